This design comes from an exercise in tuning for a short achievable clock period and few clock cycles on the open sky130 flow, not from production work. Where RTL was checked, it was by simulation tests only, not by an equivalence proof against the original. Order is by start time. A run may have started before the one above it ended, and the first run may already hold edits. The series may have gaps, and a smaller design here may also do less where the tests do not look. No functional check of the RTL was part of run 2. Power figures rest on the tool's default switching activity, not on a simulated workload.

File: constraint.sdc
create_clock -name core_clock -period 8.0 [get_ports {clk}]
set_input_delay 1.6000 -clock core_clock [delete_from_list [all_inputs] [get_ports {clk}]]
set_output_delay 1.6000 -clock core_clock [all_outputs]
set_load 0.01 [all_outputs]
File: design.v
module Alu(ALUcontrol, opA, opB, ALUresult);
input [3:0] ALUcontrol;
input [31:0] opA, opB;
output [31:0] ALUresult;
 wire [31:0] ss;
  assign ss = (opA<opB) ? 32'd1: 32'd0;
  assign ALUresult = (ALUcontrol == 4'b0010) ? (opA+opB):
						(ALUcontrol == 4'b0110) ? (opA-opB):
						(ALUcontrol == 4'b0000) ? (opA&opB):
						(ALUcontrol == 4'b0001) ?  (opA|opB): 
						(ALUcontrol == 4'b0111) ? ss : 
						(ALUcontrol == 4'b0100) ? opA << opB[10:6]:
						(ALUcontrol == 4'b0111) ? opA >> opB[10:6]: 32'd0;
endmodule 
module adder(i1, i2, o);
input [31:0] i1, i2;
output [31:0] o;
assign o = i1 + i2;
endmodule
module mux2_32bits(i1, i2, s, o);
input [31:0] i1, i2;
input s;
output [31:0] o;
assign o = s ? i2: i1;
endmodule
module mux3_32bits(i1, i2, i3, s, o);
input [31:0] i1, i2, i3;
input [1:0] s;
output [31:0] o;
assign o = (s == 2'd0) ? i1 :
            (s == 2'd1) ? i2: 
            (s == 2'd2) ? i3: 32'd0;
endmodule
module regfile(clk, rst, A1, A2, A3, WD, RegWrite, RD1, RD2);
input clk, rst, RegWrite;
input [4:0] A1, A2, A3;
input [31:0] WD;
output [31:0] RD1, RD2;
reg [31:0] mem[0:31];
integer i;
assign RD1 = mem[A1];
assign RD2 = mem[A2];
always @(posedge clk or negedge rst) begin
    if (!rst) 
        for(i = 0; i<32; i = i+1) 
            mem[i] <= 32'd0;
    else if(RegWrite && (A3 != 5'd0))
        mem[A3] <= WD;
end
endmodule 
module signextend (i, o);
    input [15:0] i;
    output [31:0] o;
    assign o = i[15] ? {16'hffff, i}: {16'd0, i};
endmodule
module RegEx_Mem(clk, Reset, RegWriteE, RegWriteM, MemtoRegE,
		 MemtoRegM, MemWriteE, MemWriteM, ALUOutE, ALUOutM,
		 WriteDataE, WriteDataM, WriteRegE, WriteRegM);
  input clk, Reset,  RegWriteE, MemtoRegE, MemWriteE;
  input [31:0] WriteRegE, WriteDataE, ALUOutE;
  output reg RegWriteM, MemtoRegM, MemWriteM;
  output reg [31:0] WriteRegM, WriteDataM, ALUOutM;
  always @ (posedge clk or negedge Reset) 
  begin
    if (!Reset) 
	 begin
			RegWriteM <= 0;
			MemtoRegM <= 0;
			MemWriteM <= 0;
			WriteRegM <= 0;
			WriteDataM <= 0;
			ALUOutM <= 0;
    end
    else 
	 begin
			RegWriteM <= RegWriteE;
			MemtoRegM <= MemtoRegE;
			MemWriteM <= MemWriteE;
			WriteRegM <= WriteRegE;
			WriteDataM <= WriteDataE;
			ALUOutM <= ALUOutE;
    end
  end
endmodule
module HazardUnit(rst, StallFi, StallDi, BranchDi, ForwardADi, ForwardBDi, FlushEi, 
		 ForwardAEi, ForwardBEi, MemtoRegEi, RegWriteEi, MemtoRegMi, RegWriteMi,
		 RegWriteWi, RsEi, RtEi, RsDi, RtDi, WriteRegMi, WriteRegWi, WriteRegEi);
  input rst, BranchDi, MemtoRegEi, RegWriteEi, MemtoRegMi, RegWriteMi, RegWriteWi;
  input [4:0] RsEi, RtEi, RsDi, RtDi, WriteRegMi, WriteRegWi, WriteRegEi;
  output StallFi, StallDi, FlushEi;
  output [1:0] ForwardAEi, ForwardBEi, ForwardADi, ForwardBDi;
  wire lwstall, branchstall;
  reg BranchD, MemtoRegE, RegWriteE, MemtoRegM, RegWriteM, RegWriteW;
  reg [4:0] RsE, RtE, RsD, RtD, WriteRegM, WriteRegW, WriteRegE;
  always @(*) begin
    BranchD = BranchDi;
    MemtoRegE = MemtoRegEi;
    RegWriteE = RegWriteEi;
    MemtoRegM = MemtoRegMi;
    RegWriteM = RegWriteMi;
    RegWriteW = RegWriteWi;
    RsE = RsEi;
    RtE = RtEi;
    RsD = RsDi;
    RtD = RtDi;
    WriteRegM = WriteRegMi;
    WriteRegW = WriteRegWi;
    WriteRegE = WriteRegEi;
  end
  assign ForwardAEi = ((RsE!=0)&&(RsE==WriteRegM)&&(RegWriteM))? 2'b10:
							((RsE!=0)&&(RsE==WriteRegW)&&(RegWriteW))? 2'b01: 2'b00;
  assign ForwardBEi = ((RtE!=0)&&(RtE==WriteRegM)&&(RegWriteM))? 2'b10:
							((RtE!=0)&&(RtE==WriteRegW)&&(RegWriteW))? 2'b01: 2'b00;
  assign branchstall = (BranchD && RegWriteE &&((WriteRegE==RsD)|| (WriteRegE==RtD)) )||
							  (BranchD && MemtoRegM &&((WriteRegM==RsD)||(WriteRegM==RtD)));
  assign ForwardADi = ((RsD!=0)&&(RsD==WriteRegM)&&RegWriteM) ? 2'b01:
                      ((RsD!=0)&&(RsD==WriteRegW)&&RegWriteW) ? 2'b10: 2'b00;
  assign ForwardBDi = ((RtD!=0)&&(RtD==WriteRegM)&&RegWriteM) ? 2'b01:
                      ((RtD!=0)&&(RtD==WriteRegW)&&RegWriteW) ? 2'b10: 2'b00;
  assign lwstall = ((RsD==RtE)||(RtD==RtE))&& MemtoRegE;
  assign StallFi = (!rst) ? 1'b0: (lwstall || branchstall);
  assign StallDi = (!rst) ? 1'b0: lwstall || branchstall;
  assign FlushEi = (!rst) ? 1'b0: lwstall || branchstall;
endmodule
module RegDe_Ex(clk, reset, FlushE, RegWriteD, RegWriteE, MemtoRegD,
		 MemtoRegE, MemWriteD, MemWriteE, ALUControlD, ALUControlE, 
		 ALUSrcD, ALUSrcE, RegDstD, RegDstE, RD1_in, RD1_out, RD2_in,
		 RD2_out, RsD, RsE, RtD, RtE, RdE, RdD, SignImmE, SignImmD);
  input clk, reset, FlushE, RegWriteD, MemtoRegD, MemWriteD, ALUSrcD, RegDstD;
  input [4:0]  RsD, RtD, RdD;
  input [3:0] ALUControlD;
  input [31:0] RD1_in, RD2_in, SignImmD;
  output reg RegWriteE, MemtoRegE, MemWriteE, ALUSrcE, RegDstE;
  output reg [4:0]  RsE, RtE, RdE;
  output reg [3:0] ALUControlE;
  output reg [31:0] RD1_out, RD2_out, SignImmE;
  always @ (posedge clk or negedge reset) 
  begin
    if (!reset) 
	 begin
			RegWriteE <= 0;
			MemtoRegE <= 0;
			MemWriteE <= 0;
			ALUSrcE <= 0;
			RegDstE <= 0;
			ALUControlE <= 0;
			RD1_out <= 0;
			RD2_out <= 0;
			RsE <= 0;
			RtE <= 0;
			RdE <= 0;
			SignImmE <= 0;
    end
    else if (FlushE)
	 begin
			RegWriteE <= 0;
			MemtoRegE <= 0;
			MemWriteE <= 0;
			ALUSrcE <= 0;
			RegDstE <= 0;
			ALUControlE <= 0;
			RD1_out <= 0;
			RD2_out <= 0;
			RsE <= 0;
			RtE <= 0;
			RdE <= 0;
			SignImmE <= 0;
    end
    else 
	 begin
			RegWriteE <= RegWriteD;
			MemtoRegE <= MemtoRegD;
			MemWriteE <= MemWriteD;
			ALUSrcE <= ALUSrcD;
			RegDstE <= RegDstD;
			ALUControlE <= ALUControlD;
			RD1_out <= RD1_in;
			RD2_out <= RD2_in;
			RsE <= RsD;
			RtE <= RtD;
			RdE <= RdD;
			SignImmE <= SignImmD;
    end
  end
endmodule
module RegFe(clk, rst, StallF, PC, PCF);
input clk, rst, StallF;
input [31:0] PC;
output reg [31:0] PCF;
always @(posedge clk or negedge rst) begin
    if(!rst) begin
        PCF <= 32'd0;
    end else if (!StallF)
        PCF <= PC;
end
endmodule
module RegFe_De(clk, rst, StallD, Flush, Ins_i, Ins_o, PC_i, PC_o);
input clk, rst, StallD, Flush;
input [31:0] Ins_i, PC_i;
output reg [31:0] PC_o, Ins_o;
always @(posedge clk or negedge rst) begin
    if(!rst) begin
        Ins_o <= 32'd0;
        PC_o <= 32'd0;
    end
    else if(!StallD) begin
        if(!Flush) begin
        Ins_o <= Ins_i;
        PC_o <= PC_i;
        end else begin
            Ins_o <= 32'd0;
            PC_o <= 32'd0;
        end
    end
end
endmodule
module RegMem_WB(clk, rst, RegWriteM, RegWriteW, MemtoRegM, MemtoRegW,
		 ReadDataM, ReadDataW, ALUOutM, ALUOutW, WriteRegM, WriteRegW);
  input clk, rst, RegWriteM, MemtoRegM;
  input [31:0] ReadDataM, ALUOutM;
  input [4:0] WriteRegM;
  output reg RegWriteW, MemtoRegW;
  output reg [31:0] ReadDataW, ALUOutW;
  output reg [4:0] WriteRegW;
  always @ (posedge clk or negedge rst) 
  begin
    if (!rst) 
	 begin
      RegWriteW <= 0;
		MemtoRegW <= 0;
		ReadDataW <= 0;
		ALUOutW <= 0;
		WriteRegW <= 0;
    end
    else 
	 begin
	   WriteRegW <= WriteRegM;
      RegWriteW <= RegWriteM;
		MemtoRegW <= MemtoRegM;
		ReadDataW <= ReadDataM;
		ALUOutW <= ALUOutM;
    end
  end
endmodule
module control(opcode, inst,
RegDst, MemWrite, MemToReg, 
ALUcontrol, ALUSrc, RegWrite, Branch, Jump, stall);
input [5:0] opcode, inst;
input stall;
output RegDst, MemWrite, MemToReg, ALUSrc, RegWrite, Branch, Jump;
output [3:0] ALUcontrol;
parameter R = 6'h00;
parameter lw = 6'h23;
parameter sw = 6'h2b;
parameter beq = 6'h04;
parameter addi = 6'h08;
parameter bne = 6'h05;
parameter J  = 6'h02;
wire [9:0] c;
assign c = 
            (opcode == R) ? 10'h122 :
            (opcode == lw) ? 10'h0f0 :
            (opcode == sw) ? 10'h1c8 :
            (opcode == beq) ? 10'h005 :
            (opcode == bne) ? 10'h004 :
            (opcode == addi) ? 10'h0a0 : 
            (opcode == J) ? 10'h200 : 10'd0 ; 
assign Jump = c[9];
assign RegDst = c[8];
assign ALUSrc = c[7];
assign MemToReg = c[6];
assign RegWrite = c[5];
assign MemWrite = c[3];
assign Branch = c[2];
wire [1:0] alu_control;
assign alu_control = c[1:0];
wire Rtype;
assign Rtype = (alu_control == 2'b10) ? 1'b1: 1'b0;
wire lww;  
assign lww = (alu_control == 2'b00) ? 1'b1: 1'b0;
parameter [5:0] And = 6'h24;
parameter [5:0] Add = 6'h20;
parameter [5:0] Sub = 6'h22;
parameter [5:0] Or = 6'h25;
parameter [5:0] Slt = 6'h2a;
parameter [5:0] Sll = 6'h00;
parameter [5:0] Srl = 6'h02;
assign ALUcontrol = lww ? 4'b0010:
                 (alu_control == 2'b01) ? 4'b0110: 
						    	(Rtype && inst == Add) ? 4'b0010:
						     (Rtype && inst == Sub) ? 4'b0110:
						     (Rtype && inst == And) ? 4'b0000:
						     (Rtype && inst == Or) ? 4'b0001:
						     (Rtype && inst == Slt) ? 4'b0111: 
						     (Rtype && inst == Sll) ? 4'b0100:
						     (Rtype && inst == Srl) ? 4'b0111: 4'b1111; 
endmodule
module Decode(clk, rst, InstrD, PCPlus4D, RegWriteW, WriteRegW, ResultW,
RegWriteD, MemToRegD, MemWriteD, ALUcontrolD, ALUSrcD, RegDstD,
PCSrcD, RD1, RD2, RsD, RtD,RdD, SignImmD, PCBranchD, BranchD, ForwardAD, ForwardBD, ALUOutM, JA, Jump, stall);
input clk, rst, RegWriteW, stall;
input [4:0] WriteRegW;
input [31:0] PCPlus4D, ResultW, InstrD, ALUOutM;
input [1:0] ForwardAD, ForwardBD;
output RegWriteD, MemToRegD, MemWriteD, ALUSrcD, RegDstD, PCSrcD, BranchD, Jump;
output [3:0] ALUcontrolD;
output [31:0] PCBranchD, SignImmD, RD1, RD2, JA;
output [4:0] RsD, RtD, RdD;
wire equal, br;
wire [31:0] shifted, c1, c2, s1, RD1i, RD2i;
control c(InstrD[31:26], InstrD[5:0],
RegDstD, MemWriteD, MemToRegD, 
ALUcontrolD, ALUSrcD, RegWriteD, BranchD, Jump, stall);
regfile rf(clk, rst, InstrD[25:21], InstrD[20:16], WriteRegW, ResultW, RegWriteW, RD1i, RD2i);
signextend se(InstrD[15:0], SignImmD);
assign shifted = SignImmD << 2;
mux3_32bits mu7(RD1i, ALUOutM, ResultW, ForwardAD, c1);
mux3_32bits mu8(RD2i, ALUOutM, ResultW, ForwardBD, c2);
adder add4_PC(shifted, PCPlus4D, PCBranchD);
assign JA = InstrD[25:0] << 2;
assign br = ((InstrD[31:26] == 6'h05) && (c1 != c2)) ? 1'b1 :
             ((InstrD[31:26] == 6'h04) && (c1  == c2)) ? 1'b1 :1'b0;
assign PCSrcD = ((br || Jump) && BranchD);
assign RsD = InstrD[25:21];
assign RtD = InstrD[20:16];
assign RdD = InstrD[15:11];
assign RD1 = c1;
assign RD2 = c2;
endmodule
module Ex(ALUcontrolE, ALUSrcE, RegDstE, RD1, RD2, RtE, RdE, ForwardAE, 
ForwardBE, ResultW, ALUOutM, SignImmE, ALUOutE, WriteDataE, WriteRegE);
input [3:0] ALUcontrolE;
input ALUSrcE, RegDstE;
input [31:0] ALUOutM, ResultW, RD1, RD2, SignImmE;
input [4:0] RtE, RdE;
input [1:0] ForwardAE, ForwardBE;
output [31:0] ALUOutE, WriteDataE;
output [4:0] WriteRegE;
wire [31:0] SrcAE, SrcBE;
mux2_32bits muxRegDst(RtE, RdE, RegDstE, WriteRegE);
mux3_32bits m1(RD1, ResultW, ALUOutM, ForwardAE, SrcAE);
mux3_32bits m2(RD2, ResultW, ALUOutM, ForwardBE, WriteDataE);
mux2_32bits m3(WriteDataE, SignImmE, ALUSrcE, SrcBE);
Alu alu(ALUcontrolE, SrcAE, SrcBE, ALUOutE);
endmodule
module Fetch(clk, rst, StallF, imem_rdata, RD, PCSrcD, PCBranchD, PCPlus4_F, PCF, PC, JA, Jump);
input clk, rst, StallF, PCSrcD, Jump;
input [31:0] PCBranchD, PCF, JA, imem_rdata;
output [31:0] RD, PCPlus4_F;
output [31:0] PC;
wire [31:0] P;
mux2_32bits PC_mux(PCPlus4_F, PCBranchD, PCSrcD, P);
mux2_32bits PCJ(P, JA, Jump, PC);
adder add4_PC(32'd4, PCF, PCPlus4_F);
assign RD = imem_rdata;
endmodule
module WB(MemToRegW, ReadDataW, ALUOutW, ResultW);
input MemToRegW;
input [31:0] ReadDataW, ALUOutW;
output [31:0] ResultW;
mux2_32bits mux6(ALUOutW, ReadDataW, MemToRegW, ResultW);
endmodule
module cpu(clk, rst, imem_addr, imem_rdata, dmem_addr, dmem_wdata, dmem_we, dmem_rdata);
input clk, rst;
input [31:0] imem_rdata, dmem_rdata;
output [31:0] imem_addr, dmem_addr, dmem_wdata;
output dmem_we;
wire StallF, PCSrcD;
wire [31:0] PC, PCF, PCPlus4F, PCBranchD, RDF;
wire StallD, RegWriteW, RegWriteD, MemToRegD, MemWriteD, ALUSrcD, RegDstD, BranchD, Jump;
wire [3:0] ALUcontrolD;
wire [31:0] InstrD, PCPlus4D, RD1_in, RD2_in, SignImmD, ALUOutM, JA, ResultW ; 
wire [4:0] RsD, RtD,RdD, WriteRegW;
wire FlushE, RegWriteE, MemtoRegE, MemWriteE, ALUSrcE, RegDstE;
wire [3:0] ALUControlE;
wire [31:0]  RD1_out, RD2_out, SignImmE, ALUOutE, WriteDataE;
wire [1:0] ForwardAE, ForwardBE, ForwardAD, ForwardBD;
wire [4:0] WriteRegE, RsE, RtE, RdE;
wire RegWriteM, MemtoRegM, MemWriteM;
wire [31:0] WriteDataM, ReadDataM;
wire [4:0] WriteRegM;
wire MemtoRegW;
wire [31:0] ReadDataW, ALUOutW;
RegFe fe(clk, rst, StallF, PC, PCF);
Fetch fetch(clk, rst, StallF, imem_rdata, RDF, PCSrcD, PCBranchD, PCPlus4F, PCF, PC, JA, Jump);
RegFe_De fe_de(clk, rst, StallD, PCSrcD, RDF, InstrD, PCPlus4F, PCPlus4D);
Decode decode(clk, rst, InstrD, PCPlus4D, RegWriteW, WriteRegW, ResultW, RegWriteD, MemToRegD, MemWriteD, ALUcontrolD, ALUSrcD, RegDstD, PCSrcD, RD1_in, RD2_in, 
RsD, RtD,RdD, SignImmD, PCBranchD, BranchD, ForwardAD, ForwardBD, ALUOutM, JA, Jump, StallD);
RegDe_Ex de_ex(clk, rst, FlushE, RegWriteD, RegWriteE, MemToRegD,
		 MemtoRegE, MemWriteD, MemWriteE, ALUcontrolD, ALUControlE, 
		 ALUSrcD, ALUSrcE, RegDstD, RegDstE, RD1_in, RD1_out, RD2_in,
		 RD2_out, RsD, RsE, RtD, RtE, RdE, RdD, SignImmE, SignImmD);
Ex ex(ALUControlE, ALUSrcE, RegDstE, RD1_out, RD2_out, RtE, RdE, ForwardAE, 
ForwardBE, ResultW, ALUOutM, SignImmE, ALUOutE, WriteDataE, WriteRegE);
RegEx_Mem ex_mem(clk, rst, RegWriteE, RegWriteM, MemtoRegE,
		 MemtoRegM, MemWriteE, MemWriteM, ALUOutE, ALUOutM,
		 WriteDataE, WriteDataM, WriteRegE, WriteRegM);
assign ReadDataM = dmem_rdata;
assign imem_addr = PCF;
assign dmem_addr = ALUOutM;
assign dmem_wdata = WriteDataM;
assign dmem_we = MemWriteM;
RegMem_WB mem_wb(clk, rst, RegWriteM, RegWriteW, MemtoRegM, MemtoRegW,
		 ReadDataM, ReadDataW, ALUOutM, ALUOutW, WriteRegM, WriteRegW);
WB wb(MemtoRegW, ReadDataW, ALUOutW, ResultW);
HazardUnit hazard(rst, StallF, StallD, BranchD, ForwardAD, ForwardBD, FlushE, 
		 ForwardAE, ForwardBE, MemtoRegE, RegWriteE, MemtoRegM, RegWriteM,
		 RegWriteW, RsE, RtE, RsD, RtD, WriteRegM, WriteRegW, WriteRegE);
endmodule
File: config.mk
export PLATFORM = sky130hd
export DESIGN_NAME = cpu
export DESIGN_NICKNAME = cpu
export VERILOG_FILES = /design/flow/design.v
export SDC_FILE = /design/flow/constraint.sdc
export NUM_CORES = 4
export LEC_CHECK = 0
export CAP_MARGIN = 30
export CORE_MARGIN = 2
export CORE_UTILIZATION = 30
export PLACE_DENSITY = 0.4
export SLEW_MARGIN = 30
File: run.sh
#!/bin/bash
# synth_recipe.tcl (not shown) runs the flow's synth.tcl, then flattens the netlist and writes it again
# the make line also repeats each setting of config.mk as NAME=value (left out here)
make -C /OpenROAD-flow-scripts/flow DESIGN_CONFIG=/design/flow/config.mk WORK_HOME=/design/flow/orfs CLKGATE_MAP_FILE= SYNTH_SCRIPT=/design/flow/synth_recipe.tcl finish
==> results of run 1 <==
==> state kept, by name (all words and copies together), names as in the netlist, 16 cells and up <==
name	flops
de_ex.RD1_out	32
de_ex.RD2_out	32
de_ex.SignImmE	16
decode.rf.mem	1024
ex_mem.ALUOutM	32
ex_mem.WriteDataM	32
fe.PCF	32
fe_de.Ins_o	32
fe_de.PC_o	32
mem_wb.ALUOutW	32
mem_wb.ReadDataW	32
==> layout by cell type, fill, tap and decap left out, types with 24 or more instances in the layout <==
| cell | synthesis | routed |
|---|---|---|
| or3_1 | 31 | 30 |
| a21oi_1 | 785 | 785 |
| xor2_1 | 64 | 64 |
| a21o_1 | 33 | 33 |
| o21a_1 | 28 | 28 |
| mux2_2 | 32 | 32 |
| inv_1 | 127 | 126 |
| clkdlybuf4s50_1 | 0 | 161 |
| buf_4 | 28 | 319 |
| o22ai_1 | 60 | 60 |
| clkbuf_1 | 547 | 39 |
| nand3_1 | 122 | 121 |
| nor2_1 | 987 | 942 |
| a211oi_1 | 53 | 51 |
| a221oi_1 | 82 | 82 |
| and2_1 | 68 | 63 |
| mux2i_4 | 0 | 34 |
| clkbuf_16 | 0 | 169 |
| nor3_1 | 68 | 56 |
| nand2b_1 | 31 | 31 |
| dfrtp_1 | 1362 | 1354 |
| a22o_1 | 64 | 64 |
| mux2i_1 | 118 | 83 |
| o21ai_0 | 640 | 637 |
| nand4_1 | 139 | 139 |
| and3_1 | 276 | 275 |
| nor4_1 | 53 | 34 |
| o31ai_1 | 53 | 51 |
| clkinv_2 | 0 | 24 |
| a2111oi_0 | 78 | 78 |
| xnor2_1 | 88 | 88 |
| nor2_4 | 5 | 69 |
| or4_1 | 27 | 27 |
| ha_1 | 127 | 127 |
| nand2_1 | 799 | 785 |
| diode_2 | 0 | 53 |
| clkbuf_8 | 0 | 33 |
| a22oi_1 | 655 | 655 |
==> layer usage <==
metal / up-vias / global-route usage (%) / share of wire (%)
met4: 32 / 20.89 / 7.0
met5: - / 0 / 0.065
li1: 29460 / - / -
met1: 36460 / 48.42 / 42
met3: 1483 / 10.49 / 11
met2: 5123 / 50.09 / 41
==> power by group <==
group	internal, W	leakage, nW	total, W	switching, W
registers	0.00750	18.4	0.00838	0.000882
clock network	0.00468	2.79	0.00812	0.00344
logic	0.00148	15.9	0.00430	0.00282
total	0.0137	37.2	0.0208	0.00714
==> worst max-delay path by stage <==
stage	from	end	slack, ps	cells after the start
finish	fe_de.Ins_o[25]$_DFFE_PN0N_	fe_de.Ins_o[18]$_DFFE_PN0N_	20	15
global route	mem_wb.WriteRegW[1]$_DFF_PN0_	ex_mem.ALUOutM[30]$_DFF_PN0_	80	21
CTS	fe_de.Ins_o[25]$_DFFE_PN0N_	fe_de.Ins_o[18]$_DFFE_PN0N_	410	15
detailed placement	fe_de.Ins_o[25]$_DFFE_PN0N_	fe_de.Ins_o[18]$_DFFE_PN0N_	440	15
global placement	fe_de.Ins_o[25]$_DFFE_PN0N_	fe_de.Ins_o[18]$_DFFE_PN0N_	-320	15
floorplan	de_ex.RtE[2]$_DFF_PN0_	ex_mem.ALUOutM[30]$_DFF_PN0_	2630	24
==> final cells by class <==
| class | count | area [µm²] | area share, % |
|---|---|---|---|
| antenna | 53 | 132.6 | 0.1556 |
| clock buffer | 241 | 4830 | 5.666 |
| clock inverter | 62 | 910.9 | 1.069 |
| inverter | 129 | 484.2 | 0.5681 |
| multi-input combinational | 5925 | 36040 | 42.28 |
| sequential | 1362 | 34100 | 40.00 |
| tap | 3185 | 3985 | 4.676 |
| timing repair buffer | 514 | 4757 | 5.581 |
==> cell families after synthesis <==
kind of cell	count (synthesis)
compound gates	2730
flops	1362
fa+ha+maj	130
simple gates	2762
mux	151
buf+inv	871
xor+xnor	152
==> worst max-delay path: stages (launching register included) <==
cell,delay (ps)
dfrtp_1,610
buf_4,330
or3_1,490
nor2_1,650
or3_2,670
buf_4,330
nor2_1,70
a211oi_2,650
o21ai_1,560
xor2_1,300
nor4_1,670
nand4_1,630
o211ai_1,490
nand2_2,470
buf_4,320
o21ai_0,510
==> through the flow <==
stage	instance area [µm²]	total power (W)
floorplan	72380	0.01039
global placement	78850	0.01264
detailed placement	79260	0.01266
CTS	85000	0.02077
global route	85110	0.02148
finish	85230	0.02080
==> flow_summary.json, run 1 <==
{
  "placed_cells": 11110,
  "fin_crit_ps": 7980,
  "slew_headroom_pct": 22.83,
  "fin_cells": 11470,
  "tritoncts": "yes",
  "yosysMostFrequentCell": "dfrtp_1",
  "grtUsageTotal_pct": 35.71,
  "critPathMaxFanout": 23,
  "antenna_found_initial": 62,
  "avgSynthCellArea_um2": 8.872,
  "async_flop_share_pct": 100.0,
  "ys_seq_area_share_pct": 47.09,
  "io-pin-count": 163,
  "detailed_place_hpwl_um": 301100,
  "synthAdderAreaFrac_pct": 2.278,
  "worstMarginPinSlew_ps": 1155,
  "synth_cell_types": 97,
  "cp.required_ps": 8700,
  "rsz0062_at_grt": "false",
  "r2r-end": "fe_de.Ins_o[18]$_DFFE_PN0N_",
  "crit_path_end_kind": "flop",
  "grt_pass1_wl_um": 603300,
  "synth_simple_gate_area_share_pct": 17.77,
  "dr.pass1.iters": 13,
  "ir_drop_mv": 0.2416,
  "skew_ps": 50.66,
  "synth_edf_count": 0,
  "p_leak_nw": 37.16,
  "via_per_inst": 6.325,
  "postSynthCellCount": 8158,
  "gp_congestion": 0.9934,
  "synth-compound-area-share_pct": 23.91,
  "die_area_um2": 245200,
  "rrSetupSlack_ps": 20,
  "reg2reg_depth": 15,
  "power.density_nw_per_um2": 244.1,
  "place_ws_ps": 442.8,
  "outcome": "finished clean",
  "fin_ws_ps": 20.30,
  "post-route-period-util_pct": 99.75,
  "crit_type": "flop to flop",
  "grt_pass1_vias": 67890,
  "clkSlewWorstSetupHoldPaths_ps": 60,
  "cts_setup_buffers": 0,
  "die_y_um": 495.2,
  "cp-start-kind": "flop",
  "final_antenna_net_count": 0,
  "clockBufferDepth": 3,
  "drt-total-wl_um": 449200,
  "yosys-top-cells-count": "1362 x dfrtp_1, 987 x nor2_1, 799 x nand2_1, 785 x a21oi_1, 655 x a22oi_1",
  "core_area_um2": 240300,
  "cp.arrival_ps": 8680,
  "synth-xor-area-share_pct": 1.839,
  "hold_slack_ps": 346.4,
  "avgRoutedWirePerCell_um": 39.16,
  "final_max_slew_viol_count": 0,
  "cts-resized-gates": 0,
  "yosys_warnings": 13,
  "setup_tns_ps": 0,
  "hold-path-cell-count": 0,
  "cts_buffers": 168,
  "yosysTopAreaCell": "dfrtp_1",
  "min_from": "de_ex.MemWriteE$_DFF_PN0_",
  "route.detailed.drc": 0,
  "synth_ff_type": "dfrtp_1",
  "muxShareOfSynthArea_pct": 2.161,
  "cts.sinks": 1362,
  "start_util_pct": 30.12,
  "hp-class": "flop to flop",
  "hold_end": "ex_mem.MemWriteM$_DFF_PN0_",
  "r2r_start": "fe_de.Ins_o[25]$_DFFE_PN0N_",
  "die_x_um": 495.2,
  "synth_top_family_by_area": "compound AO/OA/AOI/OAI gates",
  "drv_cap": 0,
  "fmax_mhz": 125.3,
  "nFillCells": 24390,
  "synth_area_um2": 72380,
  "finish.utilization_pct": 35.47,
  "cts.htree.levels": 4,
  "hold_viol": 0,
  "nets": 8296,
  "portBuffers": 162,
  "fp-row-count": 180,
  "yosys.area.top_type_share_pct": 47.09,
  "grt_max_degree": 166,
  "syn2layout_area_growth_pct": 17.75,
  "synth_area_leaders": "dfrtp_1 47%, a22oi_1 6.8%, a21oi_1 5.4%",
  "vias": 72560,
  "clock_latency_ps": 880,
  "setup_viol": 0,
  "ys_ff_latch": 1362,
  "grt-ovfl-total": 0,
  "post_route_cells_drive_above_1_share_pct": 10.88,
  "drt_iter0_markers": 11480,
  "cts-hold-fix-buffers": 0,
  "clock-root-buffer": "clkbuf_16"
}
Testbench counts, summed over its fixed seeds: cycles 75,505.
==> run 2, diff against run 1 <==
==> design.v (replaced) <==
module cpu(clk, rst, imem_addr, imem_rdata, dmem_addr, dmem_wdata, dmem_we, dmem_rdata);
input clk, rst;
input [31:0] imem_rdata, dmem_rdata;
output [31:0] imem_addr, dmem_addr, dmem_wdata;
output dmem_we;
reg  [9:0]  pcF;
reg  [31:0] instD;
reg  [9:0]  pcp1D;
reg         ptD;
reg  [31:0] aE, bE, sE;
reg         selAM, selAW, selBM, selBW, selSM, selSW, lateE;
reg         oAdd, oAnd, oOr, oSlt, oSll, subE;
reg         wrE, ldE, stE, brE, beqE, ptE;
reg  [4:0]  dstE;
reg  [9:0]  altE;
reg  [31:0] aluM, sdM;
reg         wrM, ldM, stM, lateM;
reg  [4:0]  dstM;
reg  [31:0] resW;
reg         wrW;
reg  [4:0]  dstW;
reg  [31:0] rf [1:31];
wire [31:0] instF = imem_rdata;
wire [5:0]  opF   = instF[31:26];
wire        brF   = (opF[5:1] == 5'b00010);
wire        ptF   = brF & (opF[0] | instF[15]);
wire [9:0]  pcp1F = pcF + 10'd1;
wire [9:0]  tgtF  = pcp1F + instF[9:0];
wire [5:0] opD = instD[31:26];
wire [5:0] fnD = instD[5:0];
wire [4:0] rsD = instD[25:21];
wire [4:0] rtD = instD[20:16];
wire [4:0] rdD = instD[15:11];
wire isR    = (opD == 6'h00);
wire isAddi = (opD == 6'h08);
wire isLw   = (opD == 6'h23);
wire isSw   = (opD == 6'h2b);
wire isBeq  = (opD == 6'h04);
wire isBne  = (opD == 6'h05);
wire isJ    = (opD == 6'h02);
wire [4:0] dstD = isR ? rdD : rtD;
wire wrD   = (isR | isAddi | isLw) & (dstD != 5'd0);
wire useRs = isR | isAddi | isLw | isSw | isBeq | isBne;
wire useRt = isR | isBeq | isBne;           
wire immD  = isAddi | isLw | isSw;
wire [31:0] simmD = {{16{instD[15]}}, instD[15:0]};
wire rsE_hit = wrE & (dstE == rsD);
wire rtE_hit = wrE & (dstE == rtD);
wire rsM_hit = wrM & (dstM == rsD);
wire rtM_hit = wrM & (dstM == rtD);
wire rsW_hit = wrW & (dstW == rsD);
wire rtW_hit = wrW & (dstW == rtD);
wire stall = ldE & ((useRs & rsE_hit) | (useRt & rtE_hit));
wire [31:0] rfA = (rsD == 5'd0) ? 32'd0 : rf[rsD];
wire [31:0] rfB = (rtD == 5'd0) ? 32'd0 : rf[rtD];
wire [31:0] rdA = rsW_hit ? resW : rfA;
wire [31:0] rdB = rtW_hit ? resW : rfB;
wire [9:0] tgtD = pcp1D + instD[9:0];
wire fR_add = isR & ((fnD == 6'h20) | (fnD == 6'h22));
wire fR_and = isR & (fnD == 6'h24);
wire fR_or  = isR & (fnD == 6'h25);
wire fR_slt = isR & ((fnD == 6'h2a) | (fnD == 6'h02));
wire fR_sll = isR & (fnD == 6'h00);
wire fR_sub = isR & ((fnD == 6'h22) | (fnD == 6'h2a) | (fnD == 6'h02));
wire [31:0] A  = selAM ? aluM : selAW ? resW : aE;
wire [31:0] B  = selBM ? aluM : selBW ? resW : bE;
wire [31:0] SD = selSM ? aluM : selSW ? resW : sE;
wire [31:0] Bx = subE ? ~B : B;
wire [32:0] sum = {1'b0, A} + {1'b0, Bx} + {32'd0, subE};
wire lt = ~sum[32];
wire [31:0] shl = A << B[10:6];
wire [31:0] resE = ({32{oAdd}} & sum[31:0]) | ({32{oAnd}} & (A & B)) |
                   ({32{oOr}} & (A | B)) | ({31'd0, oSlt & lt}) | ({32{oSll}} & shl);
wire eq = (A == B);
wire takenE = beqE ? eq : ~eq;
wire mispE = brE & (takenE ^ ptE);
assign imem_addr  = {20'd0, pcF, 2'b00};
assign dmem_addr  = aluM;
assign dmem_wdata = lateM ? resW : sdM;
assign dmem_we    = stM;
reg [9:0] pcN;
always @* begin
  if (mispE)      pcN = altE;
  else if (stall) pcN = pcF;
  else if (isJ)   pcN = instD[9:0];
  else if (ptF)   pcN = tgtF;
  else            pcN = pcp1F;
end
always @(posedge clk or negedge rst) begin
  if (!rst) begin
    pcF <= 10'd0;
    instD <= 32'd0;
    ptD <= 1'b0;
    wrE <= 1'b0; ldE <= 1'b0; stE <= 1'b0; brE <= 1'b0;
    wrM <= 1'b0; ldM <= 1'b0; stM <= 1'b0;
    wrW <= 1'b0;
  end else begin
    pcF <= pcN;
    if (mispE) begin
      instD <= 32'd0;
      ptD <= 1'b0;
    end else if (!stall) begin
      instD <= instF;
      ptD <= ptF & ~isJ;
    end
    if (mispE | stall) begin
      wrE <= 1'b0; ldE <= 1'b0; stE <= 1'b0; brE <= 1'b0;
    end else begin
      wrE <= wrD; ldE <= isLw; stE <= isSw; brE <= isBeq | isBne;
    end
    wrM <= wrE; ldM <= ldE; stM <= stE;
    wrW <= wrM;
  end
end
always @(posedge clk) begin
  if (!mispE && !stall) pcp1D <= pcp1F;
  aE <= rdA;
  bE <= immD ? simmD : rdB;
  sE <= rdB;
  selAM <= rsE_hit;
  selAW <= ~rsE_hit & rsM_hit;
  selBM <= ~immD & rtE_hit;
  selBW <= ~immD & ~rtE_hit & rtM_hit;
  selSM <= rtE_hit & ~ldE;
  selSW <= ~rtE_hit & rtM_hit;
  lateE <= rtE_hit & ldE;
  oAdd <= isAddi | isLw | isSw | fR_add;
  oAnd <= fR_and;
  oOr  <= fR_or;
  oSlt <= fR_slt;
  oSll <= fR_sll;
  subE <= fR_sub;
  dstE <= dstD;
  beqE <= isBeq;
  ptE  <= ptD;
  altE <= ptD ? pcp1D : tgtD;
  aluM <= resE;
  sdM <= SD;
  lateM <= lateE;
  dstM <= dstE;
  resW <= ldM ? dmem_rdata : aluM;
  dstW <= dstM;
end
integer i;
always @(posedge clk or negedge rst) begin
  if (!rst) begin
    for (i = 1; i < 32; i = i + 1) rf[i] <= 32'd0;
  end else if (wrW) begin
    rf[dstW] <= resW;
  end
end
endmodule
--- a/config.mk
+++ b/config.mk
@@ -5,8 +5,10 @@
 export SDC_FILE = /design/flow/constraint.sdc
 export NUM_CORES = 4
 export LEC_CHECK = 0
+export ABC_CLOCK_PERIOD_IN_PS = 2500
 export CAP_MARGIN = 30
 export CORE_MARGIN = 2
-export CORE_UTILIZATION = 30
-export PLACE_DENSITY = 0.4
+export CORE_UTILIZATION = 40
+export PLACE_DENSITY = 0.6
+export SETUP_SLACK_MARGIN = 5.0
 export SLEW_MARGIN = 30
==> run 2 against run 1 <==
First-iteration DRC count rose by 1.3%. Utilization is 15 points higher. Final area shrank 2.2%. Worst setup slack better by 3900 ps. Die area down 31%. Clock power shrank 15%. Clock skew is 20 ps lower. Critical endpoint is now aluM[0]$_DFF_P_. Largest power group is now clock.
==> flow_summary.json, run 2 <==
{
  "outcome": "finished clean",
  "async_flop_share_pct": 81.10,
  "fmax_mhz": 247.6,
  "final_cell_area_um2": 83340,
  "mostFrequentLayoutCells": "1060 x mux2_2, 1025 x dfrtp_1, 434 x a22oi_1, 311 x nand2_1, 295 x buf_4",
  "clkSlewWorstSetupHoldPaths_ps": 70,
  "route.met3.wl_um": 51840,
  "worstMarginPinSlew_ps": 1155,
  "yosys_warnings": 2,
  "grt_max_degree": 172,
  "min_from": "lateE$_DFF_P_",
  "topRoutingLayerUsed": "met5",
  "via_per_inst": 7.100,
  "synth_edf_count": 10,
  "r2r_start": "selBW$_DFF_P_",
  "synth_area_leaders": "dfrtp_1 39%, mux2_2 19%, dfxtp_1 7.1%",
  "net-switching-power_w": 0.004157,
  "clock-root-buffer": "clkbuf_16",
  "route.detailed.drc": 0,
  "grtUsageTotal_pct": 37.61,
  "slew_headroom_pct": 22.98,
  "p_total_w": 0.01546,
  "regMostFlops": "rf",
  "largest_reg_flops": 992,
  "synth_ff_type": "dfrtp_1",
  "yosys-top-cells-count": "1116 x mux2_2, 1043 x dfrtp_1, 453 x clkbuf_1, 448 x a22oi_1, 331 x nand2_1",
  "power.share.switching_pct": 26.89,
  "cp.arrival_ps": 4780,
  "start_util_pct": 40.16,
  "final_max_slew_viol_count": 0,
  "final_common_cell": "mux2_2",
  "synthAdderAreaFrac_pct": 2.264,
  "synth-xor-area-share_pct": 1.639,
  "die_y_um": 410.5,
  "crit_type": "flop to flop",
  "core_area_um2": 164600,
  "critPathMaxFanout": 6,
  "crit_start": "selBW$_DFF_P_",
  "gp_congestion": 0.9566,
  "fin_crit_ps": 4039,
  "setup_viol": 0,
  "synth_cell_types": 81,
  "cp-start-kind": "flop",
  "nets": 6453,
  "drt-total-wl_um": 335200,
  "drv_cap": 0,
  "p_clk_share_pct": 44.9,
  "skew_ps": 30.58,
  "syn2layout_area_growth_pct": 26.07,
  "yosysTopAreaCell": "dfrtp_1",
  "grt_pass1_vias": 57630,
  "p_leak_nw": 37.82,
  "p_int_w": 0.01130,
  "setup_tns_ps": 0,
  "tritoncts": "yes",
  "nFillCells": 14300,
  "grt_pass1_wl_um": 449300,
  "hp-class": "flop to flop",
  "grt-ovfl-total": 0,
  "clock_latency_ps": 830,
  "muxShareOfSynthArea_pct": 21.11,
  "hold_viol": 0,
  "yosys.area.top_type_share_pct": 39.48,
  "clockBufferDepth": 3,
  "cts.sinks": 1286,
  "placed_cells": 7920,
  "cts_buffers": 140,
  "io-pin-count": 163,
  "drt_iter0_markers": 11630,
  "ys_seq_area_share_pct": 46.99,
  "avgSynthCellArea_um2": 11.11,
  "cp.required_ps": 8740,
  "ys_ff_latch": 1286,
  "seqPwrFrac_pct": 43.8,
  "synth_area_um2": 66100,
  "die_x_um": 410.5,
  "die_area_um2": 168500,
  "fin_cells": 8599,
  "power.density_nw_per_um2": 185.5,
  "crit_path_end_kind": "flop",
  "avgRoutedWirePerCell_um": 38.98,
  "fp-row-count": 149,
  "vias": 61060,
  "synth_top_family_by_area": "multiplexers",
  "place_area_um2": 70590,
  "wl_met1_um": 122300,
  "detailed_place_hpwl_um": 178100,
  "combPwrFrac_pct": 11.3,
  "synth_simple_gate_area_share_pct": 6.821,
  "post_route_cells_drive_above_1_share_pct": 39.61,
  "cts.htree.levels": 4,
  "rsz0062_at_grt": "true",
  "antenna_found_initial": 17,
  "portBuffers": 140,
  "met2_length_um": 130700,
  "synth-compound-area-share_pct": 17.03,
  "dr.pass1.iters": 15,
  "post-route-period-util_pct": 50.49,
  "postSynthCellCount": 5950,
  "yosysMostFrequentCell": "mux2_2",
  "final_antenna_net_count": 0,
  "ir_drop_mv": 0.1789
}
[run 2: power by group through the flow]
stage	Clock [W]	Combinational, W	Sequential [W]
after floorplan	0	0.000814	0.00685
after global placement	0	0.00138	0.00692
after detailed placement	0	0.00140	0.00692
after CTS	0.00693	0.00157	0.00676
after global routing	0.00720	0.00184	0.00678
final	0.00694	0.00175	0.00677
[run 2: cell type report]
type	instances	area [µm²]	area share (%)
multi-input cells	3994	35420	42.50
flip-flops and latches	1286	31270	37.52
repair buffers	743	8596	10.31
clock buffers	198	4056	4.868
well taps	2189	2739	3.287
clock inverters	64	792.0	0.9504
inverters	104	409.1	0.4910
diodes	20	50.05	0.06006
repair inverters	1	5.005	0.006006
[run 2: metrics by stage]
step                setup slack [ps]  util, %  hold slack, ps
finish                          3961    50.62           318.0
global route                    3897    50.60           329.5
floorplan                       4184        -           309.6
global placement                3194    42.79           311.6
detailed placement              3197    42.88           312.0
CTS                             4069    48.44           320.8
[run 2: final timing paths]
check,endpoint,slack (ps),depth (start not counted)
max,aluM[0]$_DFF_P_,3960,17
min,lateM$_DFF_P_,320,0
max reg2reg,aluM[0]$_DFF_P_,3960,17
min reg2reg,lateM$_DFF_P_,320,0
max in group asynchronous,rf[30][13]$_DFFE_PN0P_,5310,3
min in group asynchronous,rf[21][6]$_DFFE_PN0P_,770,1
[run 2: cell families (layout without fill, tap and decap cells)]
group	Yosys count	count (layout)
compound gates	1531	1531
xor+xnor	119	119
fa+ha+maj	118	118
buf+inv	693	1110
flops	1286	1286
mux	1251	1251
other cells	1	42
simple gates	951	953
[run 2: repair_timing]
action                                  CTS  global route
endpoints found under the setup margin  281           322
hold buffers                              0             0
gates resized for setup                 793           481
pin swaps                               111           175
cloned                                   11            23
buffers inserted                        222           139
[run 2: layer usage]
| layer | up-vias | GRT usage, % |
|---|---|---|
| met2 | 5633 | 50.84 |
| met3 | 1848 | 16.89 |
| li1 | 23110 | - |
| met1 | 30440 | 47.42 |
| met5 | - | 0.9045 |
| met4 | 29 | 26.05 |
[run 2: worst max-delay path: stages, from the launching register on]
cell       delay [ps]
dfxtp_4           360
buf_12            130
mux2_4            310
mux2i_4           210
mux2i_4           280
fa_2              270
nor2b_4            50
o31a_1            250
o21a_2            250
o2111ai_4         220
o311ai_4          160
a31oi_4           270
o211ai_4          150
o21ai_4           280
o31ai_4           120
buf_6             150
o311a_1           290
o211ai_1          190
==> run 3, diff against run 2 <==
==> design.v (replaced) <==
module cpu(clk, rst, imem_addr, imem_rdata, dmem_addr, dmem_wdata, dmem_we, dmem_rdata);
input clk, rst;
input [31:0] imem_rdata, dmem_rdata;
output [31:0] imem_addr, dmem_addr, dmem_wdata;
output dmem_we;
reg  [9:0]  pcF;
reg  [31:0] instD;
reg  [9:0]  pcp1D;
reg         vD, ptD;
reg  [31:0] aE, bE, sE;
reg         lateE;
reg         oAdd, oSub, oAnd, oOr, oSlt, oSll;
reg         wrE, ldE, stE, brE, beqE, ptE;
reg  [4:0]  dstE;
reg  [9:0]  altE;
reg  [31:0] aluM, sdM;
reg         wrM, ldM, stM;
reg  [4:0]  dstM;
reg  [31:0] resW;
reg         wrW;
reg  [4:0]  dstW;
reg  [31:0] rf [1:31];
wire [31:0] instF = imem_rdata;
wire [5:0]  opF   = instF[31:26];
wire        brF   = (opF[5:1] == 5'b00010);
wire        ptF   = brF & (opF[0] | instF[15]);
wire [9:0]  pcp1F = pcF + 10'd1;
wire [9:0]  tgtF  = pcp1F + instF[9:0];
wire [31:0] sum  = aE + bE;
wire [31:0] diff = aE - bE;
wire        lt   = aE < bE;
wire [31:0] shl  = aE << bE[10:6];
wire [31:0] resE = ({32{oAdd}} & sum) | ({32{oSub}} & diff) | ({32{oAnd}} & (aE & bE)) |
                   ({32{oOr}} & (aE | bE)) | {31'd0, oSlt & lt} | ({32{oSll}} & shl);
wire eq     = (aE == bE);
wire mispE  = brE & ~(eq ^ beqE ^ ptE);    
wire takenE = beqE ? eq : ~eq;
wire [5:0] opD = instD[31:26];
wire [5:0] fnD = instD[5:0];
wire [4:0] rsD = instD[25:21];
wire [4:0] rtD = instD[20:16];
wire [4:0] rdD = instD[15:11];
wire isR    = vD & (opD == 6'h00);
wire isAddi = vD & (opD == 6'h08);
wire isLw   = vD & (opD == 6'h23);
wire isSw   = vD & (opD == 6'h2b);
wire isBeq  = vD & (opD == 6'h04);
wire isBne  = vD & (opD == 6'h05);
wire isJ    = vD & (opD == 6'h02);
wire [4:0] dstD = isR ? rdD : rtD;
wire wrD   = (isR | isAddi | isLw) & (dstD != 5'd0);
wire useRs = isR | isAddi | isLw | isSw | isBeq | isBne;
wire useRt = isR | isBeq | isBne;           
wire immD  = isAddi | isLw | isSw;
wire [31:0] simmD = {{16{instD[15]}}, instD[15:0]};
wire rsE_hit = wrE & (dstE == rsD);
wire rtE_hit = wrE & (dstE == rtD);
wire rsM_hit = wrM & (dstM == rsD);
wire rtM_hit = wrM & (dstM == rtD);
wire rsW_hit = wrW & (dstW == rsD);
wire rtW_hit = wrW & (dstW == rtD);
wire stall = ldE & ((useRs & rsE_hit) | (useRt & rtE_hit));
wire [31:0] rfA = (rsD == 5'd0) ? 32'd0 : rf[rsD];
wire [31:0] rfB = (rtD == 5'd0) ? 32'd0 : rf[rtD];
wire [31:0] valM = ldM ? dmem_rdata : aluM;      
wire [31:0] oldA = rsM_hit ? valM : rsW_hit ? resW : rfA;
wire [31:0] oldB = rtM_hit ? valM : rtW_hit ? resW : rfB;
wire [9:0] tgtD = pcp1D + instD[9:0];
wire isBrD  = isBeq | isBne;
wire [31:0] Yx = bE ^ {32{oSub}};
wire [31:0] Xy = aE ^ Yx;
wire [31:0] genc = aE | Yx;                           
wire sumEq  = (Xy[0] == oSub) & (&(Xy[31:1] ~^ genc[30:0]));
wire andEq  = ~|(aE & bE);
wire orEq   = ~|(aE | bE);
wire eqE    = ((oAdd | oSub) & sumEq) | (oAnd & andEq) | (oOr & orEq) |
              ~(oAdd | oSub | oAnd | oOr);
wire zcmp   = (rtD == 5'd0) ? rsE_hit : (rsD == 5'd0) & rtE_hit;
wire resD   = zcmp & ~(oSlt | oSll);
wire eqD    = eqE;
wire mispD  = isBrD & resD & ~(eqD ^ isBeq ^ ptD);
wire fR_add = isR & (fnD == 6'h20);
wire fR_sub = isR & (fnD == 6'h22);
wire fR_and = isR & (fnD == 6'h24);
wire fR_or  = isR & (fnD == 6'h25);
wire fR_slt = isR & ((fnD == 6'h2a) | (fnD == 6'h02));
wire fR_sll = isR & (fnD == 6'h00);
assign imem_addr  = {20'd0, pcF, 2'b00};
assign dmem_addr  = aluM;
assign dmem_wdata = sdM;
assign dmem_we    = stM;
reg [9:0] pcN;
always @* begin
  if (mispE)      pcN = altE;
  else if (stall) pcN = pcF;
  else if (mispD) pcN = ptD ? pcp1D : tgtD;
  else if (isJ)   pcN = instD[9:0];
  else if (ptF)   pcN = tgtF;
  else            pcN = pcp1F;
end
always @(posedge clk or negedge rst) begin
  if (!rst) begin
    pcF <= 10'd0;
    vD <= 1'b0;
    wrE <= 1'b0; ldE <= 1'b0; stE <= 1'b0; brE <= 1'b0;
    wrM <= 1'b0; ldM <= 1'b0; stM <= 1'b0;
    wrW <= 1'b0;
  end else begin
    pcF <= pcN;
    if (mispE | (mispD & ~stall)) vD <= 1'b0;
    else if (!stall) vD <= 1'b1;
    if (mispE | stall) begin
      wrE <= 1'b0; ldE <= 1'b0; stE <= 1'b0; brE <= 1'b0;
    end else begin
      wrE <= wrD; ldE <= isLw; stE <= isSw; brE <= isBrD & ~resD;
    end
    wrM <= wrE; ldM <= ldE; stM <= stE;
    wrW <= wrM;
  end
end
always @(posedge clk) begin
  if (!stall) begin
    instD <= instF;
    pcp1D <= pcp1F;
    ptD   <= ptF & ~isJ;
  end
  aE <= rsE_hit ? resE : oldA;
  bE <= immD ? simmD : rtE_hit ? resE : oldB;
  sE <= rtE_hit ? resE : oldB;
  lateE <= rtE_hit & ldE;
  oAdd <= isAddi | isLw | isSw | fR_add;
  oSub <= fR_sub;
  oAnd <= fR_and;
  oOr  <= fR_or;
  oSlt <= fR_slt;
  oSll <= fR_sll;
  dstE <= dstD;
  beqE <= isBeq;
  ptE  <= ptD;
  altE <= ptD ? pcp1D : tgtD;
  aluM <= resE;
  sdM <= lateE ? dmem_rdata : sE;
  dstM <= dstE;
  resW <= valM;
  dstW <= dstM;
end
integer i;
always @(posedge clk or negedge rst) begin
  if (!rst) begin
    for (i = 1; i < 32; i = i + 1) rf[i] <= 32'd0;
  end else if (wrW) begin
    rf[dstW] <= resW;
  end
end
endmodule
--- a/config.mk
+++ b/config.mk
@@ -5,7 +5,7 @@
 export SDC_FILE = /design/flow/constraint.sdc
 export NUM_CORES = 4
 export LEC_CHECK = 0
-export ABC_CLOCK_PERIOD_IN_PS = 2500
+export ABC_CLOCK_PERIOD_IN_PS = 1000
 export CAP_MARGIN = 30
 export CORE_MARGIN = 2
 export CORE_UTILIZATION = 40
==> run 3 against run 2 <==
Still clean on timing, DRC and antenna. Count of clock-buffer cells in the layout is 1 higher. Via count is 4.5% higher. Die area is 3.0% higher. Clock skew is 2.8 ps lower. First-iteration DRC count is 15% higher. Combinational power is 21% higher. Total power is 1.3% higher.
==> flow_summary.json, run 3 <==
{
  "setup_viol": 0,
  "yosys_warnings": 2,
  "via_per_inst": 7.142,
  "avgRoutedWirePerCell_um": 39.39,
  "rsz0062_at_grt": "true",
  "yosys-top-cells-count": "1085 x mux2_2, 1011 x dfrtp_1, 826 x a22oi_1, 392 x clkbuf_1, 367 x nand2_1",
  "crit_path_end_kind": "flop",
  "fin_ws_ps": 4518,
  "dr.pass1.iters": 20,
  "grt-ovfl-total": 0,
  "cp-start-kind": "flop",
  "vias": 63790,
  "yosysTopAreaCell": "dfrtp_1",
  "slowest_stage": "nor4_1",
  "crit_top_cell": "nor3_1",
  "route.detailed.drc": 0,
  "p_leak_nw": 37.98,
  "syn2layout_area_growth_pct": 25.73,
  "gp_congestion": 1.003,
  "nets": 6820,
  "hp-class": "flop to flop",
  "fmax_mhz": 287.2,
  "rrSetupSlack_ps": 4520,
  "clkSlewWorstSetupHoldPaths_ps": 60,
  "final_max_slew_viol_count": 0,
  "worstMarginPinSlew_ps": 1184,
  "grtUsageTotal_pct": 38.58,
  "grt_pass1_wl_um": 476000,
  "yosys.area.top_type_share_pct": 37.13,
  "power.density_nw_per_um2": 182.8,
  "cp.arrival_ps": 4170,
  "fp-row-count": 151,
  "fin_crit_ps": 3482,
  "synth_cell_types": 93,
  "synth_area_leaders": "dfrtp_1 37%, mux2_2 18%, a22oi_1 9.1%",
  "async_flop_share_pct": 78.98,
  "outcome": "finished clean",
  "avgSynthCellArea_um2": 10.91,
  "post-route-period-util_pct": 43.52,
  "final_common_cell": "mux2_2",
  "yosysMostFrequentCell": "mux2_2",
  "place_area_um2": 72110,
  "die_x_um": 416.7,
  "cp.required_ps": 8690,
  "io-pin-count": 163,
  "final_cell_area_um2": 85660,
  "start_util_pct": 40.25,
  "skew_ps": 27.82,
  "ir_drop_mv": 0.2335,
  "slew_headroom_pct": 21.05,
  "synth_edf_count": 43,
  "drt-total-wl_um": 351800,
  "portBuffers": 140,
  "antenna_found_initial": 19,
  "synth_area_um2": 68130,
  "die_area_um2": 173600,
  "cts.sinks": 1280,
  "clock_latency_ps": 820,
  "clockBufferDepth": 3,
  "hold_viol": 0,
  "slowest_delay_ps": 560,
  "ys_ff_latch": 1280,
  "clock-root-buffer": "clkbuf_16",
  "mostFrequentLayoutCells": "1077 x mux2_2, 1004 x dfrtp_1, 814 x a22oi_1, 373 x buf_4, 339 x nand2_1",
  "cts_buffers": 140,
  "ys_seq_area_share_pct": 45.67,
  "synth_ff_type": "dfrtp_1",
  "worstPathCellList": "bufbuf_16, ha_1, nor4_1, nand4_1, nor3_1, nor3_1, o21ai_2, xnor2_2, nor3_4, buf_12, mux2i_1, o21ai_1",
  "largest_reg_flops": 992,
  "crit_type": "flop to flop",
  "die_y_um": 416.7,
  "place_ws_ps": 3480,
  "critPathMaxFanout": 13,
  "core_area_um2": 169300,
  "drt_iter0_markers": 13320,
  "cts.htree.levels": 4,
  "drv_cap": 0,
  "tritoncts": "yes",
  "grt_pass1_vias": 60640,
  "setup_tns_ps": 0,
  "final_antenna_net_count": 0,
  "regMostFlops": "rf",
  "grt_max_degree": 159,
  "post_route_cells_drive_above_1_share_pct": 39.91,
  "postSynthCellCount": 6244,
  "detailed_place_hpwl_um": 195900
}
run 3: power breakdown:
group	switching (W)	internal [W]
clock	0.00289	0.00387
sequential	0.000155	0.00663
combinational	0.00126	0.000849
total	0.00430	0.0113
run 3: critical path, delay by kind of cell (launching register included):
family                   cells  cell delay [ps]
XOR/XNOR                     1              100
AND/OR/NAND/NOR              5             1720
multiplexers                 1              220
adder cells (fa/ha/maj)      1              210
flip-flops                   1              380
AO/OA/AOI/OAI                2              240
buffers and inverters        2              480
run 3: cell families after synthesis:
kind of cell | share of synthesized area, %
adders and majority gates | 2.983
other | 0.005504
muxes | 20.30
buffers and inverters | 4.224
AOI/OAI and AO/OA | 16.51
xor gates and xnor gates | 1.954
and+or+nand+nor | 8.351
DFF | 45.67
run 3: final cells by class:
class	instances	area (µm²)
diodes	11	27.53
well taps	2218	2775
fillers	14700	83630
flip-flops and latches	1280	31340
multi-input cells	4284	38110
repair buffers	757	8127
clock inverters	51	605.6
inverters	129	546.8
clock buffers	199	4104
repair inverters	2	23.77
run 3: metrics by stage:
step | total power [W] | util, % | hold WS [ps] | instances
2_1_floorplan | 0.007802 | - | 331.2 | 6265
3_3_place_gp | 0.008480 | 42.55 | 348.4 | 8207
3_5_place_dp | 0.008500 | 42.60 | 341.8 | 8208
4_1_cts | 0.01544 | 48.53 | 364.9 | 8761
5_1_grt | 0.01605 | 50.59 | 370.5 | 8925
6_report | 0.01566 | 50.60 | 362.7 | 8931
run 3: worst paths after layout:
path	start	end	cells past startpoint
worst max-delay path	bE[7]$_DFF_P_	pcF[5]$_DFFE_PN0P_	12
worst min-delay path	stE$_DFF_PN0_	stM$_DFF_PN0_	0
worst max register to register	bE[7]$_DFF_P_	pcF[5]$_DFFE_PN0P_	12
worst min register to register	stE$_DFF_PN0_	stM$_DFF_PN0_	0
max in group asynchronous	rst	rf[22][25]$_DFFE_PN0P_	4
min in group asynchronous	rst	rf[13][3]$_DFFE_PN0P_	1
run 3: repair_timing:
item	4_1_cts	5_1_grt
hold endpoints to repair	0	0
endpoints found under the setup margin	332	320
hold buffers	0	0
pin swaps	142	173
gates resized for setup	884	387
setup buffers	284	146
gates cloned	19	10
run 3: routing by layer:
| layer | up-vias | GRT usage [%] | part of all wire, % |
|---|---|---|---|
| met5 | - | 1.778 | 0.20 |
| met4 | 26 | 28.40 | 10 |
| met3 | 2225 | 18.53 | 15 |
| met2 | 6028 | 54.52 | 40 |
| met1 | 31330 | 45.17 | 34 |
| li1 | 24180 | - | - |
Testbench counts for the RTL of run 3, summed over its fixed seeds: cycles 66,205.
==> run 4, diff against run 3 <==
--- a/design.v
+++ b/design.v
@@ -23,7 +23,10 @@
 wire [31:0] instF = imem_rdata;
 wire [5:0]  opF   = instF[31:26];
 wire        brF   = (opF[5:1] == 5'b00010);
-wire        ptF   = brF & (opF[0] | instF[15]);
+wire        sameF = (instF[25:21] == instF[20:16]);    
+reg  [31:0] zr;     
+wire        zeqF  = zr[instF[25:21]] & zr[instF[20:16]];
+wire        ptF   = brF & ((sameF | zeqF) ? ~opF[0] : (opF[0] | instF[15]));
 wire [9:0]  pcp1F = pcF + 10'd1;
 wire [9:0]  tgtF  = pcp1F + instF[9:0];
 wire [31:0] sum  = aE + bE;
@@ -67,13 +70,12 @@
 wire [31:0] oldB = rtM_hit ? valM : rtW_hit ? resW : rfB;
 wire [9:0] tgtD = pcp1D + instD[9:0];
 wire isBrD  = isBeq | isBne;
-wire [31:0] Yx = bE ^ {32{oSub}};
-wire [31:0] Xy = aE ^ Yx;
-wire [31:0] genc = aE | Yx;                           
-wire sumEq  = (Xy[0] == oSub) & (&(Xy[31:1] ~^ genc[30:0]));
+wire [31:0] Xy = aE ^ bE;
+wire [31:0] genc = aE | bE;                           
+wire sumEq  = ~Xy[0] & (&(Xy[31:1] ~^ genc[30:0]));
 wire andEq  = ~|(aE & bE);
-wire orEq   = ~|(aE | bE);
-wire eqE    = ((oAdd | oSub) & sumEq) | (oAnd & andEq) | (oOr & orEq) |
+wire orEq   = ~|genc;
+wire eqE    = (oAdd & sumEq) | (oSub & eq) | (oAnd & andEq) | (oOr & orEq) |
               ~(oAdd | oSub | oAnd | oOr);
 wire zcmp   = (rtD == 5'd0) ? rsE_hit : (rsD == 5'd0) & rtE_hit;
 wire resD   = zcmp & ~(oSlt | oSll);
@@ -85,19 +87,24 @@
 wire fR_or  = isR & (fnD == 6'h25);
 wire fR_slt = isR & ((fnD == 6'h2a) | (fnD == 6'h02));
 wire fR_sll = isR & (fnD == 6'h00);
+function [31:0] fwd(input hit, input [31:0] other);
+  fwd = ({32{hit & oAdd}} & sum) | ({32{hit & oSub}} & diff) |
+        ({32{hit & oAnd}} & (aE & bE)) | ({32{hit & oOr}} & (aE | bE)) |
+        {31'd0, hit & oSlt & lt} | ({32{hit & oSll}} & shl) | ({32{~hit}} & other);
+endfunction
 assign imem_addr  = {20'd0, pcF, 2'b00};
 assign dmem_addr  = aluM;
 assign dmem_wdata = sdM;
 assign dmem_we    = stM;
-reg [9:0] pcN;
+reg [9:0] pcE;       
 always @* begin
-  if (mispE)      pcN = altE;
-  else if (stall) pcN = pcF;
-  else if (mispD) pcN = ptD ? pcp1D : tgtD;
-  else if (isJ)   pcN = instD[9:0];
-  else if (ptF)   pcN = tgtF;
-  else            pcN = pcp1F;
+  if (mispE)      pcE = altE;
+  else if (stall) pcE = pcF;
+  else if (mispD) pcE = ptD ? pcp1D : tgtD;
+  else            pcE = instD[9:0];
 end
+wire redir = mispE | stall | mispD | isJ;
+wire [9:0] pcN = redir ? pcE : ptF ? tgtF : pcp1F;
 always @(posedge clk or negedge rst) begin
   if (!rst) begin
     pcF <= 10'd0;
@@ -124,9 +131,9 @@
     pcp1D <= pcp1F;
     ptD   <= ptF & ~isJ;
   end
-  aE <= rsE_hit ? resE : oldA;
-  bE <= immD ? simmD : rtE_hit ? resE : oldB;
-  sE <= rtE_hit ? resE : oldB;
+  aE <= fwd(rsE_hit, oldA);
+  bE <= fwd(rtE_hit & ~immD, immD ? simmD : oldB);
+  sE <= fwd(rtE_hit, oldB);
   lateE <= rtE_hit & ldE;
   oAdd <= isAddi | isLw | isSw | fR_add;
   oSub <= fR_sub;
@@ -144,6 +151,10 @@
   resW <= valM;
   dstW <= dstM;
 end
+always @(posedge clk or negedge rst) begin
+  if (!rst) zr <= 32'hffffffff;
+  else if (wrW) zr[dstW] <= ~|resW;
+end
 integer i;
 always @(posedge clk or negedge rst) begin
   if (!rst) begin
==> run 4 against run 3 <==
Critical endpoint is now aE[7]$_DFF_P_. Sequential power grew 3%. Routed wire length grew 4.0%. Via count grew 5.3%. Die area is 1.6% higher. Clock power grew 4.0%. Register-to-register slack got worse by 170 ps.
==> flow_summary.json, run 4 <==
{
  "cts-hold-fix-buffers": 0,
  "portBuffers": 140,
  "async_flop_share_pct": 79.50,
  "clock_latency_ps": 840,
  "ys_ff_latch": 1312,
  "regArea_um2": 32200,
  "fin_cells": 9358,
  "hp-class": "flop to flop",
  "skew_ps": 41.62,
  "power.density_nw_per_um2": 179.6,
  "start_util_pct": 40.32,
  "fin_crit_ps": 3651,
  "vias": 67140,
  "setup_viol": 0,
  "final_antenna_net_count": 0,
  "largest_reg_flops": 992,
  "crit_type": "flop to flop",
  "fp-row-count": 152,
  "synth_area_um2": 69250,
  "via_per_inst": 7.174,
  "reg2reg_depth": 12,
  "busiest_layer": "met2",
  "die_area_um2": 176500,
  "p_clk_share_pct": 43.1,
  "synth_top_family_by_area": "multiplexers",
  "tritoncts": "yes",
  "cts.htree.levels": 4,
  "antenna_found_initial": 19,
  "final_common_cell": "mux2_2",
  "fin_ws_ps": 4349,
  "hold-path-cell-count": 0,
  "postSynthCellCount": 6331,
  "cp-start-kind": "flop",
  "grt-ovfl-total": 0,
  "nets": 7095,
  "setup_tns_ps": 0,
  "net-switching-power_w": 0.004491,
  "critPathMaxFanout": 13,
  "io-pin-count": 163,
  "detailed_place_hpwl_um": 202100,
  "muxShareOfSynthArea_pct": 20.10,
  "clock-root-buffer": "clkbuf_16",
  "grt_pass1_wl_um": 493500,
  "yosysMostFrequentCell": "mux2_2",
  "mostFrequentLayoutCells": "1084 x mux2_2, 1003 x dfrtp_1, 742 x a22oi_1, 495 x buf_4, 333 x nand2_1",
  "final_max_slew_viol_count": 0,
  "cp.arrival_ps": 4360,
  "power.share.switching_pct": 27.51,
  "syn2layout_area_growth_pct": 31.23,
  "combPwrFrac_pct": 14.3,
  "use_met2_pct": 53.60,
  "synth_ff_type": "dfrtp_1",
  "fmax_mhz": 273.9,
  "core_area_um2": 171700,
  "synthAdderAreaFrac_pct": 2.338,
  "outcome": "finished clean",
  "drv_cap": 0,
  "nFillCells": 14380,
  "die_x_um": 420.1,
  "multi_input_area_um2": 39340,
  "placed_cells": 8424,
  "hold_viol": 0,
  "yosysTopAreaCell": "dfrtp_1",
  "grt_pass1_vias": 62820,
  "synth_cell_types": 95,
  "slew_headroom_pct": 23.20,
  "grt_max_degree": 178,
  "finish.utilization_pct": 52.91,
  "grtUsageTotal_pct": 39.79,
  "use_met1_pct": 48.23,
  "yosys.area.top_type_share_pct": 36.54,
  "synth_area_leaders": "dfrtp_1 37%, mux2_2 18%, a22oi_1 8.6%",
  "gp_congestion": 0.9995,
  "synth-compound-area-share_pct": 16.86,
  "synth_simple_gate_area_share_pct": 8.637,
  "clockBufferDepth": 3,
  "post-route-period-util_pct": 45.63,
  "worstMarginPinSlew_ps": 1152,
  "drt_iter0_markers": 13340,
  "p_int_w": 0.01183,
  "cp.required_ps": 8710,
  "avgRoutedWirePerCell_um": 39.11,
  "yosys-top-cells-count": "1108 x mux2_2, 1011 x dfrtp_1, 797 x a22oi_1, 431 x clkbuf_1, 348 x nand2_1",
  "clkSlewWorstSetupHoldPaths_ps": 60,
  "dr.pass1.iters": 17,
  "synth_edf_count": 43,
  "ir_drop_mv": 0.2207,
  "crit_path_end_kind": "flop",
  "ys_seq_area_share_pct": 46.15,
  "avgSynthCellArea_um2": 10.94,
  "synth-xor-area-share_pct": 1.733,
  "rsz0062_at_grt": "true",
  "regMostFlops": "rf",
  "cts.sinks": 1312,
  "grt_use_met3_pct": 19.08,
  "p_leak_nw": 39.78,
  "cts_buffers": 145,
  "seqPwrFrac_pct": 42.6,
  "yosys_warnings": 2,
  "drt-total-wl_um": 366000,
  "place_ws_ps": 2820,
  "post_route_cells_drive_above_1_share_pct": 44.10,
  "route.detailed.drc": 0,
  "die_y_um": 420.1
}
[run 4: path summary, 6_finish.rpt]
path                                     endpoint  slack, ps           startpoint
max in group asynchronous       zr[4]$_DFFE_PN1P_       5420                  rst
max                                 aE[7]$_DFF_P_       4350  instD[24]$_DFFE_PN_
min in group asynchronous  rf[22][18]$_DFFE_PN0P_        720                  rst
min                                 stM$_DFF_PN0_        340        stE$_DFF_PN0_
min reg2reg                         stM$_DFF_PN0_        340        stE$_DFF_PN0_
max reg2reg                         aE[7]$_DFF_P_       4350  instD[24]$_DFFE_PN_
[run 4: worst max-delay path, stage by stage (launching register included)]
cell      delay (ps)
edfxtp_1         420
buf_12           180
or3b_4           330
nor2_4            70
buf_4            170
buf_16           190
a22oi_1          230
nand4_1          200
nor4_4           890
nor3_4           180
a211oi_4         380
a211oi_2          80
a21o_1           190
[run 4: cell type report]
type                            instances  area share [%]
Multi-Input combinational cell       4325           43.29
Sequential cell                      1312           35.43
Timing Repair Buffer                  981           11.97
Clock buffer                          211           4.712
Tap cell                             2310           3.181
Clock inverter                         55          0.6953
Inverter                              136          0.6334
Antenna cell                           27         0.07435
Timing Repair inverter                  1        0.005508
[run 4: layer usage]
| layer | wire (µm) | vias up |
|---|---|---|
| met2 | 142600 | 6706 |
| met3 | 57580 | 2297 |
| li1 | - | 25080 |
| met4 | 37610 | 28 |
| met1 | 127400 | 33020 |
| met5 | 805 | - |
[run 4: cell families (layout without fill, tap and decap cells)]
family,after synthesis,in the layout
AO/OA/AOI/OAI,1639,1642
XOR/XNOR,137,137
adder cells (fa/ha/maj),127,127
buffers and inverters,718,1384
flip-flops,1312,1312
multiplexers,1204,1204
other,1,49
AND/OR/NAND/NOR,1193,1193
[run 4: what timing repair did]
action	CTS	global route
cloned	28	6
endpoints found under the setup margin	436	392
pin swaps	255	205
gates resized for setup	1233	432
buffers inserted	397	206
endpoints found under the hold margin	0	0
[run 4: metrics by stage]
stage / hold slack (ps) / power, W / instance area (µm²)
floorplan: 331.2 / 0.007979 / 69650
global placement: 334.1 / 0.008691 / 73650
detailed placement: 337.8 / 0.008698 / 73830
CTS: 348.9 / 0.01599 / 87120
global route: 366.0 / 0.01667 / 90820
finish: 345.0 / 0.01632 / 90870
[run 4: power by group through the flow]
stage | clock (W) | combinational (W) | sequential, W
finish | 0.00703 | 0.00233 | 0.00696
global route | 0.00729 | 0.00242 | 0.00696
CTS | 0.00700 | 0.00203 | 0.00695
detailed placement | 0 | 0.00160 | 0.00710
global placement | 0 | 0.00159 | 0.00710
floorplan | 0 | 0.000945 | 0.00703
Testbench counts for the RTL of run 4, summed over its fixed seeds: cycles 63,595.
==> run 5, diff against run 4 <==
--- a/design.v
+++ b/design.v
@@ -5,6 +5,7 @@
 output dmem_we;
 reg  [9:0]  pcF;
 reg  [31:0] instD;
+reg  [31:1] rsOH, rtOH;    
 reg  [9:0]  pcp1D;
 reg         vD, ptD;
 reg  [31:0] aE, bE, sE;
@@ -30,14 +31,16 @@
 wire [9:0]  pcp1F = pcF + 10'd1;
 wire [9:0]  tgtF  = pcp1F + instF[9:0];
 wire [31:0] sum  = aE + bE;
-wire [31:0] diff = aE - bE;
-wire        lt   = aE < bE;
+wire [32:0] dif33 = {1'b0, aE} - {1'b0, bE};
+wire [31:0] diff = dif33[31:0];
+wire        lt   = dif33[32];             
 wire [31:0] shl  = aE << bE[10:6];
 wire [31:0] resE = ({32{oAdd}} & sum) | ({32{oSub}} & diff) | ({32{oAnd}} & (aE & bE)) |
                    ({32{oOr}} & (aE | bE)) | {31'd0, oSlt & lt} | ({32{oSll}} & shl);
 wire eq     = (aE == bE);
-wire mispE  = brE & ~(eq ^ beqE ^ ptE);    
-wire takenE = beqE ? eq : ~eq;
+wire mispEx = brE & ~(eq ^ beqE ^ ptE);    
+reg  mispE;             
+reg  [9:0] altM;
 wire [5:0] opD = instD[31:26];
 wire [5:0] fnD = instD[5:0];
 wire [4:0] rsD = instD[25:21];
@@ -63,8 +66,17 @@
 wire rsW_hit = wrW & (dstW == rsD);
 wire rtW_hit = wrW & (dstW == rtD);
 wire stall = ldE & ((useRs & rsE_hit) | (useRt & rtE_hit));
-wire [31:0] rfA = (rsD == 5'd0) ? 32'd0 : rf[rsD];
-wire [31:0] rfB = (rtD == 5'd0) ? 32'd0 : rf[rtD];
+reg  [31:0] rfA, rfB;
+integer k;
+integer j;
+always @* begin
+  rfA = 32'd0;
+  rfB = 32'd0;
+  for (k = 1; k < 32; k = k + 1) begin
+    rfA = rfA | ({32{rsOH[k]}} & rf[k]);
+    rfB = rfB | ({32{rtOH[k]}} & rf[k]);
+  end
+end
 wire [31:0] valM = ldM ? dmem_rdata : aluM;      
 wire [31:0] oldA = rsM_hit ? valM : rsW_hit ? resW : rfA;
 wire [31:0] oldB = rtM_hit ? valM : rtW_hit ? resW : rfB;
@@ -98,7 +110,7 @@
 assign dmem_we    = stM;
 reg [9:0] pcE;       
 always @* begin
-  if (mispE)      pcE = altE;
+  if (mispE)      pcE = altM;
   else if (stall) pcE = pcF;
   else if (mispD) pcE = ptD ? pcp1D : tgtD;
   else            pcE = instD[9:0];
@@ -110,7 +122,7 @@
     pcF <= 10'd0;
     vD <= 1'b0;
     wrE <= 1'b0; ldE <= 1'b0; stE <= 1'b0; brE <= 1'b0;
-    wrM <= 1'b0; ldM <= 1'b0; stM <= 1'b0;
+    wrM <= 1'b0; ldM <= 1'b0; stM <= 1'b0; mispE <= 1'b0;
     wrW <= 1'b0;
   end else begin
     pcF <= pcN;
@@ -121,13 +133,21 @@
     end else begin
       wrE <= wrD; ldE <= isLw; stE <= isSw; brE <= isBrD & ~resD;
     end
-    wrM <= wrE; ldM <= ldE; stM <= stE;
+    if (mispE) begin
+      wrM <= 1'b0; ldM <= 1'b0; stM <= 1'b0; mispE <= 1'b0;
+    end else begin
+      wrM <= wrE; ldM <= ldE; stM <= stE; mispE <= mispEx;
+    end
     wrW <= wrM;
   end
 end
 always @(posedge clk) begin
   if (!stall) begin
     instD <= instF;
+    for (j = 1; j < 32; j = j + 1) begin
+      rsOH[j] <= (instF[25:21] == j);
+      rtOH[j] <= (instF[20:16] == j);
+    end
     pcp1D <= pcp1F;
     ptD   <= ptF & ~isJ;
   end
@@ -145,6 +165,7 @@
   beqE <= isBeq;
   ptE  <= ptD;
   altE <= ptD ? pcp1D : tgtD;
+  altM <= altE;
   aluM <= resE;
   sdM <= lateE ? dmem_rdata : sE;
   dstM <= dstE;
==> run 5 against run 4 <==
Worst hold slack got worse by 20 ps. Register-to-register slack better by 250 ps. Clock power increased by 3.6%. Highest routed layer unchanged. Final area is 5.9% lower. First-iteration DRC count shrank 7.9%. Global-route usage decreased by 2.5 points.
==> flow_summary.json, run 5 <==
{
  "die_y_um": 424.3,
  "place_area_um2": 75070,
  "place_ws_ps": 2747,
  "cts.sinks": 1385,
  "p_clk_share_pct": 44.6,
  "slowest_stage": "dfxtp_2",
  "crit_type": "flop to flop",
  "dr.pass1.iters": 12,
  "net-switching-power_w": 0.004270,
  "ys_seq_area_share_pct": 48.18,
  "cts.htree.levels": 4,
  "clock-root-buffer": "clkbuf_16",
  "nets": 6520,
  "grt_max_degree": 171,
  "hold_slack_ps": 325.1,
  "drt-total-wl_um": 346800,
  "postSynthCellCount": 6119,
  "p_total_w": 0.01631,
  "rsz0062_at_grt": "true",
  "power.share.switching_pct": 26.17,
  "crit_path_end_kind": "flop",
  "setup_viol": 0,
  "cts_buffers": 151,
  "cp.arrival_ps": 4100,
  "via_per_inst": 7.216,
  "fp-row-count": 154,
  "largest_reg_flops": 992,
  "synth_area_um2": 70660,
  "avgRoutedWirePerCell_um": 39.37,
  "p_int_w": 0.01204,
  "io-pin-count": 163,
  "fin_crit_ps": 3398,
  "drv_cap": 0,
  "yosys_warnings": 2,
  "avgSynthCellArea_um2": 11.55,
  "final_antenna_net_count": 0,
  "cp.required_ps": 8700,
  "drt_iter0_markers": 12280,
  "worstPathCellList": "inv_1, ha_4, xor2_2, nand4_1, nor4_2, a22o_4, o21a_1, nor4_4, buf_6, buf_12, nor3_4, buf_4, buf_6, nand2_2, o221a_2",
  "p_leak_nw": 37.60,
  "yosys.area.top_type_share_pct": 35.84,
  "core_area_um2": 175900,
  "fmax_mhz": 294.3,
  "power.density_nw_per_um2": 190.8,
  "ir_drop_mv": 0.2098,
  "synth_area_leaders": "dfrtp_1 36%, mux2_2 18%, dfxtp_1 6.7%",
  "ys_ff_latch": 1385,
  "post_route_cells_drive_above_1_share_pct": 38.37,
  "grt_pass1_wl_um": 476400,
  "tritoncts": "yes",
  "grt_pass1_vias": 60480,
  "nFillCells": 15470,
  "yosysTopAreaCell": "dfrtp_1",
  "die_area_um2": 180000,
  "syn2layout_area_growth_pct": 21.04,
  "combPwrFrac_pct": 10.3,
  "skew_ps": 40.10,
  "clkSlewWorstSetupHoldPaths_ps": 60,
  "clockBufferDepth": 3,
  "regMostFlops": "rf",
  "die_x_um": 424.3,
  "grtUsageTotal_pct": 37.27,
  "async_flop_share_pct": 75.38,
  "seqPwrFrac_pct": 45.1,
  "vias": 63570,
  "hold_viol": 0,
  "grt-ovfl-total": 0,
  "cp-start-kind": "flop",
  "portBuffers": 140,
  "outcome": "finished clean",
  "crit_top_cell": "buf_6",
  "synth_cell_types": 90,
  "final_common_cell": "mux2_2",
  "detailed_place_hpwl_um": 205100,
  "antenna_found_initial": 18,
  "route.detailed.drc": 0,
  "synth_ff_type": "dfrtp_1",
  "post-route-period-util_pct": 42.48,
  "final_max_slew_viol_count": 0,
  "mostFrequentLayoutCells": "1096 x mux2_2, 1002 x dfrtp_1, 339 x buf_4, 315 x a22o_1, 307 x a221oi_1",
  "setup_tns_ps": 0,
  "slowest_delay_ps": 460,
  "yosysMostFrequentCell": "mux2_2",
  "fin_ws_ps": 4602,
  "critPathMaxFanout": 12,
  "start_util_pct": 40.17,
  "clock_latency_ps": 850,
  "yosys-top-cells-count": "1109 x mux2_2, 1012 x dfrtp_1, 437 x clkbuf_1, 319 x a221oi_1, 315 x a22o_1",
  "worstMarginPinSlew_ps": 1186,
  "synth_edf_count": 105,
  "gp_congestion": 0.9815,
  "hp-class": "flop to flop",
  "slew_headroom_pct": 20.19,
  "final_cell_area_um2": 85530
}
[run 5: worst paths after layout]
| kind | to | slack, ps | depth (start not counted) | from |
|---|---|---|---|---|
| max reg2reg | pcF[8]$_DFFE_PN0P_ | 4600 | 15 | aE[23]$_DFF_P_ |
| min in group asynchronous | rf[4][11]$_DFFE_PN0P_ | 850 | 1 | rst |
| max | pcF[8]$_DFFE_PN0P_ | 4600 | 15 | aE[23]$_DFF_P_ |
| min reg2reg | altM[0]$_DFF_P_ | 330 | 0 | altE[0]$_DFF_P_ |
| max in group asynchronous | pcF[2]$_DFFE_PN0P_ | 5340 | 3 | rst |
| min | altM[0]$_DFF_P_ | 330 | 0 | altE[0]$_DFF_P_ |
[run 5: per-stage QoR]
stage / util, % / std cells
final: 48.62 / 8809
after detailed placement: 42.67 / 8278
after global placement: 42.62 / 8275
after global routing: 48.60 / 8796
after CTS: 47.73 / 8717
after floorplan: - / 6140
[run 5: cell type report]
type                       instances  area (µm²)  share of cell area, %
antenna                           13       32.53                0.03804
multi-input combinational       4060       37150                  43.44
clock inverter                    69       818.3                 0.9567
timing repair inverter             1       7.507               0.008777
inverter                         138       559.3                 0.6539
clock buffer                     210        4273                  4.996
timing repair buffer             593        5500                  6.431
sequential                      1385       34260                  40.06
tap                             2340        2928                  3.423
[run 5: routing by layer]
metal,wire length [µm],global-route usage (%),vias to the layer above
li1,-,-,23990
met2,141100,52.35,5836
met1,123300,46.05,31920
met4,31390,26.85,18
met5,167,0.2646,-
met3,50900,15.17,1812
[run 5: logic make-up (layout without fill, tap and decap cells)]
group / Yosys count / count (layout) / synth area share, %
AOI/OAI and AO/OA: 1571 / 1571 / 17.27
DFF: 1385 / 1385 / 48.18
and+or+nand+nor: 1011 / 1015 / 7.145
adders and majority gates: 124 / 124 / 2.238
buffers and inverters: 699 / 1011 / 3.896
muxes: 1196 / 1196 / 19.63
other: 1 / 35 / 0.005307
xor gates and xnor gates: 132 / 132 / 1.636
[run 5: power by group through the flow]
| stage | Sequential [W] | Combinational, W | Clock, W |
|---|---|---|---|
| 2_1_floorplan | 0.00746 | 0.000739 | 0 |
| 4_1_cts | 0.00736 | 0.00150 | 0.00728 |
| 5_1_grt | 0.00736 | 0.00175 | 0.00756 |
| 3_3_place_gp | 0.00751 | 0.00127 | 0 |
| 6_report | 0.00736 | 0.00168 | 0.00728 |
| 3_5_place_dp | 0.00751 | 0.00127 | 0 |
[run 5: timing repair]
item | in CTS | in global routing
endpoints found under the setup margin | 829 | 436
gates cloned | 10 | 1
resized for setup | 872 | 219
buffers inserted | 150 | 75
hold buffers | 0 | 0
pin swaps | 121 | 86
[run 5: critical path: cells and delay by family, from the launching register on]
kind                       cells  cell delay, ps
adders and majority gates      1             400
buffers and inverters          5             670
and+or+nand+nor                5             930
xor gates and xnor gates       1             270
AOI/OAI and AO/OA              3             500
DFF                            1             460
Testbench counts for the RTL of run 5, summed over its fixed seeds: cycles 64,002.
==> run 6, diff against run 5 <==
--- a/design.v
+++ b/design.v
@@ -85,14 +85,9 @@
 wire [31:0] Xy = aE ^ bE;
 wire [31:0] genc = aE | bE;                           
 wire sumEq  = ~Xy[0] & (&(Xy[31:1] ~^ genc[30:0]));
-wire andEq  = ~|(aE & bE);
-wire orEq   = ~|genc;
-wire eqE    = (oAdd & sumEq) | (oSub & eq) | (oAnd & andEq) | (oOr & orEq) |
-              ~(oAdd | oSub | oAnd | oOr);
 wire zcmp   = (rtD == 5'd0) ? rsE_hit : (rsD == 5'd0) & rtE_hit;
-wire resD   = zcmp & ~(oSlt | oSll);
-wire eqD    = eqE;
-wire mispD  = isBrD & resD & ~(eqD ^ isBeq ^ ptD);
+wire resD   = zcmp & oAdd;                             
+wire mispD  = isBrD & resD & ~(sumEq ^ isBeq ^ ptD);
 wire fR_add = isR & (fnD == 6'h20);
 wire fR_sub = isR & (fnD == 6'h22);
 wire fR_and = isR & (fnD == 6'h24);
@@ -112,11 +107,11 @@
 always @* begin
   if (mispE)      pcE = altM;
   else if (stall) pcE = pcF;
-  else if (mispD) pcE = ptD ? pcp1D : tgtD;
   else            pcE = instD[9:0];
 end
-wire redir = mispE | stall | mispD | isJ;
-wire [9:0] pcN = redir ? pcE : ptF ? tgtF : pcp1F;
+wire redir = mispE | stall | isJ;
+wire [9:0] pcN0 = redir ? pcE : ptF ? tgtF : pcp1F;
+wire [9:0] pcN = (mispD & ~mispE & ~stall) ? (ptD ? pcp1D : tgtD) : pcN0;
 always @(posedge clk or negedge rst) begin
   if (!rst) begin
     pcF <= 10'd0;
==> run 6 against run 5 <==
Global-route usage down 0.66 points. Synthesized area up 0.16%. Synthesized cell count rose by 1.1%. Final cell count rose by 0.41%. Sequential share of layout area is essentially flat. Worst setup slack improved by 50 ps. Non-clock buffer count down 20. Fmax up 1.5%. Die area is 0.16% higher. Largest cell class unchanged.
==> flow_summary.json, run 6 <==
{
  "critPathMaxFanout": 4,
  "crit_type": "primary input to flop",
  "grt_max_degree": 186,
  "route.met3.wl_um": 48260,
  "rsz0062_at_grt": "true",
  "met2_length_um": 138800,
  "final_cell_area_um2": 85380,
  "ir_drop_mv": 0.1912,
  "async_flop_share_pct": 75.38,
  "yosysTopAreaCell": "dfrtp_1",
  "hold_slack_ps": 316.2,
  "nFillCells": 15600,
  "start_util_pct": 40.23,
  "die_x_um": 424.6,
  "ys_seq_area_share_pct": 48.10,
  "die_y_um": 424.6,
  "post_route_cells_drive_above_1_share_pct": 37.02,
  "outcome": "finished clean",
  "synth_ff_type": "dfrtp_1",
  "synth_area_leaders": "dfrtp_1 36%, mux2_2 18%, dfxtp_1 6.7%",
  "grt_pass1_wl_um": 469200,
  "postSynthCellCount": 6185,
  "dr.pass1.iters": 10,
  "nets": 6559,
  "yosys.area.top_type_share_pct": 35.78,
  "fp-row-count": 154,
  "grt_pass1_vias": 60170,
  "multi_input_area_um2": 36900,
  "cts-hold-fix-buffers": 0,
  "cts.htree.levels": 4,
  "cp-start-kind": "primary input",
  "crit_start": "imem_rdata[17]",
  "route.detailed.drc": 0,
  "avgSynthCellArea_um2": 11.44,
  "power.density_nw_per_um2": 191.1,
  "p_leak_nw": 37.34,
  "skew_ps": 44.63,
  "clock-root-buffer": "clkbuf_16",
  "largest_reg_flops": 992,
  "cts_buffers": 152,
  "topRoutingLayerUsed": "met5",
  "vias": 63200,
  "io-pin-count": 163,
  "final_common_cell": "mux2_2",
  "drt-total-wl_um": 342000,
  "ys_ff_latch": 1385,
  "clockBufferDepth": 3,
  "syn2layout_area_growth_pct": 20.64,
  "die_area_um2": 180300,
  "antenna_found_initial": 16,
  "regArea_um2": 34190,
  "synth_area_um2": 70770,
  "core_area_um2": 175900,
  "synth_edf_count": 105,
  "drt_iter0_markers": 11230,
  "r2r_start": "aE[25]$_DFF_P_",
  "clock_latency_ps": 820,
  "drv_cap": 0,
  "grt-ovfl-total": 0,
  "cp.required_ps": 8660,
  "yosys-top-cells-count": "1111 x mux2_2, 1012 x dfrtp_1, 442 x clkbuf_1, 348 x a22oi_1, 306 x a221oi_1",
  "post-route-period-util_pct": 41.85,
  "fin_cells": 8845,
  "portBuffers": 140,
  "tritoncts": "yes",
  "yosys_warnings": 2,
  "hold_viol": 0,
  "crit_path_end_kind": "flop",
  "final_antenna_net_count": 0,
  "setup_viol": 0,
  "regMostFlops": "rf",
  "grtUsageTotal_pct": 36.62,
  "mostFrequentLayoutCells": "1103 x mux2_2, 1005 x dfrtp_1, 344 x a22oi_1, 298 x buf_4, 294 x a22o_1",
  "wl_met1_um": 120700,
  "hp-class": "flop to flop",
  "yosysMostFrequentCell": "mux2_2",
  "setup_tns_ps": 0,
  "worstMarginPinSlew_ps": 1156,
  "cts.sinks": 1385,
  "detailed_place_hpwl_um": 197600,
  "clkSlewWorstSetupHoldPaths_ps": 60,
  "gp_congestion": 0.9728,
  "slew_headroom_pct": 22.94,
  "place_area_um2": 75050,
  "fin_crit_ps": 3348,
  "via_per_inst": 7.145,
  "final_max_slew_viol_count": 0,
  "cp.arrival_ps": 4010,
  "min_from": "altE[4]$_DFF_P_",
  "synth_cell_types": 86,
  "fmax_mhz": 298.7,
  "finish.utilization_pct": 48.53,
  "avgRoutedWirePerCell_um": 38.67,
  "placed_cells": 8329
}
==> run 6: cell types whose count changed in the layout (fill, tap and decap cells not counted), sizes merged, moves of 14 or more <==
cell,before,now
a22oi,299,348
xor2,77,39
xnor2,55,91
buf,499,466
nor2,222,254
nor3,93,120
mux2i,46,70
clkbuf,217,240
nand2,239,216
a22o,316,294
mux4,41,22
nand4,157,139
dlygate4sd2,1,15
==> run 6: path summary, 6_finish.rpt <==
check,to,depth (start not counted),slack [ps]
min in group asynchronous,rf[24][16]$_DFFE_PN0P_,1,790
min reg2reg,altM[4]$_DFF_P_,0,320
max reg2reg,pcF[9]$_DFFE_PN0P_,11,4750
min,altM[4]$_DFF_P_,0,320
max in group asynchronous,rf[18][27]$_DFFE_PN0P_,3,5460
max,pcF[8]$_DFFE_PN0P_,11,4650
==> run 6: area by class of cell <==
class                           count  area share, %
Sequential cell                  1385          40.05
Multi-Input combinational cell   4117          43.21
Antenna cell                       12        0.03517
Inverter                          139         0.6858
Timing Repair Buffer              573          6.524
Timing Repair inverter              1        0.01026
Tap cell                         2340          3.429
Clock buffer                      234          5.410
Clock inverter                     44         0.6448
==> run 6: what timing repair did <==
action	4_1_cts	5_1_grt
setup buffers	138	73
cloned	7	3
endpoints found under the setup margin	965	440
gates resized for setup	761	265
pin swaps	108	124
==> run 6: cell families (layout without fill, tap and decap cells) <==
kind of cell    after synthesis  in the layout  share of synthesized area (%)
compound gates             1605           1605                          17.60
flops                      1385           1385                          48.10
mux                        1203           1203                          19.37
simple gates               1030           1033                          7.132
buf+inv                     707            991                          3.951
xor+xnor                    130            130                          1.609
fa+ha+maj                   124            124                          2.235
other cells                   1             34                       0.005299
==> run 6: metal layers <==
layer / vias up / GRT usage [%]
li1: 24160 / -
met1: 31510 / 44.53
met2: 5587 / 51.32
met3: 1912 / 15.03
met4: 26 / 28.09
met5: - / 0.5026
==> run 6: through the flow <==
stage	worst slack, ps	power [W]
after CTS	4642	0.01618
after global placement	2389	0.008790
after floorplan	4045	0.008206
final	4652	0.01631
after global routing	4570	0.01670
after detailed placement	2419	0.008797
==> run 6: power breakdown <==
| group | internal [W] | leakage (nW) | switching, W | total (W) |
|---|---|---|---|---|
| Combinational | 0.000646 | 17.2 | 0.00101 | 0.00165 |
| Clock | 0.00420 | 2.54 | 0.00312 | 0.00732 |
| Sequential | 0.00723 | 17.6 | 0.000116 | 0.00734 |
| Total | 0.0121 | 37.3 | 0.00424 | 0.0163 |
==> run 6: critical path: stages <==
cell and delay [ps]:
buf_16 90, mux4_2 510, a221oi_2 250, a31oi_1 70
or3_4 410, a21o_1 210, a211oi_4 200, buf_6 180
mux2i_1 200, nor2_1 60, a211o_1 230
Testbench counts for the RTL of run 6, summed over its fixed seeds: cycles 64,038.
==> run 7, diff against run 6 <==
--- a/config.mk
+++ b/config.mk
@@ -8,7 +8,7 @@
 export ABC_CLOCK_PERIOD_IN_PS = 1000
 export CAP_MARGIN = 30
 export CORE_MARGIN = 2
-export CORE_UTILIZATION = 40
-export PLACE_DENSITY = 0.6
+export CORE_UTILIZATION = 55
+export PLACE_DENSITY = 0.7
 export SETUP_SLACK_MARGIN = 5.0
 export SLEW_MARGIN = 30
==> run 7 against run 6 <==
Critical endpoint is now pcF[2]$_DFFE_PN0P_. Synthesized cell count is the same. First-iteration DRC count rose by 21%. Worst hold slack better by 4.7 ps. Critical path type unchanged. Clock power grew 2%. Critical path depth increased by 1. Register-to-register slack got worse by 30 ps. Clock skew shrank 4.2 ps. Via count is 1.1% higher. Flip-flop and latch count unchanged. Die area fell by 27%.
==> flow_summary.json, run 7 <==
{
  "avgRoutedWirePerCell_um": 40.09,
  "grt_pass1_vias": 61030,
  "grtUsageTotal_pct": 48.27,
  "final_max_slew_viol_count": 0,
  "p_leak_nw": 37.09,
  "post-route-period-util_pct": 41.35,
  "synth_edf_count": 105,
  "clock-root-buffer": "clkbuf_16",
  "via_per_inst": 7.839,
  "setup_viol": 0,
  "cp.required_ps": 8690,
  "vias": 63910,
  "yosys-top-cells-count": "1111 x mux2_2, 1012 x dfrtp_1, 442 x clkbuf_1, 348 x a22oi_1, 306 x a221oi_1",
  "ir_drop_mv": 0.1913,
  "cts-hold-fix-buffers": 0,
  "synth_area_um2": 70770,
  "outcome": "finished clean",
  "nFillCells": 9602,
  "async_flop_share_pct": 75.38,
  "clock_latency_ps": 830,
  "yosys.area.top_type_share_pct": 35.78,
  "place_area_um2": 74080,
  "synth_cell_types": 86,
  "placed_cells": 7641,
  "io-pin-count": 163,
  "grt_max_degree": 174,
  "ys_seq_area_share_pct": 48.10,
  "regArea_um2": 34150,
  "slowest_stage": "mux4_2",
  "critPathMaxFanout": 6,
  "rsz0062_at_grt": "true",
  "critical-path-top-delay-family": "compound AO/OA/AOI/OAI gates",
  "start_util_pct": 55.43,
  "tritoncts": "yes",
  "crit_path_end_kind": "flop",
  "cts_buffers": 148,
  "postSynthCellCount": 6185,
  "drt-total-wl_um": 326800,
  "die_area_um2": 131600,
  "yosysMostFrequentCell": "mux2_2",
  "core_area_um2": 127700,
  "mostFrequentLayoutCells": "1103 x mux2_2, 1007 x dfrtp_1, 343 x a22oi_1, 306 x buf_4",
  "power.density_nw_per_um2": 196.5,
  "worstPathCellList": "buf_16, mux4_2, a221oi_2, a31oi_1, or3_4, a2111oi_4, a211oi_4, buf_6, buf_4, nor2_2, a21oi_1, o221a_2",
  "largest_reg_flops": 992,
  "synth_ff_type": "dfrtp_1",
  "fin_cells": 8153,
  "slew_headroom_pct": 23.55,
  "grt-ovfl-total": 0,
  "yosysTopAreaCell": "dfrtp_1",
  "cp.arrival_ps": 4000,
  "synth_area_leaders": "dfrtp_1 36%, mux2_2 18%, dfxtp_1 6.7%",
  "cts.htree.levels": 4,
  "drv_cap": 0,
  "ys_ff_latch": 1385,
  "detailed_place_hpwl_um": 185400,
  "yosys_warnings": 2,
  "gp_congestion": 0.9952,
  "nets": 6529,
  "slowest_delay_ps": 520,
  "cts.sinks": 1385,
  "cp-start-kind": "primary input",
  "post_route_cells_drive_above_1_share_pct": 35.92,
  "hold_viol": 0,
  "hp-class": "flop to flop",
  "antenna_found_initial": 19,
  "multi_input_area_um2": 36570,
  "critPathBufInv": 3,
  "skew_ps": 40.39,
  "avgSynthCellArea_um2": 11.44,
  "final_cell_area_um2": 83840,
  "grt_pass1_wl_um": 451400,
  "fin_ws_ps": 4692,
  "fmax_mhz": 302.3,
  "crit_type": "primary input to flop",
  "syn2layout_area_growth_pct": 18.46,
  "place_ws_ps": 2382,
  "clkSlewWorstSetupHoldPaths_ps": 60,
  "clockBufferDepth": 3,
  "setup_tns_ps": 0,
  "fp-row-count": 131,
  "dr.pass1.iters": 15,
  "portBuffers": 140,
  "drt_iter0_markers": 13630,
  "die_y_um": 362.7,
  "die_x_um": 362.7,
  "worstMarginPinSlew_ps": 1147,
  "regMostFlops": "rf",
  "final_antenna_net_count": 0,
  "final_common_cell": "mux2_2",
  "route.detailed.drc": 0,
  "fin_crit_ps": 3308
}
==> run 7: final timing paths <==
path | from | endpoint | slack (ps) | cells past startpoint
min in group asynchronous | rst | rf[27][30]$_DFFE_PN0P_ | 820 | 1
worst min-delay path | altE[6]$_DFF_P_ | altM[6]$_DFF_P_ | 320 | 0
worst max-delay path | imem_rdata[17] | pcF[2]$_DFFE_PN0P_ | 4690 | 12
worst min register to register | altE[6]$_DFF_P_ | altM[6]$_DFF_P_ | 320 | 0
max in group asynchronous | rst | rf[16][20]$_DFFE_PN0P_ | 5450 | 3
worst max register to register | aE[0]$_DFF_P_ | aluM[28]$_DFF_P_ | 4720 | 16
==> run 7: timing repair <==
action | 4_1_cts | 5_1_grt
pin swaps | 91 | 129
endpoints found under the setup margin | 869 | 536
gates cloned | 2 | 3
resized for setup | 603 | 311
setup buffers | 111 | 92
==> run 7: cells by family after synthesis <==
| logic type | count (synthesis) | synth area share [%] |
|---|---|---|
| multiplexers | 1203 | 19.37 |
| flip-flops | 1385 | 48.10 |
| XOR/XNOR | 130 | 1.609 |
| other | 1 | 0.005299 |
| AO/OA/AOI/OAI | 1605 | 17.60 |
| buffers and inverters | 707 | 3.951 |
| AND/OR/NAND/NOR | 1030 | 7.132 |
| adder cells (fa/ha/maj) | 124 | 2.235 |
==> run 7: metrics by stage <==
step           utilization (%)  hold WS, ps  power [W]
2_1_floorplan                -        309.6   0.008206
3_3_place_gp             57.91        310.1   0.008772
3_5_place_dp             58.02        312.1   0.008789
4_1_cts                  64.10        325.3    0.01626
5_1_grt                  65.62        328.2    0.01682
6_report                 65.66        320.9    0.01647
==> run 7: layout make-up <==
| class | count | share of cell area, % |
|---|---|---|
| timing repair inverter | 1 | 0.01343 |
| timing repair buffer | 550 | 6.129 |
| clock buffer | 215 | 5.202 |
| multi-input combinational | 4114 | 43.61 |
| sequential | 1385 | 40.73 |
| tap | 1662 | 2.480 |
| antenna | 26 | 0.07760 |
| inverter | 139 | 0.7268 |
| clock inverter | 61 | 1.028 |
==> run 7: layer usage <==
metal  track usage (%)  vias to the layer above  routed length, µm  share of wire [%]
li1                  -                    24040                  -                  -
met1             60.08                    31410             113500                 35
met2             64.27                     6202             126100                 39
met3             23.94                     2239              54350                 17
met4             34.31                       26              32350                9.9
met5             2.738                        -                551               0.17
==> run 7: report_power, final <==
group | internal [W] | switching [W]
Sequential | 0.00723 | 0.000117
Combinational | 0.000645 | 0.00100
Clock | 0.00442 | 0.00306
==> run 8, diff against run 7 <==
--- a/design.v
+++ b/design.v
@@ -26,8 +26,7 @@
 wire        brF   = (opF[5:1] == 5'b00010);
 wire        sameF = (instF[25:21] == instF[20:16]);    
 reg  [31:0] zr;     
-wire        zeqF  = zr[instF[25:21]] & zr[instF[20:16]];
-wire        ptF   = brF & ((sameF | zeqF) ? ~opF[0] : (opF[0] | instF[15]));
+wire        ptF   = brF & (sameF ? ~opF[0] : (opF[0] | instF[15]));
 wire [9:0]  pcp1F = pcF + 10'd1;
 wire [9:0]  tgtF  = pcp1F + instF[9:0];
 wire [31:0] sum  = aE + bE;
@@ -59,12 +58,7 @@
 wire useRt = isR | isBeq | isBne;           
 wire immD  = isAddi | isLw | isSw;
 wire [31:0] simmD = {{16{instD[15]}}, instD[15:0]};
-wire rsE_hit = wrE & (dstE == rsD);
-wire rtE_hit = wrE & (dstE == rtD);
-wire rsM_hit = wrM & (dstM == rsD);
-wire rtM_hit = wrM & (dstM == rtD);
-wire rsW_hit = wrW & (dstW == rsD);
-wire rtW_hit = wrW & (dstW == rtD);
+reg rsE_hit, rtE_hit, rsM_hit, rtM_hit, rsW_hit, rtW_hit;
 wire stall = ldE & ((useRs & rsE_hit) | (useRt & rtE_hit));
 reg  [31:0] rfA, rfB;
 integer k;
@@ -88,6 +82,10 @@
 wire zcmp   = (rtD == 5'd0) ? rsE_hit : (rsD == 5'd0) & rtE_hit;
 wire resD   = zcmp & oAdd;                             
 wire mispD  = isBrD & resD & ~(sumEq ^ isBeq ^ ptD);
+wire zA     = (rsD == 5'd0) | (|(rsOH & zr[31:1]));
+wire zB     = (rtD == 5'd0) | (|(rtOH & zr[31:1]));
+wire ovrD   = isBrD & ~resD & zA & zB & (ptD ^ isBeq);
+wire redD   = mispD | ovrD;
 wire fR_add = isR & (fnD == 6'h20);
 wire fR_sub = isR & (fnD == 6'h22);
 wire fR_and = isR & (fnD == 6'h24);
@@ -111,7 +109,7 @@
 end
 wire redir = mispE | stall | isJ;
 wire [9:0] pcN0 = redir ? pcE : ptF ? tgtF : pcp1F;
-wire [9:0] pcN = (mispD & ~mispE & ~stall) ? (ptD ? pcp1D : tgtD) : pcN0;
+wire [9:0] pcN = (redD & ~mispE & ~stall) ? (ptD ? pcp1D : tgtD) : pcN0;
 always @(posedge clk or negedge rst) begin
   if (!rst) begin
     pcF <= 10'd0;
@@ -121,7 +119,7 @@
     wrW <= 1'b0;
   end else begin
     pcF <= pcN;
-    if (mispE | (mispD & ~stall)) vD <= 1'b0;
+    if (mispE | (redD & ~stall)) vD <= 1'b0;
     else if (!stall) vD <= 1'b1;
     if (mispE | stall) begin
       wrE <= 1'b0; ldE <= 1'b0; stE <= 1'b0; brE <= 1'b0;
@@ -136,7 +134,17 @@
     wrW <= wrM;
   end
 end
+wire [4:0] rsN = stall ? rsD : instF[25:21];      
+wire [4:0] rtN = stall ? rtD : instF[20:16];
+wire wrEN = wrD & ~stall & ~mispE;                 
+wire wrMN = wrE & ~mispE;                          
 always @(posedge clk) begin
+  rsE_hit <= wrEN & (dstD == rsN);
+  rtE_hit <= wrEN & (dstD == rtN);
+  rsM_hit <= wrMN & (dstE == rsN);
+  rtM_hit <= wrMN & (dstE == rtN);
+  rsW_hit <= wrM & (dstM == rsN);
+  rtW_hit <= wrM & (dstM == rtN);
   if (!stall) begin
     instD <= instF;
     for (j = 1; j < 32; j = j + 1) begin
@@ -158,8 +166,8 @@
   oSll <= fR_sll;
   dstE <= dstD;
   beqE <= isBeq;
-  ptE  <= ptD;
-  altE <= ptD ? pcp1D : tgtD;
+  ptE  <= ptD ^ ovrD;
+  altE <= (ptD ^ ovrD) ? pcp1D : tgtD;
   altM <= altE;
   aluM <= resE;
   sdM <= lateE ? dmem_rdata : sE;
--- a/config.mk
+++ b/config.mk
@@ -8,7 +8,7 @@
 export ABC_CLOCK_PERIOD_IN_PS = 1000
 export CAP_MARGIN = 30
 export CORE_MARGIN = 2
-export CORE_UTILIZATION = 55
-export PLACE_DENSITY = 0.7
+export CORE_UTILIZATION = 40
+export PLACE_DENSITY = 0.6
 export SETUP_SLACK_MARGIN = 5.0
 export SLEW_MARGIN = 30
==> run 8 against run 7 <==
Clock power down 3.2%. Combinational power up 5%. Total power down 0.75%. Final area up 2.2%. First-iteration DRC count down 11%. Sequential power about the same. Via count up 0.74%. Critical path depth down 1. Register-to-register slack about the same. Utilization down 17 points. Largest power group is now registers.
==> flow_summary.json, run 8 <==
{
  "cp.required_ps": 8700,
  "cts_buffers": 152,
  "fmax_mhz": 305.1,
  "muxShareOfSynthArea_pct": 19.20,
  "yosysMostFrequentCell": "mux2_2",
  "ys_seq_area_share_pct": 47.92,
  "yosys.area.top_type_share_pct": 35.55,
  "tritoncts": "yes",
  "grt_pass1_wl_um": 476100,
  "synth_area_um2": 71230,
  "via_per_inst": 7.220,
  "regMostFlops": "rf",
  "fin_crit_ps": 3277,
  "synth_edf_count": 105,
  "grt_use_met3_pct": 16.87,
  "yosys-top-cells-count": "1090 x mux2_2, 1012 x dfrtp_1, 459 x clkbuf_1, 346 x a221oi_1, 340 x a22oi_1",
  "synth-compound-area-share_pct": 18.28,
  "antenna_found_initial": 13,
  "cp-start-kind": "flop",
  "cts.sinks": 1390,
  "route.detailed.drc": 0,
  "largest_reg_flops": 992,
  "grt-ovfl-total": 0,
  "slew_headroom_pct": 24.59,
  "ir_drop_mv": 0.1820,
  "final_antenna_net_count": 0,
  "drv_cap": 0,
  "use_met2_pct": 48.78,
  "skew_ps": 34.70,
  "finish.utilization_pct": 48.56,
  "final_cell_area_um2": 85700,
  "postSynthCellCount": 6216,
  "core_area_um2": 176500,
  "io-pin-count": 163,
  "post_route_cells_drive_above_1_share_pct": 36.35,
  "nets": 6625,
  "hold-path-cell-count": 0,
  "power.density_nw_per_um2": 190.8,
  "synth_top_family_by_area": "multiplexers",
  "synthAdderAreaFrac_pct": 2.220,
  "syn2layout_area_growth_pct": 20.31,
  "die_area_um2": 181500,
  "setup_tns_ps": 0,
  "post-route-period-util_pct": 40.97,
  "grtUsageTotal_pct": 37.09,
  "synth_ff_type": "dfrtp_1",
  "vias": 64390,
  "cp.arrival_ps": 3980,
  "crit_type": "flop to flop",
  "die_x_um": 426,
  "p_leak_nw": 37.35,
  "rsz0062_at_grt": "true",
  "final_common_cell": "mux2_2",
  "avgSynthCellArea_um2": 11.46,
  "fp-row-count": 154,
  "hp-class": "flop to flop",
  "cts.htree.levels": 4,
  "die_y_um": 426,
  "synth-xor-area-share_pct": 1.648,
  "clkSlewWorstSetupHoldPaths_ps": 60,
  "hold_viol": 0,
  "yosysTopAreaCell": "dfrtp_1",
  "outcome": "finished clean",
  "place_area_um2": 75630,
  "synth_cell_types": 106,
  "detailed_place_hpwl_um": 201500,
  "drt-total-wl_um": 348200,
  "critPathMaxFanout": 6,
  "final_max_slew_viol_count": 0,
  "async_flop_share_pct": 75.04,
  "start_util_pct": 40.36,
  "crit_path_end_kind": "flop",
  "clock_latency_ps": 820,
  "reg2reg_depth": 11,
  "portBuffers": 140,
  "use_met1_pct": 48.66,
  "clock-root-buffer": "clkbuf_16",
  "avgRoutedWirePerCell_um": 39.04,
  "dr.pass1.iters": 10,
  "drt_iter0_markers": 12080,
  "ys_ff_latch": 1390,
  "worstMarginPinSlew_ps": 1131,
  "yosys_warnings": 2,
  "synth_area_leaders": "dfrtp_1 36%, mux2_2 17%, dfxtp_1 6.8%",
  "clockBufferDepth": 3,
  "mostFrequentLayoutCells": "1084 x mux2_2, 1007 x dfrtp_1, 367 x buf_4, 340 x a22oi_1, 330 x a22o_1",
  "grt_max_degree": 180,
  "synth_simple_gate_area_share_pct": 6.599,
  "fin_ws_ps": 4723,
  "grt_pass1_vias": 60560,
  "gp_congestion": 0.9851,
  "busiest_layer": "met2",
  "place_ws_ps": 2765,
  "nFillCells": 15820,
  "setup_viol": 0
}
==> run 8: cell types whose count changed in the layout (fill, tap and decap cells not counted), moves of 36 or more <==
cell and change:
buf_4 +61, a222oi_1 -62, a211oi_1 -38, o21ai_0 +38, a22o_1 +36, a21oi_1 +63
==> run 8: final timing paths <==
| kind | startpoint | end | slack, ps |
|---|---|---|---|
| min in group asynchronous | rst | rf[25][2]$_DFFE_PN0P_ | 780 |
| min | altE[1]$_DFF_P_ | altM[1]$_DFF_P_ | 320 |
| min reg2reg | altE[1]$_DFF_P_ | altM[1]$_DFF_P_ | 320 |
| max reg2reg | aE[3]$_DFF_P_ | bE[22]$_DFF_P_ | 4720 |
| max in group asynchronous | rst | rf[31][22]$_DFFE_PN0P_ | 5370 |
| max | aE[3]$_DFF_P_ | bE[22]$_DFF_P_ | 4720 |
==> run 8: kinds of logic after synthesis <==
logic type,count (synthesis)
AOI/OAI and AO/OA,1707
DFF,1390
muxes,1184
and+or+nand+nor,962
buffers and inverters,714
xor gates and xnor gates,134
adders and majority gates,124
other,1
==> run 8: report_power, final <==
part,total (W),internal (W),switching (W)
sequential,0.00737,0.00725,0.000118
combinational,0.00174,0.000701,0.00104
clock,0.00724,0.00409,0.00315
==> run 8: area by class of cell <==
| cell class | instances | area, µm² | share of cell area [%] |
|---|---|---|---|
| antenna | 17 | 42.54 | 0.04964 |
| clock buffer | 224 | 4428 | 5.167 |
| clock inverter | 56 | 624.3 | 0.7285 |
| inverter | 141 | 600.6 | 0.7008 |
| multi-input combinational | 4136 | 37150 | 43.35 |
| sequential | 1390 | 34310 | 40.03 |
| tap | 2340 | 2928 | 3.416 |
| timing repair buffer | 612 | 5603 | 6.538 |
| timing repair inverter | 2 | 17.52 | 0.02044 |
==> run 8: critical path, cell delays in order (launching register included) <==
cell and delay (ps):
dfxtp_4 350, buf_4 170, ha_1 270, o31a_1 340
or3_4 420, a2111oi_4 310, buf_6 200, and2_4 160
mux2_4 310, a221oi_4 300, mux2i_1 140, a21o_1 190
==> run 8: timing repair <==
item | in CTS | in global routing
pin swaps | 101 | 111
setup endpoints to repair | 537 | 256
gates resized for setup | 694 | 256
hold buffers | 0 | 0
setup buffers | 157 | 80
gates cloned | 9 | 1
==> run 8: per-layer routing <==
metal | share of wire [%] | wire length (µm)
met1 | 37 | 129900
met2 | 39 | 134600
met3 | 16 | 54870
met4 | 8.2 | 28390
met5 | 0.11 | 394
==> run 8: per-stage QoR <==
stage	hold slack [ps]	power (W)	std cells
floorplan	309.6	0.008319	6237
global placement	311.0	0.008915	8368
detailed placement	312.1	0.008921	8370
CTS	320.5	0.01620	8816
global route	328.8	0.01675	8902
finish	318.0	0.01635	8918
Testbench counts for the RTL of run 8, summed over its fixed seeds: cycles 64,412.
==> run 9, diff against run 8 <==
--- a/design.v
+++ b/design.v
@@ -9,7 +9,7 @@
 reg  [9:0]  pcp1D;
 reg         vD, ptD;
 reg  [31:0] aE, bE, sE;
-reg         lateE;
+reg         lateE, sfwdE;    
 reg         oAdd, oSub, oAnd, oOr, oSlt, oSll;
 reg         wrE, ldE, stE, brE, beqE, ptE;
 reg  [4:0]  dstE;
@@ -156,8 +156,9 @@
   end
   aE <= fwd(rsE_hit, oldA);
   bE <= fwd(rtE_hit & ~immD, immD ? simmD : oldB);
-  sE <= fwd(rtE_hit, oldB);
+  sE <= oldB;
   lateE <= rtE_hit & ldE;
+  sfwdE <= rtE_hit & ~ldE;
   oAdd <= isAddi | isLw | isSw | fR_add;
   oSub <= fR_sub;
   oAnd <= fR_and;
@@ -170,7 +171,7 @@
   altE <= (ptD ^ ovrD) ? pcp1D : tgtD;
   altM <= altE;
   aluM <= resE;
-  sdM <= lateE ? dmem_rdata : sE;
+  sdM <= lateE ? dmem_rdata : sfwdE ? aluM : sE;
   dstM <= dstE;
   resW <= valM;
   dstW <= dstM;
==> run 9 against run 8 <==
First-iteration DRC count decreased by 2.1%. Sequential power about the same. Utilization rose by 0.11 points. Global-route usage increased by 0.48 points. Total power grew 0.45%. Synthesized cell count unchanged.
==> flow_summary.json, run 9 <==
{
  "fin_crit_ps": 3439,
  "grt_pass1_vias": 60880,
  "crit_type": "flop to flop",
  "crit_top_cell": "buf_4",
  "vias": 64120,
  "placed_cells": 8368,
  "reg2reg_depth": 9,
  "drt-total-wl_um": 350500,
  "yosysTopAreaCell": "dfrtp_1",
  "io-pin-count": 163,
  "rrSetupSlack_ps": 4560,
  "antenna_found_initial": 21,
  "hold_end": "altM[5]$_DFF_P_",
  "slowest_delay_ps": 740,
  "portBuffers": 140,
  "hold-path-cell-count": 0,
  "cp-start-kind": "flop",
  "nets": 6639,
  "regMostFlops": "rf",
  "setup_viol": 0,
  "cts.sinks": 1391,
  "final_antenna_net_count": 0,
  "synth_area_leaders": "dfrtp_1 36%, mux2_2 17%, dfxtp_1 6.9%",
  "yosysMostFrequentCell": "mux2_2",
  "hold_viol": 0,
  "cts_buffers": 150,
  "drv_cap": 0,
  "grt_max_degree": 178,
  "via_per_inst": 7.183,
  "yosys.area.top_type_share_pct": 35.66,
  "worstPathCellList": "buf_4, buf_4, a22o_1, a221oi_1, nand4_1, o32ai_1, nor2_1, a211oi_1, a21oi_1",
  "p_leak_nw": 37.40,
  "setup_tns_ps": 0,
  "place_area_um2": 75630,
  "gp_congestion": 0.9700,
  "critPathMaxFanout": 18,
  "synth_cell_types": 108,
  "worstMarginPinSlew_ps": 1152,
  "ys_seq_area_share_pct": 48.10,
  "skew_ps": 55.41,
  "die_y_um": 425.4,
  "route.detailed.drc": 0,
  "min_from": "altE[5]$_DFF_P_",
  "final_cell_area_um2": 85790,
  "slowest_stage": "a211oi_1",
  "critPathBufInv": 2,
  "avgRoutedWirePerCell_um": 39.26,
  "final_max_slew_viol_count": 0,
  "hp-class": "flop to flop",
  "outcome": "finished clean",
  "fmax_mhz": 290.8,
  "grt_pass1_wl_um": 480700,
  "fin_cells": 8927,
  "syn2layout_area_growth_pct": 20.81,
  "critical-path-top-delay-family": "compound AO/OA/AOI/OAI gates",
  "synth_edf_count": 105,
  "grt-ovfl-total": 0,
  "clkSlewWorstSetupHoldPaths_ps": 60,
  "synth_area_um2": 71010,
  "postSynthCellCount": 6216,
  "async_flop_share_pct": 74.98,
  "r2r-end": "aE[3]$_DFF_P_",
  "die_area_um2": 180900,
  "r2r_start": "rsOH[22]$_DFFE_PN_",
  "tritoncts": "yes",
  "ys_ff_latch": 1391,
  "cp.arrival_ps": 4080,
  "crit_path_end_kind": "flop",
  "yosys-top-cells-count": "1055 x mux2_2, 1012 x dfrtp_1, 460 x clkbuf_1, 338 x a221oi_1, 335 x a22oi_1",
  "clock_latency_ps": 860,
  "start_util_pct": 40.28,
  "power.density_nw_per_um2": 191.4,
  "mostFrequentLayoutCells": "1045 x mux2_2, 1006 x dfrtp_1, 362 x buf_4, 335 x a22oi_1, 328 x a22o_1",
  "fp-row-count": 154,
  "avgSynthCellArea_um2": 11.42,
  "clockBufferDepth": 3,
  "die_x_um": 425.4,
  "cp.required_ps": 8640,
  "core_area_um2": 176300,
  "grtUsageTotal_pct": 37.57,
  "ir_drop_mv": 0.1997,
  "clock-root-buffer": "clkbuf_16",
  "cts.htree.levels": 4,
  "slew_headroom_pct": 23.17,
  "hold_slack_ps": 325.7,
  "p_total_w": 0.01642,
  "post_route_cells_drive_above_1_share_pct": 35.79,
  "synth_ff_type": "dfrtp_1",
  "detailed_place_hpwl_um": 205300,
  "largest_reg_flops": 992,
  "post-route-period-util_pct": 42.98,
  "yosys_warnings": 2,
  "rsz0062_at_grt": "true",
  "final_common_cell": "mux2_2",
  "dr.pass1.iters": 10,
  "drt_iter0_markers": 11820
}
## run 9: changes by cell type in the layout (fill, tap and decap cells not counted), moves of 11 or more
cell | previous run | this run
inv_1 | 126 | 114
o21ai_0 | 127 | 189
mux2i_1 | 43 | 102
xnor2_1 | 77 | 95
nand2_1 | 229 | 246
o22ai_1 | 2 | 14
mux2_2 | 1084 | 1045
buf_12 | 24 | 43
a21oi_2 | 31 | 18
a211oi_2 | 24 | 13
nor2_1 | 205 | 165
dlygate4sd2_1 | 2 | 16
dfxtp_2 | 34 | 54
## run 9: cell families after synthesis
family,synth area share [%]
AO/OA/AOI/OAI,18.28
flip-flops,48.10
multiplexers,19.20
AND/OR/NAND/NOR,6.426
buffers and inverters,4.022
XOR/XNOR,1.739
adder cells (fa/ha/maj),2.227
other,0.005281
## run 9: per-stage QoR
stage               setup WS [ps]  utilization, %
finish                       4561           48.66
global route                 4662           48.64
CTS                          4747           47.62
detailed placement           3068           42.90
global placement             2950           42.68
floorplan                    4686               -
## run 9: final cells by class
class | count | area (µm²)
diodes | 15 | 37.54
multi-input cells | 4130 | 36860
clock buffers | 210 | 4293
repair inverters | 3 | 28.78
clock inverters | 65 | 718.2
flip-flops and latches | 1391 | 34320
inverters | 141 | 598.1
fillers | 15740 | 90510
repair buffers | 632 | 6012
well taps | 2340 | 2928
## run 9: repair_timing
item,4_1_cts,5_1_grt
hold buffers,0,0
endpoints found under the setup margin,670,392
cloned,5,4
setup buffers,170,88
gates resized for setup,660,233
pin swaps,100,101
## run 9: worst max path at each step
stage                     cells past startpoint                from                 end  slack [ps]
after floorplan                              11       imem_rdata[0]  pcF[8]$_DFFE_PN0P_        4690
after global placement                       10      imem_rdata[20]  pcF[7]$_DFFE_PN0P_        2950
after detailed placement                     10      imem_rdata[25]  pcF[5]$_DFFE_PN0P_        3070
after CTS                                    11       aE[0]$_DFF_P_      aE[30]$_DFF_P_        4750
after global routing                         11      aE[17]$_DFF_P_      aE[30]$_DFF_P_        4660
final                                         9  rsOH[22]$_DFFE_PN_       aE[3]$_DFF_P_        4560
## run 9: per-layer routing
layer | share of wire [%] | vias to the layer above | GRT usage (%)
li1 | - | 24260 | -
met4 | 8.4 | 24 | 24.81
met2 | 38 | 5889 | 48.79
met3 | 16 | 1755 | 17.28
met5 | 0.16 | - | 1.640
met1 | 38 | 32200 | 49.20
## run 9: power breakdown
part | switching (W) | total [W] | internal [W] | leakage [nW]
combinational | 0.00107 | 0.00181 | 0.000740 | 17.3
sequential | 0.000120 | 0.00738 | 0.00726 | 17.7
clock | 0.00316 | 0.00723 | 0.00407 | 2.47
total | 0.00435 | 0.0164 | 0.0121 | 37.4
Testbench counts for the RTL of run 9, summed over its fixed seeds: cycles 64,412.
==> run 10, diff against run 9 <==
--- a/config.mk
+++ b/config.mk
@@ -8,7 +8,7 @@
 export ABC_CLOCK_PERIOD_IN_PS = 1000
 export CAP_MARGIN = 30
 export CORE_MARGIN = 2
-export CORE_UTILIZATION = 40
-export PLACE_DENSITY = 0.6
+export CORE_UTILIZATION = 55
+export PLACE_DENSITY = 0.7
 export SETUP_SLACK_MARGIN = 5.0
 export SLEW_MARGIN = 30
==> run 10 against run 9 <==
Still clean. Final area fell by 1.8%. Register-to-register slack better by 120 ps. Critical path depth grew 2. Highest routed layer unchanged.
==> flow_summary.json, run 10 <==
{
  "outcome": "finished clean",
  "synth_ff_type": "dfrtp_1",
  "cp.required_ps": 8710,
  "grtUsageTotal_pct": 49.34,
  "synth_simple_gate_area_share_pct": 6.426,
  "post_route_cells_drive_above_1_share_pct": 34.80,
  "start_util_pct": 55.55,
  "clock-root-buffer": "clkbuf_16",
  "final_common_cell": "mux2_2",
  "nets": 6585,
  "drv_cap": 0,
  "core_area_um2": 127800,
  "gp_congestion": 1.013,
  "use_met1_pct": 62.11,
  "fin_crit_ps": 3318,
  "avgSynthCellArea_um2": 11.42,
  "rrSetupSlack_ps": 4680,
  "p_int_w": 0.01207,
  "syn2layout_area_growth_pct": 18.64,
  "synth_area_leaders": "dfrtp_1 36%, mux2_2 17%, dfxtp_1 6.9%",
  "drt-total-wl_um": 333600,
  "vias": 64750,
  "yosys_warnings": 2,
  "mostFrequentLayoutCells": "1052 x mux2_2, 1006 x dfrtp_1, 335 x a22oi_1, 328 x a22o_1, 324 x a221oi_1",
  "synth-compound-area-share_pct": 18.28,
  "muxShareOfSynthArea_pct": 19.20,
  "crit_path_end_kind": "flop",
  "cp.arrival_ps": 4020,
  "synth_edf_count": 105,
  "yosys-top-cells-count": "1055 x mux2_2, 1012 x dfrtp_1, 460 x clkbuf_1, 338 x a221oi_1, 335 x a22oi_1",
  "setup_tns_ps": 0,
  "fp-row-count": 131,
  "tritoncts": "yes",
  "power.share.switching_pct": 26.19,
  "finish.utilization_pct": 65.90,
  "synth_top_family_by_area": "multiplexers",
  "yosysMostFrequentCell": "mux2_2",
  "synth_cell_types": 108,
  "cts-hold-fix-buffers": 0,
  "setup_viol": 0,
  "grt_max_degree": 185,
  "r2r_start": "aE[9]$_DFF_P_",
  "rsz0062_at_grt": "true",
  "hold_end": "altM[4]$_DFF_P_",
  "yosys.area.top_type_share_pct": 35.66,
  "reg2reg_depth": 11,
  "ir_drop_mv": 0.2360,
  "via_per_inst": 7.894,
  "skew_ps": 51.67,
  "hold-path-cell-count": 0,
  "use_met2_pct": 63.45,
  "grt_pass1_wl_um": 459400,
  "slew_headroom_pct": 22.59,
  "hp-class": "flop to flop",
  "largest_reg_flops": 992,
  "p_leak_nw": 37.06,
  "synthAdderAreaFrac_pct": 2.227,
  "die_area_um2": 132000,
  "antenna_found_initial": 22,
  "route.detailed.drc": 0,
  "worstMarginPinSlew_ps": 1161,
  "postSynthCellCount": 6216,
  "final_max_slew_viol_count": 0,
  "yosysTopAreaCell": "dfrtp_1",
  "portBuffers": 140,
  "min_from": "altE[4]$_DFF_P_",
  "async_flop_share_pct": 74.98,
  "net-switching-power_w": 0.004282,
  "final_antenna_net_count": 0,
  "clkSlewWorstSetupHoldPaths_ps": 60,
  "fmax_mhz": 301.4,
  "grt_pass1_vias": 60740,
  "detailed_place_hpwl_um": 185300,
  "p_clk_share_pct": 44.2,
  "synth-xor-area-share_pct": 1.739,
  "regMostFlops": "rf",
  "die_x_um": 363.3,
  "ys_ff_latch": 1391,
  "cts.htree.levels": 4,
  "cts.sinks": 1391,
  "clock_latency_ps": 830,
  "die_y_um": 363.3,
  "seqPwrFrac_pct": 45.1,
  "critPathMaxFanout": 4,
  "dr.pass1.iters": 10,
  "drt_iter0_markers": 12830,
  "power.density_nw_per_um2": 194.1,
  "clockBufferDepth": 3,
  "avgRoutedWirePerCell_um": 40.67,
  "combPwrFrac_pct": 10.7,
  "grt-ovfl-total": 0,
  "ys_seq_area_share_pct": 48.10,
  "cp-start-kind": "flop",
  "synth_area_um2": 71010,
  "grt_use_met3_pct": 26.47,
  "io-pin-count": 163,
  "busiest_layer": "met2",
  "hold_viol": 0,
  "post-route-period-util_pct": 41.47,
  "cts_buffers": 149,
  "r2r-end": "aE[27]$_DFF_P_",
  "crit_type": "flop to flop"
}
[run 10: cell counts after synthesis]
No cell type changed its count.
[run 10: cell families (layout without fill, tap and decap cells)]
family                   count (synthesis)  in the layout
multiplexers                          1201           1201
AND/OR/NAND/NOR                        919            921
flip-flops                            1391           1391
XOR/XNOR                               141            141
AO/OA/AOI/OAI                         1722           1722
buffers and inverters                  717            992
adder cells (fa/ha/maj)                124            124
other                                    1             49
[run 10: how the worst max path moves through the flow]
stage / cells past startpoint / slack (ps) / startpoint / end
after CTS: 12 / 4790 / aE[18]$_DFF_P_ / aE[27]$_DFF_P_
after global routing: 12 / 4700 / bE[9]$_DFF_P_ / aE[26]$_DFF_P_
after detailed placement: 10 / 3020 / imem_rdata[20] / pcF[3]$_DFFE_PN0P_
after floorplan: 11 / 4690 / imem_rdata[0] / pcF[8]$_DFFE_PN0P_
final: 11 / 4680 / aE[9]$_DFF_P_ / aE[27]$_DFF_P_
after global placement: 10 / 3110 / imem_rdata[25] / pcF[1]$_DFFE_PN0P_
[run 10: what timing repair did]
| action | CTS | global route |
|---|---|---|
| hold endpoints to repair | 0 | 0 |
| setup buffers | 133 | 81 |
| endpoints found under the setup margin | 621 | 346 |
| gates cloned | 7 | 5 |
| pin swaps | 116 | 103 |
| gates resized for setup | 662 | 217 |
[run 10: area by class of cell]
| cell class | instances | area [µm²] |
|---|---|---|
| inverter | 141 | 594.3 |
| clock buffer | 223 | 4308 |
| multi-input combinational | 4131 | 36700 |
| clock inverter | 47 | 715.7 |
| antenna | 27 | 67.56 |
| fill | 9729 | 43590 |
| timing repair inverter | 2 | 20.02 |
| sequential | 1391 | 34320 |
| tap | 1662 | 2079 |
| timing repair buffer | 579 | 5446 |
[run 10: critical path, stage by stage (launching register included)]
cell and delay, ps:
dfxtp_4 360, buf_4 140, buf_4 150, mux4_2 510
nand2_1 90, nand2_1 70, mux2i_1 440, o21ai_0 390
a21oi_1 340, nand3_1 120, or3_4 340, mux2_4 260
[run 10: power groups by stage]
stage / logic (W) / registers [W] / clock network [W]
global placement: 0.00136 / 0.00753 / 0
detailed placement: 0.00137 / 0.00753 / 0
finish: 0.00175 / 0.00738 / 0.00722
CTS: 0.00160 / 0.00737 / 0.00719
global route: 0.00185 / 0.00738 / 0.00751
floorplan: 0.000838 / 0.00749 / 0
[run 10: metrics by stage]
stage | power [W] | cell area [µm²] | hold WS (ps) | instances | worst slack [ps]
after floorplan | 0.008327 | 71440 | 309.6 | 6237 | 4686
after global placement | 0.008890 | 74310 | 310.7 | 7673 | 3107
after detailed placement | 0.008902 | 74420 | 312.1 | 7674 | 3024
after CTS | 0.01616 | 82510 | 325.9 | 8084 | 4791
after global routing | 0.01674 | 84190 | 333.0 | 8176 | 4702
final | 0.01635 | 84250 | 325.4 | 8203 | 4682
[run 10: routing by layer]
metal  vias up  wire length [µm]
met4        22             32940
met5         -               261
li1      24180                 -
met1     31730            116900
met3      2218             57460
met2      6604            126100
==> run 11, diff against run 10 <==
--- a/design.v
+++ b/design.v
@@ -9,7 +9,7 @@
 reg  [9:0]  pcp1D;
 reg         vD, ptD;
 reg  [31:0] aE, bE, sE;
-reg         lateE, sfwdE;    
+reg         lateE;
 reg         oAdd, oSub, oAnd, oOr, oSlt, oSll;
 reg         wrE, ldE, stE, brE, beqE, ptE;
 reg  [4:0]  dstE;
@@ -156,9 +156,8 @@
   end
   aE <= fwd(rsE_hit, oldA);
   bE <= fwd(rtE_hit & ~immD, immD ? simmD : oldB);
-  sE <= oldB;
+  sE <= fwd(rtE_hit, oldB);
   lateE <= rtE_hit & ldE;
-  sfwdE <= rtE_hit & ~ldE;
   oAdd <= isAddi | isLw | isSw | fR_add;
   oSub <= fR_sub;
   oAnd <= fR_and;
@@ -171,7 +170,7 @@
   altE <= (ptD ^ ovrD) ? pcp1D : tgtD;
   altM <= altE;
   aluM <= resE;
-  sdM <= lateE ? dmem_rdata : sfwdE ? aluM : sE;
+  sdM <= lateE ? dmem_rdata : sE;
   dstM <= dstE;
   resW <= valM;
   dstW <= dstM;
==> run 11 against run 10 <==
Still clean. Sequential share of layout area decreased by 0.43 points. Routed wire length decreased by 0.26%. Register-to-register slack got worse by 70 ps. Die area increased by 0.31%. Utilization increased by 0.077 points. Flip-flop and latch count decreased by 1. Worst setup slack got worse by 66 ps. Total power decreased by 1.5%. Final cell count increased by 1.3%. Clock skew decreased by 14 ps. Clock power decreased by 3.0%. Critical endpoint is now bE[26]$_DFF_P_. Highest routed layer unchanged.
==> flow_summary.json, run 11 <==
{
  "r2r_start": "bE[7]$_DFF_P_",
  "hold_end": "altM[8]$_DFF_P_",
  "cts.sinks": 1390,
  "skew_ps": 37.44,
  "crit_path_end_kind": "flop",
  "hp-class": "flop to flop",
  "die_y_um": 363.9,
  "synth_top_family_by_area": "multiplexers",
  "synthAdderAreaFrac_pct": 2.220,
  "synth_area_leaders": "dfrtp_1 36%, mux2_2 17%, dfxtp_1 6.8%",
  "largest_reg_flops": 992,
  "die_area_um2": 132400,
  "final_cell_area_um2": 85110,
  "dr.pass1.iters": 14,
  "grt_max_degree": 167,
  "grt_pass1_vias": 60860,
  "hold_viol": 0,
  "regMostFlops": "rf",
  "worstMarginPinSlew_ps": 1213,
  "reg2reg_depth": 15,
  "yosys-top-cells-count": "1090 x mux2_2, 1012 x dfrtp_1, 459 x clkbuf_1, 346 x a221oi_1, 340 x a22oi_1",
  "fmax_mhz": 295.5,
  "antenna_found_initial": 20,
  "portBuffers": 140,
  "muxShareOfSynthArea_pct": 19.20,
  "yosysTopAreaCell": "dfrtp_1",
  "synth-compound-area-share_pct": 18.28,
  "setup_tns_ps": 0,
  "post_route_cells_drive_above_1_share_pct": 36.50,
  "crit_top_cell": "buf_6",
  "crit_type": "flop to flop",
  "place_area_um2": 74710,
  "p_total_w": 0.01611,
  "avgRoutedWirePerCell_um": 40.06,
  "avgSynthCellArea_um2": 11.46,
  "rsz0062_at_grt": "true",
  "busiest_layer": "met2",
  "io-pin-count": 163,
  "final_common_cell": "mux2_2",
  "nets": 6614,
  "cp.arrival_ps": 4070,
  "fp-row-count": 132,
  "ys_ff_latch": 1390,
  "setup_viol": 0,
  "critPathMaxFanout": 7,
  "syn2layout_area_growth_pct": 19.47,
  "tritoncts": "yes",
  "use_met2_pct": 63.15,
  "ys_seq_area_share_pct": 47.92,
  "core_area_um2": 129000,
  "power.density_nw_per_um2": 189.3,
  "cts_buffers": 148,
  "cp-start-kind": "flop",
  "detailed_place_hpwl_um": 190200,
  "final_antenna_net_count": 0,
  "clock_latency_ps": 820,
  "die_x_um": 363.9,
  "yosysMostFrequentCell": "mux2_2",
  "cp.required_ps": 8680,
  "grtUsageTotal_pct": 48.53,
  "worstPathCellList": "buf_12, clkinv_8, ha_4, nor4_4, o31a_1, or3_4, a2111oi_4, buf_6, buf_6, buf_6, a41oi_2, xnor2_1, a221oi_2, o21ai_2, a21o_1",
  "gp_congestion": 1.015,
  "rrSetupSlack_ps": 4620,
  "synth_edf_count": 105,
  "hold-path-cell-count": 0,
  "use_met1_pct": 61.02,
  "clkSlewWorstSetupHoldPaths_ps": 60,
  "postSynthCellCount": 6216,
  "yosys_warnings": 2,
  "via_per_inst": 7.811,
  "cts.htree.levels": 4,
  "min_from": "altE[8]$_DFF_P_",
  "synth_ff_type": "dfrtp_1",
  "grt_use_met3_pct": 25.51,
  "grt-ovfl-total": 0,
  "drt_iter0_markers": 13520,
  "start_util_pct": 55.23,
  "r2r-end": "bE[26]$_DFF_P_",
  "slew_headroom_pct": 19.14,
  "async_flop_share_pct": 75.04,
  "finish.utilization_pct": 65.98,
  "clock-root-buffer": "clkbuf_16",
  "slowest_stage": "or3_4",
  "drt-total-wl_um": 332800,
  "outcome": "finished clean",
  "yosys.area.top_type_share_pct": 35.55,
  "slowest_delay_ps": 430,
  "final_max_slew_viol_count": 0,
  "drv_cap": 0,
  "grt_pass1_wl_um": 455500,
  "mostFrequentLayoutCells": "1085 x mux2_2, 1005 x dfrtp_1, 344 x buf_4, 337 x a22oi_1, 330 x a22o_1",
  "p_leak_nw": 37.36,
  "synth_simple_gate_area_share_pct": 6.599,
  "clockBufferDepth": 3,
  "vias": 64890,
  "route.detailed.drc": 0,
  "synth-xor-area-share_pct": 1.648,
  "synth_area_um2": 71230,
  "fin_crit_ps": 3384,
  "synth_cell_types": 106,
  "post-route-period-util_pct": 42.30,
  "ir_drop_mv": 0.2152
}
run 11: cell count changes after synthesis, moves of 19 or more:
| cell | before | now |
|---|---|---|
| mux2_2 | 1055 | 1090 |
| o21ai_1 | 29 | 1 |
| a211oi_1 | 35 | 55 |
| o21ai_0 | 210 | 161 |
| nor2_1 | 196 | 239 |
| mux2i_1 | 120 | 58 |
| a21oi_1 | 184 | 203 |
run 11: kinds of logic after synthesis:
logic type | Yosys count
buffers and inverters | 714
DFF | 1390
muxes | 1184
xor gates and xnor gates | 134
AOI/OAI and AO/OA | 1707
and+or+nand+nor | 962
other | 1
adders and majority gates | 124
run 11: how the worst max path moves through the flow:
| stage | from | to | depth (start not counted) |
|---|---|---|---|
| final | bE[7]$_DFF_P_ | bE[26]$_DFF_P_ | 15 |
| after detailed placement | imem_rdata[20] | pcF[0]$_DFFE_PN0P_ | 10 |
| after global routing | aE[0]$_DFF_P_ | bE[26]$_DFF_P_ | 15 |
| after global placement | imem_rdata[20] | pcF[0]$_DFFE_PN0P_ | 10 |
| after floorplan | imem_rdata[20] | pcF[0]$_DFFE_PN0P_ | 10 |
| after CTS | aE[0]$_DFF_P_ | bE[22]$_DFF_P_ | 13 |
run 11: area by class of cell:
type                            instances  area (µm²)
Timing Repair Buffer                  607        5854
Inverter                              141       589.3
Fill cell                            9730       43880
Clock buffer                          207        4270
Tap cell                             1742        2180
Sequential cell                      1390       34310
Antenna cell                           26       65.06
Clock inverter                         58       564.3
Multi-Input combinational cell       4134       37260
Timing Repair inverter                  2       17.52
run 11: metrics by stage:
stage | cells | setup WS, ps | hold slack, ps
detailed placement | 7757 | 2718 | 313.2
finish | 8307 | 4616 | 326.8
global route | 8283 | 4542 | 335.2
floorplan | 6237 | 4557 | 309.6
CTS | 8157 | 4694 | 328.2
global placement | 7755 | 2721 | 310.3
run 11: per-layer routing:
layer	vias to the layer above	wire length [µm]
li1	24270	-
met1	31810	115100
met2	6641	126000
met3	2136	58450
met4	26	32360
met5	-	929
run 11: power breakdown:
group          switching, W  total (W)  internal [W]
combinational       0.00104    0.00174      0.000703
clock               0.00304    0.00700       0.00396
sequential         0.000120    0.00737       0.00725
run 11: what timing repair did:
action,in CTS,in global routing
pin swaps,91,116
gates cloned,6,7
setup buffers,129,115
hold endpoints to repair,0,0
gates resized for setup,637,336
hold buffers,0,0
endpoints found under the setup margin,710,333
run 11: worst max-delay path, delay by kind of cell, from the launching register on:
kind,cells,cell delay (ps)
AO/OA/AOI/OAI,6,1250
buffers and inverters,5,610
AND/OR/NAND/NOR,2,480
flip-flops,1,380
adder cells (fa/ha/maj),1,340
XOR/XNOR,1,180
Testbench counts for the RTL of run 11, summed over its fixed seeds: cycles 64,412.

[static timing again, ports no longer ideal]
The results above use ideal ports. As a check the final layouts listed here were re-extracted and re-timed, cells and wires unchanged. Step 1, drivers: a clkbuf_16 drives clk and a buf_2 each remaining input, both assumed. Step 2, shift: input delay + t, output delay - t, t = (earliest + latest rising clock arrival at the registers) / 2. This alone moves slack from input paths to output paths. Slacks: ideal ports / drivers / drivers and shift; pairs: ideal ports / drivers.
run	shift t [ns]	setup WS [ns]	hold slack, ns	worst slew at a driven data input, ns
run 1	0.953	0.020 / 0.020 / 0.020	0.346 / 0.346 / 0.346	0.09
run 2	0.900	3.961 / 3.961 / 3.754	0.318 / 0.318 / 0.318	0.10
run 3	0.890	4.518 / 4.518 / 3.848	0.363 / 0.363 / 0.363	0.07
run 4	0.912	4.349 / 4.349 / 3.778	0.345 / 0.345 / 0.345	0.09
run 5	0.912	4.602 / 4.602 / 3.813	0.325 / 0.325 / 0.325	0.06
run 6	0.890	4.652 / 4.633 / 3.743	0.316 / 0.316 / 0.316	0.18
run 7	0.887	4.692 / 4.603 / 3.717	0.321 / 0.321 / 0.321	0.21
run 8	0.906	4.723 / 4.723 / 4.237	0.318 / 0.318 / 0.318	0.09
run 9	0.911	4.561 / 4.561 / 4.097	0.326 / 0.326 / 0.326	0.07
run 10	0.893	4.682 / 4.682 / 4.091	0.325 / 0.325 / 0.325	0.07
run 11	0.895	4.616 / 4.616 / 4.194	0.327 / 0.327 / 0.327	0.07
After both steps setup and hold are still met in every run listed. For run 7, which loses most, drivers alone change the setup slack by -0.089 ns; drivers and shift together by -0.975 ns.
